What follows belongs to an exercise in optimizing a design on an open flow for a short achievable clock period and few clock cycles; a production flow would make more cautious choices. The RTL was checked by simulation tests, not by an equivalence proof against the original design. Runs are listed by start time; runs that overlapped did not see each other's results, and the first one shown may already differ from the original design. The series may have gaps, and a smaller design here may also do less where the tests do not look. No activity file was given, so power comes from the tool's default toggle rates.

--- flow/run.sh ---
#!/bin/bash
# synth_recipe.tcl (not shown) runs the flow's synth.tcl, then flattens the netlist and writes it again
# the make line also repeats each setting of config.mk as NAME=value (left out here)
make -C /OpenROAD-flow-scripts/flow DESIGN_CONFIG=/design/flow/config.mk WORK_HOME=/design/flow/orfs CLKGATE_MAP_FILE= SYNTH_SCRIPT=/design/flow/synth_recipe.tcl finish
--- flow/config.mk ---
export PLATFORM = sky130hd
export DESIGN_NAME = arm_core
export DESIGN_NICKNAME = arm_core
export VERILOG_FILES = /design/flow/design.v
export SDC_FILE = /design/flow/constraint.sdc
export NUM_CORES = 4
export LEC_CHECK = 0
export CAP_MARGIN = 20
export CORE_MARGIN = 2
export CORE_UTILIZATION = 40
export SETUP_SLACK_MARGIN = 1.0
export SLEW_MARGIN = 20
--- flow/constraint.sdc ---
create_clock -name core_clock -period 22.0 [get_ports {clk}]
set_input_delay 4.4000 -clock core_clock [delete_from_list [all_inputs] [get_ports {clk}]]
set_output_delay 4.4000 -clock core_clock [all_outputs]
set_load 0.01 [all_outputs]
--- flow/design.v ---
module ALU (
    input[31:0] input1, input2,
    input carry_in,
    input[3:0] command,
    output reg[31:0] out,
    output reg carry_out, V,
	output N, Z
);
    always @ (input1, input2, carry_in, command) begin
        out = 32'b0;
        carry_out = 1'b0;
        case (command) 
            4'b0001: out = input2;
            4'b1001: out = ~input2;
            4'b0010: {carry_out, out} = input1 + input2;
            4'b0011: {carry_out, out} = input1 + input2 + carry_in;
            4'b0100: {carry_out, out} = input1 - input2;
            4'b0101: {carry_out, out} = input1 - input2 - 1 + carry_in;  
            4'b0110: out = input1 & input2;
            4'b0111: out = input1 | input2;
            4'b1000: out = input1 ^ input2;
            default: {carry_out, out} = 33'b0;
        endcase
    end
    assign N = out[31];
    assign Z = (out == 32'b0);
    always @(command, input1, input2, N) begin
        V = 1'b0;
        case (command)
            4'b0010: V = (input1[31] & input2[31] & (~N)) || ( (~input1[31]) & (~input2[31]) & N);
            4'b0011: V = (input1[31] & input2[31] & (~N)) || ( (~input1[31]) & (~input2[31]) & N);
            4'b0100: V = (input1[31] & (~input2[31]) & (~N)) || ( (~input1[31]) & input2[31] & N);
            4'b0101: V = (input1[31] & (~input2[31]) & (~N)) || ( (~input1[31]) & input2[31] & N);
            default: V = 1'b0;
        endcase
    end
endmodule
module ConditionCheck (
    input [3:0] cond,
    input [3:0] SR,    
    output reg condition_check_result
  );
  always @ (cond, SR)
  case (cond)
    4'b0000:
      condition_check_result = SR[2];
    4'b0001:
      condition_check_result = !SR[2];
    4'b0010:
      condition_check_result = SR[1];
    4'b0011:
      condition_check_result = !SR[1];
    4'b0100:
      condition_check_result = SR[3];
    4'b0101:
      condition_check_result = !SR[3];
    4'b0110:
      condition_check_result = SR[0];
    4'b0111:
      condition_check_result = !SR[0];
    4'b1000:
      condition_check_result = SR[1] && !SR[2];
    4'b1001:
      condition_check_result = !SR[1] || SR[2];
    4'b1010:
      condition_check_result = SR[3] == SR[0];
    4'b1011:
      condition_check_result = SR[3] != SR[0];
    4'b1100:
      condition_check_result = !SR[2] && (SR[3] == SR[0]);
    4'b1101:
      condition_check_result = SR[2] && (SR[3] != SR[0]);
    4'b1110:
      condition_check_result = 1'b1;
    4'b1111:
      condition_check_result = 1'b0;
  endcase
endmodule
module ControlUnit (
    input [3:0] opcode,
    input [1:0] mode,
    input S_IN,
    output reg [3:0] EXE_CMD,
    output reg writeBackEn, MEM_R_en, MEM_W_en, b, S
  );
  always @(mode, opcode, S_IN)
  begin
    {EXE_CMD, writeBackEn, MEM_R_en, MEM_W_en, b, S} = 9'b0;
    case(mode)
      2'b00:
      begin
        S = S_IN;
        case(opcode)
          4'b1101:
          begin
            EXE_CMD = 4'b0001;
            writeBackEn = 1'b1;
          end
          4'b1111:
          begin
            EXE_CMD = 4'b1001;
            writeBackEn = 1'b1;
          end
          4'b0100:
          begin
            EXE_CMD = 4'b0010;
            writeBackEn = 1'b1;
          end
          4'b0101:
          begin
            EXE_CMD = 4'b0011;
            writeBackEn = 1'b1;
          end
          4'b0010:
          begin
            EXE_CMD = 4'b0100;
            writeBackEn = 1'b1;
          end
          4'b0110:
          begin
            EXE_CMD = 4'b0101;
            writeBackEn = 1'b1;
          end
          4'b0000:
          begin
            EXE_CMD = 4'b0110;
            writeBackEn = 1'b1;
          end
          4'b1100:
          begin
            EXE_CMD = 4'b0111;
            writeBackEn = 1'b1;
          end
          4'b0001:
          begin
            EXE_CMD = 4'b1000;
            writeBackEn = 1'b1;
          end
          4'b1010:
          begin
            EXE_CMD = 4'b0100;
          end
          4'b1000:
          begin
            EXE_CMD = 4'b0110;
          end
          default:
            EXE_CMD = 4'b0000;
        endcase
      end
      2'b01:
      begin
        EXE_CMD = 4'b0010;
        MEM_R_en = S_IN;
        MEM_W_en = !S_IN;
        writeBackEn = S_IN;
      end
      2'b10:
      begin
        b = 1'b1;
      end
      default:;
    endcase
  end
endmodule
module EXE_Reg (
    input clk, rst, freeze, WB_en_in, MEM_R_en_in, MEM_W_en_in, 
    input[31:0] ALU_result_in, ST_val_in,
    input[3:0] Dest_in, 
    output reg WB_en, MEM_R_en, MEM_W_en,
    output reg[31:0] address, data, 
    output reg[3:0] Dest
);
    always @(posedge clk, posedge rst) begin
        if (rst) begin
            address <= 32'b0; 
            data <= 32'b0;
            Dest <= 4'b0;
            WB_en <= 1'b0; 
            MEM_R_en <= 1'b0; 
            MEM_W_en <= 1'b0;
        end else if (~freeze) begin
            address <= ALU_result_in; 
            data <= ST_val_in;
            Dest <= Dest_in;
            WB_en <= WB_en_in; 
            MEM_R_en <= MEM_R_en_in; 
            MEM_W_en <= MEM_W_en_in;            
        end
    end
endmodule
module EXE_Stage (
    input clk, rst,
    input[3:0] EXE_CMD,
    input MEM_R_en, MEM_W_en,
    input[31:0] PC_ID_Stage_Reg,
    input[31:0] Val_Rm_in, Val_Rn, ALU_res_f, WB_val_f,
    input imm,
    input[11:0] Shift_operand,
    input[23:0] Signed_imm_24,
    input[3:0] status_IN,
    input [1:0] sel_src1, sel_src2,
    output[31:0] address, Branch_Address, Val_Rm_out,
    output[3:0] status
  );
  wire [31:0] ALU_src_1, Val2_src;
  wire[31:0] Signed_imm_32 = { {6{Signed_imm_24[23]}}, Signed_imm_24, 2'b00};
  wire mem = MEM_R_en || MEM_W_en;
  wire[31:0] Val2;
  assign ALU_src_1 = (sel_src1 == 2'b00) ? Val_Rn :
         (sel_src1 == 2'b01) ? ALU_res_f:
         (sel_src1 == 2'b10) ? WB_val_f:
         Val_Rn;
  assign Val2_src = (sel_src2 == 2'b00) ? Val_Rm_in :
         (sel_src2 == 2'b01) ? ALU_res_f:
         (sel_src2 == 2'b10) ? WB_val_f:
         Val_Rm_in;
  assign Val_Rm_out = Val2_src;
  num2 num2_(
                     .Shift_operand(Shift_operand),
                     .RM_value(Val2_src),
                     .imm(imm),
                     .mem(mem),
                     .Val2(Val2)
                   );
  ALU alu(
        .input1(ALU_src_1),
        .input2(Val2),
        .carry_in(status_IN[1]),
        .command(EXE_CMD),
        .out(address),
        .carry_out(status[1]),
        .V(status[0]),
        .Z(status[2]),
        .N(status[3])
      );
  Adder adder(
          .a(PC_ID_Stage_Reg),
          .b(Signed_imm_32),
          .res(Branch_Address)
        );
endmodule
module Forwarding_unit (input forward_en,
                        input [3:0] src1, 
                        input [3:0] src2,
                        input [3:0] WB_dest, 
                        input [3:0] MEM_dest,
                        input WB_WB_en, 
                        input MEM_WB_en,
                        output reg [1:0] sel_src1, 
                        output reg [1:0] sel_src2
                        );
  always @(forward_en, src1, src2, MEM_WB_en, MEM_dest, WB_WB_en, WB_dest)
  begin
    sel_src1 = 2'b00;
    if (forward_en)
    begin
      if (MEM_WB_en && (src1 == MEM_dest))
      begin
        sel_src1 = 2'b01;
      end
      else if (WB_WB_en && (src1 == WB_dest))
      begin
        sel_src1 = 2'b10;
      end
      else
      begin
        sel_src1 = 2'b00;
      end
    end
  end
  always @(forward_en, src1, src2, MEM_WB_en, MEM_dest, WB_WB_en, WB_dest)
  begin
    sel_src2 = 2'b00;
    if (forward_en)
    begin
      if (MEM_WB_en && (src2 == MEM_dest))
      begin
        sel_src2 = 2'b01;
      end
      else if (WB_WB_en && (src2 == WB_dest))
      begin
        sel_src2 = 2'b10;
      end
      else
      begin
        sel_src2 = 2'b00;
      end
    end
  end
endmodule
module HazardDetector (input [3:0] src1,
                         input [3:0] src2,
                         input [3:0] Exe_Dest,
                         input Exe_WB_EN,
                         input [3:0] Mem_Dest,
                         input Mem_WB_EN,
                         input Two_src,
                         input use_src1,
                         input forward_mode,
                         input Exe_Mem_R_EN,
                         output hazard_Detected
                        );
  assign hazard_Detected = !forward_mode && ((Exe_WB_EN && (use_src1 && src1 == Exe_Dest)) ||
         (Exe_WB_EN && (Two_src  && src2 == Exe_Dest)) ||
         (Mem_WB_EN && (use_src1 && src1 == Mem_Dest)) ||
         (Mem_WB_EN && (Two_src  && src2 == Mem_Dest))) || Exe_Mem_R_EN && (src1 == Exe_Dest || src2 == Exe_Dest);
endmodule
module ID_Stage (
    input clk, rst,
    input hazard, WB_WB_EN,
    input [3:0] Dest_wb, SR,
    input [31:0] Ins, dest_wb,
    output writeBackEn, MEM_R_en, MEM_W_en, b, S, Two_src, imm, use_src1,
    output [3:0] EXE_CMD, Dest, src1, src2,
    output [11:0] Shift_operand,
    output [23:0] Signed_imm_24,
    output [31:0] Val_Rn, Val_Rm
  );
  wire stop, WB_EN_CU, MEM_R_EN_CU, MEM_W_EN_CU, B_CU, S_CU;
  wire [3:0] EXE_CMD_CU;
  wire [3:0] cond = Ins[31:28];
  wire [1:0] mode = Ins[27:26];
  wire I = Ins[25];
  wire [3:0] opcode = Ins[24:21];
  wire S_in = Ins[20];
  wire [3:0] Rn = Ins[19:16];
  wire [3:0] Rd = Ins[15:12];
  wire [3:0] Rm = MEM_W_EN_CU ? Rd : Ins[3:0];
  assign Shift_operand = Ins[11:0];
  assign Signed_imm_24 = Ins[23:0];
  ConditionCheck CC (
                   .cond(cond),
                   .SR(SR),
                   .condition_check_result(Is_Valid)
                 );
  Register_File RF (
                 .clk(clk),
                 .rst(rst),
                 .src_1(Rn),
                 .src_2(Rm),
                 .WB_WB_EN(WB_WB_EN),
                 .Dest_wb(Dest_wb),
                 .dest_wb(dest_wb),
                 .Val_Rn(Val_Rn),
                 .Val_Rm(Val_Rm)
               );
  ControlUnit CU (
                .opcode(opcode),
                .mode(mode),
                .S_IN(S_in),
                .EXE_CMD(EXE_CMD_CU),
                .writeBackEn(WB_EN_CU),
                .MEM_R_en(MEM_R_EN_CU),
                .MEM_W_en(MEM_W_EN_CU),
                .b(B_CU),
                .S(S_CU)
              );
  assign imm = I;
  assign Dest = Rd;
  assign stop = hazard || !Is_Valid;
  assign {EXE_CMD, writeBackEn, MEM_R_en, MEM_W_en, b, S} = stop ? 9'b0 : {EXE_CMD_CU, WB_EN_CU, MEM_R_EN_CU, MEM_W_EN_CU, B_CU, S_CU};
  assign Two_src = MEM_W_EN_CU || (!I && mode == 2'b00);
  assign use_src1 = opcode != 4'b1101 && opcode != 4'b1111 && mode != 2'b10;
  assign src1 = Rn;
  assign src2 = Rm;
endmodule
module ID_Stage_Reg (
    input clk, rst, freeze, flush,
    input WB_en_in, MEM_R_en_in, MEM_W_en_in, B_IN, S_IN, imm_IN,
    input [3:0] EXE_CMD_IN, Dest_in, Status_R_in,
    input [11:0] shift_operand_IN,
    input [23:0] signed_imm_24_IN,
    input [31:0] PC_IF_stage_Reg, Val_Rn_IN, Val_Rm_IN,
    input [3:0] src1_in, src2_in,
    output reg WB_en, MEM_R_en, MEM_W_EN, B, S, imm,
    output reg [3:0] EXE_CMD, Dest, Status_R_out,
    output reg [11:0] Shift_operand,
    output reg [23:0] Signed_imm_24,
    output reg [31:0] PC_out, Val_Rn, Val_Rm,
    output reg [3:0] src1_out, src2_out
  );
  always @(posedge clk, posedge rst)
  begin
    if (rst)
    begin
      PC_out <= 0;
      {WB_en, MEM_R_en, MEM_W_EN, B, S, EXE_CMD, Val_Rn, Val_Rm, imm, Shift_operand, Signed_imm_24, Dest, Status_R_out, src1_out, src2_out} <= 126'b0;
    end
    else if (freeze)
    begin
      PC_out <= PC_out;
      {WB_en, MEM_R_en, MEM_W_EN, B, S, EXE_CMD, Val_Rn, Val_Rm, imm, Shift_operand, Signed_imm_24, Dest, Status_R_out, src1_out, src1_out} <=
      {WB_en, MEM_R_en, MEM_W_EN, B, S, EXE_CMD, Val_Rn, Val_Rm, imm, Shift_operand, Signed_imm_24, Dest, Status_R_out, src1_out, src2_out};
    end
    else if (flush)
    begin
      PC_out <= 0;
      {WB_en, MEM_R_en, MEM_W_EN, B, S, EXE_CMD, Val_Rn, Val_Rm, imm, Shift_operand, Signed_imm_24, Dest, Status_R_out, src1_out, src2_out} <= 126'b0;
    end
    else
    begin
      PC_out <= PC_IF_stage_Reg;
      {WB_en, MEM_R_en, MEM_W_EN, B, S, EXE_CMD, Val_Rn, Val_Rm, imm, Shift_operand, Signed_imm_24, Dest, Status_R_out, src1_out, src2_out} <=
      {WB_en_in, MEM_R_en_in, MEM_W_en_in, B_IN, S_IN, EXE_CMD_IN, Val_Rn_IN, Val_Rm_IN, imm_IN, shift_operand_IN, signed_imm_24_IN, Dest_in, Status_R_in, src1_in, src2_in};
    end
  end
endmodule
module IF_Stage (
    input clk, rst, freeze, Branch_taken,
    input [31:0] Branch_Address,
    input  [31:0] Ins_in,
    output [31:0] PC_ID_Stage_Reg, Ins, PC_out
  );
  wire [31:0] PC_reg_in;
  reg  [31:0] PC_reg_out;
  Mux mux (
        PC_ID_Stage_Reg,
        Branch_Address,
        Branch_taken,
        PC_reg_in
      );
  Adder pcAdder (
          PC_reg_out,
          4,
          PC_ID_Stage_Reg
        );
  assign PC_out = PC_reg_out;
  assign Ins = Ins_in;
  always @(posedge clk, posedge rst)
  begin
    if (rst)
      PC_reg_out <= 0;
    else if (~freeze)
      PC_reg_out <= PC_reg_in;
  end
endmodule
module IF_stage_Reg (
    input clk, rst, freeze, flush,
    input [31:0] PC_IF_stage_Reg, Instruction_in,
    output reg [31:0] PC_out, Ins
  );
  always @(posedge clk, posedge rst)
  begin
    if (rst)
    begin
      PC_out <= 0;
      Ins <= 0;
    end
    else if (flush)
    begin
      PC_out <= 0;
      Ins <= 0;
    end
    else if (~freeze)
    begin
      PC_out <= PC_IF_stage_Reg;
      Ins <= Instruction_in;
    end
  end
endmodule
module MEM_Reg (
    input clk, rst, freeze, WB_en_in, MEM_R_en_in,
    input[31:0] ALU_result_in, Mem_read_value_in,
    input[3:0] Dest_in, 
    output reg WB_en, MEM_R_en, 
    output reg[31:0] address, MEM_result,
    output reg[3:0] Dest
);
    always @(posedge clk, posedge rst) begin
        if (rst) begin
            Dest <= 0;
            WB_en <= 0;
            MEM_R_en <= 0;
            address <= 0;
            MEM_result <= 0;
        end else if(~freeze) begin
            WB_en <= WB_en_in;
            MEM_R_en <= MEM_R_en_in;
            Dest <= Dest_in;
            address <= ALU_result_in;
            MEM_result <= Mem_read_value_in;
        end
    end
endmodule
module Mux (
    input [31:0] a, b,
    input sel,
    output [31:0] c
  );
  assign c = (sel ? b : a);
endmodule
module Adder (
    input  [31:0] a, b,
    output [31:0] res
  );
  assign res = a + b;
endmodule
module Register_File (
    input clk, rst,
    input [3:0] Dest_wb, src_1, src_2,
    input [31:0] dest_wb,
    input WB_WB_EN,
    output [31:0] Val_Rn, Val_Rm
  );
  reg [31:0] RegFile [0:14];
  integer i;
  assign Val_Rn = RegFile[src_1];
  assign Val_Rm = RegFile[src_2];
  always @(negedge clk, posedge rst)
  begin
    if (rst)
      for (i = 0; i < 15 ; i = i + 1 )
        RegFile[i] <= i;
    else if (WB_WB_EN)
      RegFile[Dest_wb] <= dest_wb;
  end
endmodule
module Status_Register (
    input clk, rst,
    input [3:0] status_in,
    input S,
    output reg [3:0] status_out
  );
  always @(negedge clk, posedge rst)
  begin
    if (rst)
      status_out <= 0;
    else if (S)
      status_out <= status_in;
  end
endmodule
module WB_Stage (
    input clk, rst, MEM_R_en,
    input[31:0] address, MEM_result,
    output[31:0] WB_value
);
    Mux mux(
        .a(address),
        .b(MEM_result),
        .sel(MEM_R_en),
        .c(WB_value)
    );
endmodule
module num2 (
    input[11:0] Shift_operand,
    input[31:0] RM_value,
    input imm, mem,
    output reg[31:0] Val2
);
    wire[7:0] immed_8 = Shift_operand[7:0];
    wire[3:0] rotate_imm = Shift_operand[11:8];
    wire[4:0] shift_imm = Shift_operand[11:7];
    wire[1:0] shift = Shift_operand[6:5];
    reg[63:0] temp_64;
    always @ (*) begin
        temp_64 = 64'b0;
        Val2 = 32'b0;
        if (mem)
            Val2 = { {20{Shift_operand[11]}}, Shift_operand };
        else if (imm) begin
            temp_64[39:32] = immed_8;
            temp_64 = temp_64 >> (2*rotate_imm);
            Val2 = temp_64[31:0] | temp_64[63:32];
        end else begin
            temp_64[63:32] = RM_value;
            if (shift == 2'b11) begin
                temp_64[63:32] = RM_value;
                temp_64 = temp_64 >> shift_imm;
                Val2 = temp_64[31:0] | temp_64[63:32];
            end else if (shift == 2'b01) 
                Val2 = RM_value >> shift_imm;
			else if (shift == 2'b10) 
                Val2 = RM_value >>> shift_imm;
            else 
                Val2 = RM_value << shift_imm; 
        end
    end
endmodule
module arm_core (
    input clk,
    input rst,
    output [31:0] imem_addr,
    input  [31:0] imem_data,
    output [31:0] dmem_addr,
    output [31:0] dmem_wdata,
    output        dmem_we,
    input  [31:0] dmem_rdata
  );
  wire branch_taken;
  wire [31:0] branchAddr, PC_IF, inst_IF;
  wire wb_en_ID, mem_r_en_ID, mem_w_en_ID, b_ID, s_ID, imm_ID, hazard;
  wire[3:0] exe_cmd_ID, dest_ID;
  wire[31:0] val_rn_ID, val_rm_ID, PC_ID, inst_ID;
  wire[11:0] shift_operand_ID;
  wire[23:0] signed_imm_24_ID;
  wire two_src, use_src1;
  wire wb_en_EXE, mem_r_en_EXE, mem_w_en_EXE, s_EXE, imm_EXE;
  wire[3:0] exe_cmd_EXE, dest_EXE, src1_ID, src2_ID, src1_EXE, src2_EXE;
  wire[31:0] val_rn_EXE, val_rm_EXE, PC_EXE, ALU_res_EXE, val_rm_EXE_out;
  wire[11:0] shift_operand_EXE;
  wire[23:0] signed_imm_24_EXE;
  wire wb_en_MEM, mem_r_en_MEM, mem_w_en_MEM;
  wire[31:0] ALU_res_MEM, val_rm_MEM, mem_out_MEM;
  wire[3:0] Dest_MEM;
  wire[31:0] WB_value;
  wire[3:0] WB_Dest;
  wire WB_EN_WB, MEM_R_EN_WB;
  wire[31:0] ALU_res_WB, mem_out_WB;
  wire[3:0] status_EXE_in, status_EXE_out, status_ID;
  wire [1:0] sel_src1, sel_src2;
  assign dmem_addr  = ALU_res_MEM;
  assign dmem_wdata = val_rm_MEM;
  assign dmem_we    = mem_w_en_MEM;
  assign mem_out_MEM = dmem_rdata;
  Status_Register status_register (
                   .clk(clk),
                   .rst(rst),
                   .status_in(status_EXE_out),
                   .S(s_EXE),
                   .status_out(status_ID)
                 );
  IF_Stage if_stage (
             .clk(clk),
             .rst(rst),
             .freeze(hazard),
             .Branch_taken(branch_taken),
             .Branch_Address(branchAddr),
             .Ins_in(imem_data),
             .PC_ID_Stage_Reg(PC_IF),
             .Ins(inst_IF),
             .PC_out(imem_addr)
           );
  IF_stage_Reg if_reg (
           .clk(clk),
           .rst(rst),
           .freeze(hazard),
           .flush(branch_taken),
           .PC_IF_stage_Reg(PC_IF),
           .Instruction_in(inst_IF),
           .PC_out(PC_ID),
           .Ins(inst_ID)
         );
  ID_Stage id_stage (
             .clk(clk),
             .rst(rst),
             .hazard(hazard),
             .WB_WB_EN(WB_EN_WB),
             .Dest_wb(WB_Dest),
             .dest_wb(WB_value),
             .SR(status_ID),
             .Ins(inst_ID),
             .writeBackEn(wb_en_ID),
             .MEM_R_en(mem_r_en_ID),
             .MEM_W_en(mem_w_en_ID),
             .b(b_ID),
             .S(s_ID),
             .Two_src(two_src),
             .use_src1(use_src1),
             .imm(imm_ID),
             .EXE_CMD(exe_cmd_ID),
             .Dest(dest_ID),
             .Shift_operand(shift_operand_ID),
             .Signed_imm_24(signed_imm_24_ID),
             .Val_Rn(val_rn_ID),
             .Val_Rm(val_rm_ID),
             .src1(src1_ID),
             .src2(src2_ID)
           );
  ID_Stage_Reg id_reg (
           .clk(clk),
           .rst(rst),
           .freeze(1'b0),
           .flush(branch_taken),
           .WB_en_in(wb_en_ID),
           .MEM_R_en_in(mem_r_en_ID),
           .MEM_W_en_in(mem_w_en_ID),
           .B_IN(b_ID),
           .S_IN(s_ID),
           .EXE_CMD_IN(exe_cmd_ID),
           .PC_IF_stage_Reg(PC_ID),
           .Val_Rn_IN(val_rn_ID),
           .Val_Rm_IN(val_rm_ID),
           .imm_IN(imm_ID),
           .shift_operand_IN(shift_operand_ID),
           .signed_imm_24_IN(signed_imm_24_ID),
           .Dest_in(dest_ID),
           .Status_R_in(status_ID),
           .src1_in(src1_ID),
           .src2_in(src2_ID),
           .WB_en(wb_en_EXE),
           .MEM_R_en(mem_r_en_EXE),
           .MEM_W_EN(mem_w_en_EXE),
           .B(branch_taken),
           .S(s_EXE),
           .EXE_CMD(exe_cmd_EXE),
           .PC_out(PC_EXE),
           .Val_Rn(val_rn_EXE),
           .Val_Rm(val_rm_EXE),
           .imm(imm_EXE),
           .Shift_operand(shift_operand_EXE),
           .Signed_imm_24(signed_imm_24_EXE),
           .Dest(dest_EXE),
           .Status_R_out(status_EXE_in),
           .src1_out(src1_EXE),
           .src2_out(src2_EXE)
         );
  EXE_Stage exe_stage(
              .clk(clk),
              .rst(rst),
              .EXE_CMD(exe_cmd_EXE),
              .MEM_R_en(mem_r_en_EXE),
              .MEM_W_en(mem_w_en_EXE),
              .PC_ID_Stage_Reg(PC_EXE),
              .Val_Rm_in(val_rm_EXE),
              .Val_Rn(val_rn_EXE),
              .ALU_res_f(ALU_res_MEM),
              .WB_val_f(WB_value),
              .imm(imm_EXE),
              .Shift_operand(shift_operand_EXE),
              .Signed_imm_24(signed_imm_24_EXE),
              .status_IN(status_EXE_in),
              .sel_src1(sel_src1),
              .sel_src2(sel_src2),
              .address(ALU_res_EXE),
              .Branch_Address(branchAddr),
              .Val_Rm_out(val_rm_EXE_out),
              .status(status_EXE_out)
            );
  EXE_Reg exe_reg(
            .clk(clk),
            .rst(rst),
            .freeze(1'b0),
            .WB_en_in(wb_en_EXE),
            .MEM_R_en_in(mem_r_en_EXE),
            .MEM_W_en_in(mem_w_en_EXE),
            .ALU_result_in(ALU_res_EXE),
            .ST_val_in(val_rm_EXE_out),
            .Dest_in(dest_EXE),
            .WB_en(wb_en_MEM),
            .MEM_W_en(mem_w_en_MEM),
            .MEM_R_en(mem_r_en_MEM),
            .address(ALU_res_MEM),
            .data(val_rm_MEM),
            .Dest(Dest_MEM)
          );
  MEM_Reg mem_reg(
            .clk(clk),
            .rst(rst),
            .freeze(1'b0),
            .WB_en_in(wb_en_MEM),
            .MEM_R_en_in(mem_r_en_MEM),
            .ALU_result_in(ALU_res_MEM),
            .Mem_read_value_in(mem_out_MEM),
            .Dest_in(Dest_MEM),
            .WB_en(WB_EN_WB),
            .MEM_R_en(MEM_R_EN_WB),
            .address(ALU_res_WB),
            .MEM_result(mem_out_WB),
            .Dest(WB_Dest)
          );
  WB_Stage wb_stage(
             .clk(clk),
             .rst(rst),
             .MEM_R_en(MEM_R_EN_WB),
             .address(ALU_res_WB),
             .MEM_result(mem_out_WB),
             .WB_value(WB_value)
           );
  HazardDetector hazard_unit(
                   .src1(src1_ID),
                   .src2(src2_ID),
                   .Exe_Dest(dest_EXE),
                   .Exe_WB_EN(wb_en_EXE),
                   .Mem_Dest(Dest_MEM),
                   .Mem_WB_EN(wb_en_MEM),
                   .Two_src(two_src),
                   .use_src1(use_src1),
                   .forward_mode(1'b1),
                   .Exe_Mem_R_EN(mem_r_en_EXE),
                   .hazard_Detected(hazard)
                 );
  Forwarding_unit FU (
                   .forward_en(1'b1),
                   .src1(src1_EXE),
                   .src2(src2_EXE),
                   .MEM_WB_en(wb_en_MEM),
                   .MEM_dest(Dest_MEM),
                   .WB_WB_en(WB_EN_WB),
                   .WB_dest(WB_Dest),
                   .sel_src1(sel_src1),
                   .sel_src2(sel_src2)
                 );
endmodule
==> metrics.md, run 1 <==
| Metric | Value |
|---|---|
| CP required | 11.66 ns |
| Clk latency of the worst-skew pair | 0.73 ns |
| Worst VDD drop | 74.9 µV |
| FF-to-FF path depth | 26 |
| Fin util | 46.1% |
| Power per cell area | 179 nW/µm² |
| HP Start | id_reg.WB_en$_DFF_PP0_ |
| GRT Util Overall | 36.2% |
| Worst-margin pin slew | 1.24 ns |
| Critical path origin | exe_reg.Dest[0]$_DFF_PP0_ |
| Worst min path class | reg2reg |
| Cell taking the most area after synthesis | dfrtn_1 |
| Initial antenna violation count | 11 |
| CORE AREA | 130000 µm² |
| Largest cells by area after synthesis | dfrtn_1 (22%), dfrtp_1 (18%), a21oi_1 (5.7%) |
| Clock skew | 0.0879 ns |
| Fin Setup TNS | 0 ns |
| Clock root cell | clkbuf_16 |
| DRT iter0 DRCs | 7183 |
| Post-DRT Antenna Nets | 0 |
| Critical Path End Type | flop |
| Kind of critical path | reg2reg |
| FF-to-FF setup slack | 1.23 ns |
| Die height | 366 µm |
| Max clock buf depth | 3 |
| Yosys top cell area share | 21.7% |
| R2r startpoint | exe_reg.Dest[0]$_DFF_PP0_ |
| Layout filler cell count | 12700 |
| TritonRoute pass-1 iters | 8 |
| Crit path max fanout | 23 |
| Port Buffer Count | 162 |
| Grt total ovfl | 0 |
| Final Hold Violating Endpoints | 0 |
| Max cap viols | 0 |
| Placed cell area | 56400 µm² |
| Final Hold Slack | 0.359 ns |
| Arr. time, crit path | 10.43 ns |
| CTS Buf Count | 94 |
| Final cell count without fillers | 7858 |
| Routability Congestion | 1.10 |
| DRC viols | 0 |
| Die width | 366 µm |
| Largest net degree at the start of global routing | 178 |
| RSZ-0062 raised after global routing | no |
| Worst Setup EP | status_register.status_out[2]$_DFFE_NP0P_ |
| Area grow syn2layout | 14.0% |
| Post-synth EDFFs | 0 |
| Synthesized cell area | 52500 µm² |
| CTS tree | done |
| Fin area | 59800 µm² |
| Worst rel slew slack | 17.2% |
| Detailed-route via count | 52600 |
| First-pass GRT wire length | 359 mm |
| Wirelength per Cell | 32.0 µm |
| Row count | 132 |
| Clock Sinks | 856 |
| HPWL after DPL | 167 mm |
| Clock-pin slew on the worst setup and hold paths | 0.06 ns |
| DR vias/cell | 6.69 |
| Setup-failing EPs final | 0 |
| Synth cell count leaders | nor2_1 (615), a21oi_1 (602), nand2_1 (582) |
| Die area | 134000 µm² |
| Cells after DPL | 7649 |
| Top FF cell, synth | dfrtn_1 |
| Fin. max-slew vios | 0 |
| Synth warn | 14 |
| Final wirelength | 251 mm |
| #FFs+latches synth | 856 |
| Cell variety after synth | 106 |
| Syn nets | 6256 |
| Async SR Flop Fraction | 100% |
| Static Leak | 24.9 nW |
| Num ports | 163 |
| Share of cells above drive strength 1 | 11.2% |
| Gate Count Post-Synth | 6051 |
| Crit path launch type | flop |
| Post-synthesis area per instance | 8.67 µm² |
| Outcome | finished clean |
| R2R Path End | status_register.status_out[2]$_DFFE_NP0P_ |
| Count leader, synth | nor2_1 |
| Vias in the first global route | 49800 |
| Final #Nets | 6238 |
| Post-synthesis sequential area ratio | 40.9% |
| H-tree depth | 3 |
| Initial Util | 40.4% |
-- cells in the final DEF (no fill, tap or decap), types with 19 or more instances in the layout --
cell type	Yosys	routed
or2_2	24	24
a31oi_1	36	36
o21ai_0	422	419
clkdlybuf4s50_1	0	162
and3_1	68	65
clkbuf_16	0	97
nand3_1	181	181
o22ai_1	76	75
mux2i_1	96	86
inv_1	137	160
nor2_4	0	30
nand4_1	103	103
o31a_1	22	22
nor2_1	615	581
xor2_1	66	66
nor2b_1	75	75
xnor2_1	113	113
clkinv_2	0	22
ha_1	136	135
dfstp_2	28	28
nor3_1	77	70
dfrtn_1	456	456
o211ai_1	31	31
a222oi_1	66	66
a22oi_1	362	362
a211oi_1	72	69
nand2b_1	33	32
mux4_2	33	33
and2_1	26	24
dfrtp_1	372	365
o221a_2	70	70
buf_4	2	202
a21o_1	35	35
nor4_1	35	30
or3_1	24	21
a221oi_1	41	41
a21oi_1	602	602
nand2_1	582	581
o311ai_0	41	36
clkbuf_8	0	19
-- flip-flops by register name, summed over array words and instances (netlist names), 4 cells and up --
name,cells
id_reg.Signed_imm_24,24
id_reg.PC_out,32
id_reg.src2_out,4
mem_reg.Dest,4
if_reg.Ins,32
mem_reg.MEM_result,32
id_stage.RF.RegFile,480
mem_reg.address,32
if_reg.PC_out,32
id_reg.EXE_CMD,4
exe_reg.data,32
status_register.status_out,4
exe_reg.Dest,4
id_reg.Val_Rm,32
if_stage.PC_reg_out,32
id_reg.Val_Rn,32
exe_reg.address,32
-- per-layer routing --
metal / track usage (%) / share of wire [%]
met5: 0 / 0.0080
met4: 25.0 / 8.3
met3: 8.70 / 11
met2: 54.0 / 43
met1: 46.4 / 38
-- area by class of cell --
cell class	count	area, µm²	share of cell area (%)
clock inverter	74	563	0.941
timing repair buffer	370	3260	5.45
inverter	150	576	0.962
tap	1742	2180	3.64
clock buffer	131	2750	4.59
multi-input combinational	4533	29000	48.5
sequential	856	21500	35.9
antenna	2	5.00	0.00837
-- critical path: stages (launching register included) --
cell and delay, ns:
dfrtp_1 0.41, xnor2_1 0.17, and3_1 0.29, and2_4 0.30
buf_4 0.25, o31a_1 0.38, inv_1 0.50, mux2i_1 0.32
a222oi_1 1.12, o221a_2 0.47, nand2_1 0.10, a311oi_1 0.63
o21a_1 0.41, ha_1 0.36, a21oi_1 0.46, nor4b_1 0.64
a21oi_1 0.31, a41o_1 0.31, a31oi_1 0.37, nor4b_1 0.45
nand2_1 0.12, xnor2_1 0.16, a21oi_1 0.19, o211ai_1 0.13
nor2_1 0.10, or4b_1 0.46, o41ai_2 0.31
-- through the flow --
| step | setup WS (ns) | total power [mW] |
|---|---|---|
| 5_1_grt | 1.00 | 11.2 |
| 4_1_cts | 1.16 | 10.5 |
| 3_5_place_dp | 1.16 | 8.77 |
| 3_3_place_gp | 0.525 | 8.75 |
| 6_report | 1.23 | 10.7 |
| 2_1_floorplan | -4.81 | 6.46 |
-- worst min-delay path by stage --
stage | endpoint | slack, ns | cells past startpoint
finish | exe_reg.WB_en$_DFF_PP0_ | 0.36 | 0
global route | exe_reg.WB_en$_DFF_PP0_ | 0.38 | 0
CTS | exe_reg.WB_en$_DFF_PP0_ | 0.37 | 0
detailed placement | exe_reg.WB_en$_DFF_PP0_ | 0.35 | 0
global placement | exe_reg.WB_en$_DFF_PP0_ | 0.36 | 0
floorplan | exe_reg.WB_en$_DFF_PP0_ | 0.33 | 0
-- cell families after synthesis --
family          Yosys count  share of synthesized area (%)
fa+ha+maj               139                           3.36
mux                     146                           3.61
compound gates         2142                           27.3
simple gates           1926                           17.0
xor+xnor                179                           2.99
buf+inv                 663                           4.86
flops                   856                           40.9
-- timing repair --
action / 4_1_cts / 5_1_grt
setup buffers: 0 / 1
gates resized for setup: 0 / 19
setup endpoints to repair: 0 / 3
hold buffers: 0 / 0
hold endpoints to repair: 0 / 0
-- report_power, final --
| group | internal, mW | switching (mW) | leakage (nW) |
|---|---|---|---|
| Combinational | 2.13 | 4.07 | 12.0 |
| Sequential | 2.21 | 0.632 | 11.1 |
| Clock | 0.936 | 0.725 | 1.74 |
Testbench counts, summed over its fixed seeds: cycles 62,451.
==> run 2: changes to the inputs <==
==> flow/design.v (replaced) <==
module arm_core (
    input clk,
    input rst,
    output [31:0] imem_addr,
    input  [31:0] imem_data,
    output [31:0] dmem_addr,
    output [31:0] dmem_wdata,
    output        dmem_we,
    input  [31:0] dmem_rdata
  );
  function cond_ok;
    input [3:0] c;
    input n, z, cy, v;
    case (c)
      4'b0000: cond_ok = z;
      4'b0001: cond_ok = !z;
      4'b0010: cond_ok = cy;
      4'b0011: cond_ok = !cy;
      4'b0100: cond_ok = n;
      4'b0101: cond_ok = !n;
      4'b0110: cond_ok = v;
      4'b0111: cond_ok = !v;
      4'b1000: cond_ok = cy && !z;
      4'b1001: cond_ok = !cy || z;
      4'b1010: cond_ok = n == v;
      4'b1011: cond_ok = n != v;
      4'b1100: cond_ok = !z && (n == v);
      4'b1101: cond_ok = z && (n != v);
      4'b1110: cond_ok = 1'b1;
      default: cond_ok = 1'b0;
    endcase
  endfunction
  reg [31:0] pc;
  reg        x_v;
  reg [31:0] x_ir;
  reg        x_pt;       
  reg [31:0] x_alt;      
  reg [31:0] R [0:14];
  reg        fN, fZ, fC, fV;
  reg        m_we, m_ld;
  reg [3:0]  m_rd;
  reg [31:0] m_addr, m_wdata;
  assign imem_addr  = pc;
  assign dmem_addr  = m_addr;
  assign dmem_wdata = m_wdata;
  assign dmem_we    = m_we;
  wire [3:0] xc   = x_ir[31:28];
  wire [1:0] xmd  = x_ir[27:26];
  wire       xI   = x_ir[25];
  wire [3:0] xop  = x_ir[24:21];
  wire       xS   = x_ir[20];
  wire [3:0] xrn  = x_ir[19:16];
  wire [3:0] xrd  = x_ir[15:12];
  wire [3:0] xrm  = x_ir[3:0];
  wire x_ok  = x_v && cond_ok(xc, fN, fZ, fC, fV);
  wire x_dp  = xmd == 2'b00;
  wire x_mem = xmd == 2'b01;
  wire x_br  = xmd == 2'b10;
  wire x_ld  = x_mem && xS;
  wire x_st  = x_mem && !xS;
  wire op_mov = xop == 4'b1101, op_mvn = xop == 4'b1111;
  wire op_add = xop == 4'b0100, op_adc = xop == 4'b0101;
  wire op_sub = xop == 4'b0010, op_sbc = xop == 4'b0110;
  wire op_and = xop == 4'b0000, op_orr = xop == 4'b1100, op_eor = xop == 4'b0001;
  wire op_cmp = xop == 4'b1010, op_tst = xop == 4'b1000;
  wire op_wr  = op_mov | op_mvn | op_add | op_adc | op_sub | op_sbc | op_and | op_orr | op_eor;
  wire use_rn = (x_dp && !op_mov && !op_mvn) || x_mem;
  wire use_rm = x_dp && !xI;
  wire stall = x_ok && m_ld &&
       ((use_rn && xrn == m_rd) || (use_rm && xrm == m_rd));
  wire x_go = x_ok && !stall;
  wire [31:0] rn_val = R[xrn];
  wire [31:0] rm_val = R[xrm];
  wire [31:0] rd_val = R[xrd];
  reg  [31:0] op2;
  wire [4:0]  sh_amt = x_ir[11:7];
  wire [63:0] ror_imm = {24'b0, x_ir[7:0], 24'b0, x_ir[7:0]} >> {x_ir[11:8], 1'b0};
  wire [63:0] ror_reg = {rm_val, rm_val} >> sh_amt;
  always @(*) begin
    if (xI)
      op2 = ror_imm[31:0];
    else case (x_ir[6:5])
      2'b00: op2 = rm_val << sh_amt;
      2'b11: op2 = ror_reg[31:0];
      default: op2 = rm_val >> sh_amt;
    endcase
  end
  wire        arith = op_add | op_adc | op_sub | op_sbc | op_cmp;
  wire        neg   = op_sub | op_sbc | op_cmp;
  wire        cin   = (op_adc | op_sbc) ? fC : (op_sub | op_cmp);
  wire [31:0] b2    = neg ? ~op2 : op2;
  wire [32:0] sum   = {1'b0, rn_val} + {1'b0, b2} + {32'b0, cin};
  reg  [31:0] res;
  always @(*) begin
    case (1'b1)
      op_mov: res = op2;
      op_mvn: res = ~op2;
      op_and | op_tst: res = rn_val & op2;
      op_orr: res = rn_val | op2;
      op_eor: res = rn_val ^ op2;
      arith:  res = sum[31:0];
      default: res = 32'b0;
    endcase
  end
  wire r_n = res[31];
  wire r_z = res == 32'b0;
  wire r_c = arith ? (sum[32] ^ neg) : 1'b0;
  wire r_v = arith ? ((rn_val[31] & b2[31] & ~r_n) | (~rn_val[31] & ~b2[31] & r_n)) : 1'b0;
  wire x_wr  = x_go && x_dp && op_wr;
  wire x_fl  = x_go && x_dp && xS;
  wire [31:0] ea = rn_val + {{20{x_ir[11]}}, x_ir[11:0]};
  wire [3:0]  fc    = imem_data[31:28];
  wire        f_br  = imem_data[27:26] == 2'b10;
  wire        x_sets_flags = x_ok && x_dp && xS;
  wire        f_now = cond_ok(fc, fN, fZ, fC, fV);
  wire        f_pred = f_br && (fc == 4'b1110 ||
                       (fc != 4'b1111 && (x_sets_flags ? imem_data[23] : f_now)));
  wire [31:0] pc4   = pc + 32'd4;
  wire [31:0] ftgt  = pc4 + {{6{imem_data[23]}}, imem_data[23:0], 2'b00};
  wire redirect = x_ok ? (x_br && !x_pt) : (x_v && x_br && x_pt);
  integer i;
  always @(posedge clk, posedge rst) begin
    if (rst) begin
      pc <= 32'b0;
      x_v <= 1'b0;
      x_ir <= 32'b0;
      x_pt <= 1'b0;
      x_alt <= 32'b0;
    end else if (redirect) begin
      pc <= x_alt;
      x_v <= 1'b0;
    end else if (!stall) begin
      pc <= f_pred ? ftgt : pc4;
      x_v <= 1'b1;
      x_ir <= imem_data;
      x_pt <= f_pred;
      x_alt <= f_pred ? pc4 : ftgt;
    end
  end
  always @(posedge clk, posedge rst) begin
    if (rst) begin
      fN <= 1'b0; fZ <= 1'b0; fC <= 1'b0; fV <= 1'b0;
    end else if (x_fl) begin
      fN <= r_n; fZ <= r_z; fC <= r_c; fV <= r_v;
    end
  end
  always @(posedge clk, posedge rst) begin
    if (rst) begin
      m_we <= 1'b0;
      m_ld <= 1'b0;
      m_rd <= 4'b0;
      m_addr <= 32'b0;
      m_wdata <= 32'b0;
    end else begin
      m_we <= x_go && x_st;
      m_ld <= x_go && x_ld;
      if (x_go && x_mem) begin
        m_rd <= xrd;
        m_addr <= ea;
        m_wdata <= (m_ld && m_rd == xrd) ? dmem_rdata : rd_val;
      end
    end
  end
  always @(posedge clk, posedge rst) begin
    if (rst) begin
      for (i = 0; i < 15; i = i + 1)
        R[i] <= i;
    end else begin
      for (i = 0; i < 15; i = i + 1)
        if (x_wr && xrd == i)
          R[i] <= res;
        else if (m_ld && m_rd == i)
          R[i] <= dmem_rdata;
    end
  end
endmodule
==> run 2 against run 1 <==
  * Core utilization fell by 1.0 points
  * Critical endpoint is now fZ$_DFFE_PP0P_
  * Via count rose by 11%
  * Critical path type unchanged
  * Synthesized cell count rose by 7.4%
==> metrics.md, run 2 <==
| Metric | Value |
|---|---|
| Outcome | finished clean |
| Reg with most FFs | R |
| Max clock buf depth | 3 |
| Worst min path class | reg2reg |
| Top FF cell, synth | dfrtp_1 |
| Post-synthesis area per instance | 8.27 µm² |
| Cell variety after synth | 100 |
| Clock skew | 0.0717 ns |
| Row count | 134 |
| HPWL after DPL | 213 mm |
| Synth cell count leaders | nand2_1 (745), dfrtp_1 (624), o21ai_0 (546) |
| Final Hold Violating Endpoints | 0 |
| Max FFs per register | 480 |
| Wirelength per Cell | 37.5 µm |
| Kind of critical path | reg2reg |
| Area grow syn2layout | 11.7% |
| Die width | 371 µm |
| Largest net degree at the start of global routing | 163 |
| First-pass GRT wire length | 427 mm |
| CORE AREA | 133000 µm² |
| Slowest stage delay, CP | 1.03 ns |
| Hold_buf cts | 0 |
| Critical path origin | x_ir[1]$_DFFE_PP0P_ |
| Grt total ovfl | 0 |
| Crit path max fanout | 57 |
| Final wirelength | 307 mm |
| Post-DRT Antenna Nets | 0 |
| Post-synth EDFFs | 0 |
| Kind of cell adding the most delay to the critical path | compound AO/OA/AOI/OAI gates |
| H-tree depth | 3 |
| #FFs+latches synth | 652 |
| CTS Buf Count | 79 |
| Initial antenna violation count | 20 |
| Share of cells above drive strength 1 | 13.2% |
| Worst-margin pin slew | 1.27 ns |
| Setup-failing EPs final | 0 |
| Synth warn | 2 |
| Clock root cell | clkbuf_16 |
| Critical path's slowest cell | a311oi_1 |
| Die height | 371 µm |
| Async SR Flop Fraction | 100% |
| Clk latency of the worst-skew pair | 0.75 ns |
| Fin crit period | 11.58 ns |
| Initial Util | 40.3% |
| Clock-pin slew on the worst setup and hold paths | 0.07 ns |
| Setup Buffers After CTS | 0 |
| Largest cells by area after synthesis | dfrtp_1 (29%), mux2i_1 (6.5%), mux2_2 (6.3%) |
| Clock Sinks | 652 |
| Final #Nets | 6580 |
| Post-synthesis sequential area ratio | 30.4% |
| TritonRoute pass-1 iters | 12 |
| HP Start | m_addr[20]$_DFFE_PP0P_ |
| CP required | 22.67 ns |
| Resized cells post-CTS | 0 |
| DRC viols | 0 |
| F_max | 0.0863 GHz |
| Cell taking the most area after synthesis | dfrtp_1 |
| R2r startpoint | x_ir[1]$_DFFE_PP0P_ |
| Worst rel slew slack | 15.1% |
| Max cap viols | 0 |
| Arr. time, crit path | 12.25 ns |
| Synthesized cell area | 53800 µm² |
| Count leader, synth | nand2_1 |
| CTS tree | done |
| DR vias/cell | 7.15 |
| Final Cycle Share | 52.6% |
| Num ports | 163 |
| Detailed-route via count | 58600 |
| Routability Congestion | 1.12 |
| Gate Count Post-Synth | 6500 |
| Yosys top cell area share | 29.0% |
| RSZ-0062 raised after global routing | no |
| Worst Path Buf+Inv | 2 |
| Crit path launch type | flop |
| Commonest non-fill, non-tap cell in the layout | nand2_1 |
| GRT Util Overall | 43.5% |
| Fin Setup TNS | 0 ns |
| Die area | 137000 µm² |
| Fin util | 45.0% |
| Vias in the first global route | 54600 |
| Commonest non-fill, non-tap cells in the layout | nand2_1 (729), dfrtp_1 (615), o21ai_0 (546) |
| Critical Path End Type | flop |
| Fin. max-slew vios | 0 |
| Syn nets | 6727 |
| DRT iter0 DRCs | 10600 |
| Port Buffer Count | 162 |
run 2: cell count changes in the layout (fill, tap and decap cells not counted), moves of 40 or more:
cell / before / now
o221a_2: 70 / 5
a21oi_1: 602 / 510
inv_1: 160 / 102
dfrtn_1: 456 / 0
nand3b_1: 8 / 50
o21ai_0: 419 / 546
nand2_1: 581 / 729
and3_1: 65 / 25
mux2i_1: 86 / 350
nor2_1: 581 / 511
mux2_2: 17 / 299
a22o_1: 14 / 68
dfrtp_1: 365 / 615
run 2: stage by stage:
stage	cells	hold WS (ns)	area, µm²	setup slack [ns]
floorplan	6500	0.440	53800	8.71
global placement	8037	0.452	57200	11.22
detailed placement	8037	0.465	57200	10.97
CTS	8182	0.478	60000	10.94
global route	8186	0.500	60100	10.03
finish	8192	0.472	60100	10.42
run 2: final timing paths:
path,end,slack [ns],cells after the start
worst max-delay path,fZ$_DFFE_PP0P_,10.42,29
worst min-delay path,m_addr[20]$_DFFE_PP0P_,0.47,2
worst max register to register,fZ$_DFFE_PP0P_,10.42,29
worst min register to register,m_addr[20]$_DFFE_PP0P_,0.47,2
max in group asynchronous,m_wdata[12]$_DFFE_PP0P_,13.90,7
min in group asynchronous,R[8][10]$_DFFE_PP0P_,4.11,2
run 2: area by class of cell:
class	count	area (µm²)
tap	1768	2210
antenna	7	17.5
inverter	110	417
timing repair buffer	366	3220
clock buffer	112	2270
fill	13200	73400
multi-input combinational	5144	35100
clock inverter	33	520
sequential	652	16400
run 2: logic make-up (layout without fill, tap and decap cells):
kind of cell               Yosys count  after routing  synth area share (%)
DFF                                652            652                  30.4
adders and majority gates          161            161                  3.80
buffers and inverters              704            621                  5.24
xor gates and xnor gates           168            168                  2.74
AOI/OAI and AO/OA                 2218           2218                  27.4
muxes                              687            687                  14.3
other                                0              7                     0
and+or+nand+nor                   1910           1910                  16.1
run 2: worst min-delay path: stages (launching register included):
cell and delay (ns):
dfrtp_1 0.34, nand2_1 0.05, nand2_1 0.05
run 2: per-layer routing:
metal,vias up,share of wire (%),track usage [%]
li1,24000,-,-
met1,28400,38,55.3
met2,4801,40,60.5
met3,1353,14,17.5
met4,20,8.1,27.8
met5,-,0.077,0.455
Testbench counts for the RTL of run 2, summed over its fixed seeds: cycles 52,046.
Power of run 2 is not shown: default switching activity piles up to over one toggle a cycle in this logic, so the estimate is an artifact.
==> run 3: changes to the inputs <==
==> flow/design.v (replaced) <==
module arm_alu (
    input  [31:0] opn, opm,
    input  [4:0]  rot,
    input  [31:0] msk, imm,
    input         mov, mvn, and_, orr, eor, arith, neg, cfl, cone, fc,
    output [31:0] res,
    output        r_n, r_z, r_c, r_v
  );
  wire [63:0] rotw = {opm, opm} >> rot;
  wire [31:0] op2  = (rotw[31:0] & msk) | imm;
  wire        cin = cfl ? fc : cone;
  wire [31:0] b2  = neg ? ~op2 : op2;
  wire [33:0] s34 = {opn, 1'b1} + {b2, cin};
  wire [32:0] sum = s34[33:1];
  wire [31:0] lres = ({32{mov}} & op2) | ({32{mvn}} & ~op2) |
                     ({32{and_}} & (opn & op2)) | ({32{orr}} & (opn | op2)) |
                     ({32{eor}} & (opn ^ op2));
  assign res = arith ? sum[31:0] : lres;
  wire [31:0] hx = opn ^ b2;
  wire [31:0] hg = opn & b2;
  wire        zsum = (hx[0] == cin) && (hx[31:1] == (hx[30:0] | hg[30:0]));
  assign r_n = res[31];
  assign r_z = arith ? zsum : (lres == 32'b0);
  assign r_c = arith & (sum[32] ^ neg);
  assign r_v = arith & ((opn[31] & b2[31] & ~r_n) | (~opn[31] & ~b2[31] & r_n));
endmodule
module arm_ftgt (
    input  [31:0] pc,
    input  [20:0] hi_p1, hi_m1,
    input  [9:0]  off,       
    output [31:0] tgt
  );
  wire [10:0] lo_s = {1'b0, pc[10:2], 1'b1} + {1'b0, off[8:0], 1'b1};
  wire [20:0] hi   = off[9] ? (lo_s[10] ? pc[31:11] : hi_m1) :
                              (lo_s[10] ? hi_p1 : pc[31:11]);
  assign tgt = {hi, lo_s[9:1], 2'b00};
endmodule
module arm_rfread (
    input  [479:0] r,
    input  [3:0]   sel,
    output reg [31:0] q
  );
  integer i;
  always @(*) begin
    q = 32'b0;
    for (i = 0; i < 15; i = i + 1)
      q = q | ({32{sel == i}} & r[32*i +: 32]);
  end
endmodule
module arm_core (
    input clk,
    input rst,
    output [31:0] imem_addr,
    input  [31:0] imem_data,
    output [31:0] dmem_addr,
    output [31:0] dmem_wdata,
    output        dmem_we,
    input  [31:0] dmem_rdata
  );
  function cond_ok;
    input [3:0] c;
    input n, z, cy, v;
    case (c)
      4'b0000: cond_ok = z;
      4'b0001: cond_ok = !z;
      4'b0010: cond_ok = cy;
      4'b0011: cond_ok = !cy;
      4'b0100: cond_ok = n;
      4'b0101: cond_ok = !n;
      4'b0110: cond_ok = v;
      4'b0111: cond_ok = !v;
      4'b1000: cond_ok = cy && !z;
      4'b1001: cond_ok = !cy || z;
      4'b1010: cond_ok = n == v;
      4'b1011: cond_ok = n != v;
      4'b1100: cond_ok = !z && (n == v);
      4'b1101: cond_ok = z && (n != v);
      4'b1110: cond_ok = 1'b1;
      default: cond_ok = 1'b0;
    endcase
  endfunction
  reg [31:0] pc;
  reg        x_v;
  reg [31:0] x_ir;
  reg        x_pt;       
  reg [31:0] x_pc4;      
  reg [29:0] x_key;      
  reg        x_fb_v, x_fb_pt;
  reg [3:0]  x_fb_c;
  reg [31:0] x_fb_alt;
  reg        p_v, p_pt;
  reg [3:0]  p_c;
  reg [31:0] p_alt;
  localparam BW = 3;      
  localparam BN = 1 << BW;
  reg        bt_v   [0:BN-1];
  reg [29-BW:0] bt_tag [0:BN-1];
  reg [29:0] bt_tgt [0:BN-1];
  reg [3:0]  bt_c   [0:BN-1];
  reg        bt_bwd [0:BN-1];
  reg [14:0] x_rd_oh;
  reg [31:0] x_opn, x_opm, x_opd;   
  reg [4:0]  x_rot;          
  reg [31:0] x_msk, x_imm;   
  reg        x_dp, x_mem, x_br, x_ld, x_st, x_wrop, x_S, x_use_rn, x_use_rm;
  reg        x_mov, x_mvn, x_and, x_orr, x_eor, x_arith, x_neg, x_cfl, x_cone;
  reg [31:0] R [0:14];
  reg [14:0] r_set;
  reg        fN, fZ, fC, fV;
  reg        m_we, m_ld;
  reg [3:0]  m_rd;
  reg [14:0] m_rd_oh;
  reg [31:0] m_addr, m_wdata;
  assign imem_addr  = pc;
  assign dmem_addr  = m_addr;
  assign dmem_wdata = m_wdata;
  assign dmem_we    = m_we;
  integer i;
  wire [3:0] xrn = x_ir[19:16];
  wire [3:0] xrd = x_ir[15:12];
  wire [3:0] xrm = x_ir[3:0];
  wire x_fbok = !x_fb_v || (cond_ok(x_fb_c, fN, fZ, fC, fV) == x_fb_pt);
  wire x_cnd  = cond_ok(x_ir[31:28], fN, fZ, fC, fV);
  wire x_ok   = x_v && x_fbok && x_cnd;
  wire fb_bad = x_v && !x_fbok;
  wire stall = x_ok && m_ld &&
       ((x_use_rn && xrn == m_rd) || (x_use_rm && xrm == m_rd));
  wire x_go = x_ok && !stall;
  wire [31:0] rn_val = x_opn;
  wire [31:0] rm_val = x_opm;
  wire [31:0] res;
  wire        r_n, r_z, r_c, r_v;
  arm_alu alu (
    .opn(rn_val), .opm(rm_val), .rot(x_rot), .msk(x_msk), .imm(x_imm),
    .mov(x_mov), .mvn(x_mvn), .and_(x_and), .orr(x_orr), .eor(x_eor),
    .arith(x_arith), .neg(x_neg), .cfl(x_cfl), .cone(x_cone), .fc(fC),
    .res(res), .r_n(r_n), .r_z(r_z), .r_c(r_c), .r_v(r_v)
  );
  wire x_wr = x_go && x_wrop;
  wire x_fl = x_go && x_S;
  wire [31:0] ea = rn_val + {{20{x_ir[11]}}, x_ir[11:0]};
  wire [31:0] d     = imem_data;
  wire        f_dp  = d[27:26] == 2'b00;
  wire        f_mem = d[27:26] == 2'b01;
  wire [3:0]  fc    = d[31:28];
  wire        f_br  = d[27:26] == 2'b10;
  wire        x_sets_flags = x_ok && x_S;
  wire        f_now = cond_ok(fc, fN, fZ, fC, fV);
  wire        f_pred = f_br && f_short && (fc == 4'b1110 ||
                       (fc != 4'b1111 && (x_sets_flags ? d[23] : f_now)));
  wire [31:0] pc4   = pc + 32'd4;
  wire        f_short = d[23:9] == 15'h0000 || d[23:9] == 15'h7fff;
  wire [20:0] hi_p1   = pc[31:11] + 21'd1;
  wire [20:0] hi_m1   = pc[31:11] - 21'd1;
  wire [31:0] ftgt;
  arm_ftgt ftg (.pc(pc), .hi_p1(hi_p1), .hi_m1(hi_m1), .off({d[23], d[8:0]}), .tgt(ftgt));
  wire [29:0] x_tgt   = x_pc4[31:2] + {{6{x_ir[23]}}, x_ir[23:0]};
  wire br_bad   = x_v && x_fbok && x_br && (x_cnd != x_pt);
  wire redirect = fb_bad || br_bad;
  wire [31:0] redirect_pc = fb_bad ? x_fb_alt : x_pt ? x_pc4 : {x_tgt, 2'b00};
  wire [BW-1:0] bi   = pc[BW+1:2];
  wire        bhit   = bt_v[bi] && bt_tag[bi] == pc[31:BW+2];
  wire [3:0]  bc     = bt_c[bi];
  wire        f_fold = bhit && !f_br;
  wire        f_sets = f_dp && d[20];
  wire        b_now  = cond_ok(bc, fN, fZ, fC, fV);
  wire        b_pred = bc == 4'b1110 ||
                       (bc != 4'b1111 && ((x_sets_flags || f_sets) ? bt_bwd[bi] : b_now));
  wire [31:0] btgt   = {bt_tgt[bi], 2'b00};
  wire [31:0] pc8    = pc + 32'd8;
  wire [31:0] f_next = f_pred ? ftgt : f_fold ? (b_pred ? btgt : pc8) : pc4;
  wire [3:0] f_rn = d[19:16];
  wire [3:0] f_rm = d[3:0];
  wire [3:0] f_rd = d[15:12];
  wire [479:0] rpk;
  genvar gi;
  generate
    for (gi = 0; gi < 15; gi = gi + 1) begin : pk
      assign rpk[32*gi +: 32] = r_set[gi] ? R[gi] : gi;
    end
  endgenerate
  wire [31:0] f_rdn, f_rdm;
  arm_rfread rdn (.r(rpk), .sel(f_rn), .q(f_rdn));
  arm_rfread rdm (.r(rpk), .sel(f_rm), .q(f_rdm));
  wire [31:0] f_rdd;
  arm_rfread rdd (.r(rpk), .sel(f_rd), .q(f_rdd));
  wire [31:0] f_opn = (x_wr && xrd == f_rn) ? res :
                      (m_ld && m_rd == f_rn) ? dmem_rdata : f_rdn;
  wire [31:0] f_opm = (x_wr && xrd == f_rm) ? res :
                      (m_ld && m_rd == f_rm) ? dmem_rdata : f_rdm;
  wire [31:0] f_opd = (x_wr && xrd == f_rd) ? res :
                      (m_ld && m_rd == f_rd) ? dmem_rdata : f_rdd;
  wire [4:0]  f_amt = d[11:7];
  wire [63:0] f_immw = {24'b0, d[7:0], 24'b0, d[7:0]} >> {d[11:8], 1'b0};
  wire [4:0]  f_rot = d[25] ? 5'd0 : (d[6:5] == 2'b00) ? 5'd0 - f_amt : f_amt;
  wire [31:0] f_msk = d[25] ? 32'b0 :
                      (d[6:5] == 2'b00) ? 32'hffffffff << f_amt :
                      (d[6:5] == 2'b11) ? 32'hffffffff : 32'hffffffff >> f_amt;
  wire [31:0] f_imm = d[25] ? f_immw[31:0] : 32'b0;
  wire [3:0] fop   = d[24:21];
  wire f_mov = fop == 4'b1101, f_mvn = fop == 4'b1111;
  wire f_add = fop == 4'b0100, f_adc = fop == 4'b0101;
  wire f_sub = fop == 4'b0010, f_sbc = fop == 4'b0110;
  wire f_and = fop == 4'b0000, f_orr = fop == 4'b1100, f_eor = fop == 4'b0001;
  wire f_cmp = fop == 4'b1010, f_tst = fop == 4'b1000;
  always @(posedge clk, posedge rst) begin
    if (rst) begin
      pc <= 32'b0;
      x_v <= 1'b0;
      p_v <= 1'b0;
    end else if (redirect) begin
      pc <= redirect_pc;
      x_v <= 1'b0;
      p_v <= 1'b0;
    end else if (!stall) begin
      pc <= f_next;
      x_v <= 1'b1;
      p_v <= f_fold;
    end
  end
  always @(posedge clk) begin
    if (!redirect && !stall) begin
      x_ir <= d;
      x_pt <= f_pred;
      x_pc4 <= pc4;
      x_key <= pc[31:2] - 30'd1;
      x_fb_v <= p_v;
      x_fb_c <= p_c;
      x_fb_pt <= p_pt;
      x_fb_alt <= p_alt;
      p_c <= bc;
      p_pt <= b_pred;
      p_alt <= b_pred ? pc8 : btgt;
      for (i = 0; i < 15; i = i + 1)
        x_rd_oh[i] <= d[15:12] == i;
      x_opn <= f_opn;
      x_opm <= f_opm;
      x_opd <= f_opd;
      x_rot <= f_rot;
      x_msk <= f_msk;
      x_imm <= f_imm;
      x_dp <= f_dp;
      x_mem <= f_mem;
      x_br <= f_br;
      x_ld <= f_mem && d[20];
      x_st <= f_mem && !d[20];
      x_wrop <= f_dp && (f_mov | f_mvn | f_add | f_adc | f_sub | f_sbc | f_and | f_orr | f_eor);
      x_S <= f_dp && d[20];
      x_use_rn <= (f_dp && !f_mov && !f_mvn) || f_mem;
      x_use_rm <= f_dp && !d[25];
      x_mov <= f_mov;
      x_mvn <= f_mvn;
      x_and <= f_and | f_tst;
      x_orr <= f_orr;
      x_eor <= f_eor;
      x_arith <= f_add | f_adc | f_sub | f_sbc | f_cmp;
      x_neg <= f_sub | f_sbc | f_cmp;
      x_cfl <= f_adc | f_sbc;
      x_cone <= f_sub | f_cmp;
    end else if (!redirect) begin
      if (m_ld && m_rd == xrn) x_opn <= dmem_rdata;
      if (m_ld && m_rd == xrm) x_opm <= dmem_rdata;
      if (m_ld && m_rd == xrd) x_opd <= dmem_rdata;
    end
  end
  always @(posedge clk, posedge rst) begin
    if (rst) begin
      for (i = 0; i < BN; i = i + 1)
        bt_v[i] <= 1'b0;
    end else if (x_v && x_br) begin
      bt_v[x_key[BW-1:0]] <= 1'b1;
    end
  end
  always @(posedge clk) begin
    if (x_v && x_br) begin
      bt_tag[x_key[BW-1:0]] <= x_key[29:BW];
      bt_tgt[x_key[BW-1:0]] <= x_tgt;
      bt_c[x_key[BW-1:0]] <= x_ir[31:28];
      bt_bwd[x_key[BW-1:0]] <= x_ir[23];
    end
  end
  always @(posedge clk, posedge rst) begin
    if (rst) begin
      fN <= 1'b0; fZ <= 1'b0; fC <= 1'b0; fV <= 1'b0;
    end else if (x_fl) begin
      fN <= r_n; fZ <= r_z; fC <= r_c; fV <= r_v;
    end
  end
  always @(posedge clk, posedge rst) begin
    if (rst) begin
      m_we <= 1'b0;
      m_ld <= 1'b0;
    end else begin
      m_we <= x_go && x_st;
      m_ld <= x_go && x_ld;
    end
  end
  always @(posedge clk) begin
    if (x_go && x_mem) begin
      m_rd <= xrd;
      m_rd_oh <= x_rd_oh;
      m_addr <= ea;
      m_wdata <= (m_ld && m_rd == xrd) ? dmem_rdata : x_opd;
    end
  end
  wire [14:0] r_wx = {15{x_wr}} & x_rd_oh;
  wire [14:0] r_wm = {15{m_ld}} & m_rd_oh;
  always @(posedge clk, posedge rst) begin
    if (rst)
      r_set <= 15'b0;
    else
      r_set <= r_set | r_wx | r_wm;
  end
  always @(posedge clk) begin
    for (i = 0; i < 15; i = i + 1)
      if (r_wx[i])
        R[i] <= res;
      else if (r_wm[i])
        R[i] <= dmem_rdata;
  end
endmodule
==> flow/flow/run.sh (new file) <==
#!/bin/bash
set -euo pipefail
MARGIN=${MARGIN:-17}
bash standard.sh SETUP_SLACK_MARGIN=$MARGIN TNS_END_PERCENT=0 finish > flow_make.log 2>&1
==> flow/standard.sh (new file) <==
#!/bin/bash
# synth_recipe.tcl (not shown) runs the flow's synth.tcl, then flattens the netlist and writes it again
# the make line also repeats each setting of config.mk as NAME=value (left out here)
make -C /OpenROAD-flow-scripts/flow DESIGN_CONFIG=/design/flow/config.mk WORK_HOME=/design/flow/orfs CLKGATE_MAP_FILE= SYNTH_SCRIPT=/design/flow/synth_recipe.tcl "${@:-finish}"
--- a/flow/config.mk
+++ b/flow/config.mk
@@ -7,6 +7,5 @@
 export LEC_CHECK = 0
-export CAP_MARGIN = 20
+export CAP_MARGIN = 30
 export CORE_MARGIN = 2
 export CORE_UTILIZATION = 40
-export SETUP_SLACK_MARGIN = 1.0
-export SLEW_MARGIN = 20
+export SLEW_MARGIN = 30
removed: flow/run.sh
==> run 3 against run 2 <==
  * Worst setup slack improved by 4.9 ns
  * Still clean on timing, DRC and antenna
  * First-iteration DRC count increased by 23%
  * Via count rose by 28%
  * Highest routed layer unchanged
  * Sequential cell count rose by 832
  * Worst hold slack worse by 0.063 ns
  * Critical path depth fell by 17
  * Fmax increased by 73%
  * Non-clock buffer count is 214 higher
==> metrics.md, run 3 <==
| Metric | Value |
|---|---|
| Synth cell count leaders | edfxtp_1 (1421), nand2_1 (1196), o21ai_0 (633) |
| Gate Count Post-Synth | 7962 |
| Post-synthesis sequential area ratio | 52.0% |
| H-tree depth | 4 |
| Initial antenna violation count | 44 |
| Crit path max fanout | 10 |
| Post-synthesis area per instance | 10.7 µm² |
| Worst rel slew slack | 26.3% |
| Die area | 216000 µm² |
| Grt total ovfl | 0 |
| Area fraction in compound gates after synthesis | 15.1% |
| Kind of critical path | in2reg |
| Fraction of synthesized area in multiplexers | 9.02% |
| CP required | 22.62 ns |
| Port Buffer Count | 162 |
| Crit path launch type | primary input |
| Clock skew | 0.0771 ns |
| Final Cycle Share | 30.4% |
| Final Hold Violating Endpoints | 0 |
| RSZ-0062 raised after global routing | yes |
| Clock root cell | clkbuf_16 |
| Clk latency of the worst-skew pair | 0.89 ns |
| TritonRoute pass-1 iters | 12 |
| Final wirelength | 416 mm |
| Fin Setup TNS | 0 ns |
| Fin. max-slew vios | 0 |
| Cell variety after synth | 103 |
| F_max | 0.150 GHz |
| Cell taking the most area after synthesis | edfxtp_1 |
| Syn nets | 8267 |
| Final Hold Slack | 0.408 ns |
| Post-DRT Antenna Nets | 0 |
| Crit-path cells | buf_2 > buf_12 > clkinvlp_4 > nor2_2 > nand3_1 > buf_6 > bufbuf_16 > o22ai_1 > nor2_1 > nand3_1 > nor3_1 > a221oi_1 |
| Worst-margin pin slew | 1.10 ns |
| Clock-pin slew on the worst setup and hold paths | 0.07 ns |
| Count leader, synth | edfxtp_1 |
| Final #Nets | 8369 |
| Reg with most FFs | R |
| Max cap viols | 0 |
| Outcome | finished clean |
| Detailed-route via count | 75000 |
| Arr. time, crit path | 7.30 ns |
| GRT Util Overall | 37.3% |
| Top FF cell, synth | edfxtp_1 |
| Die width | 465 µm |
| CTS Buf Count | 163 |
| Synth Area in XOR/XNOR | 3.35% |
| First-pass GRT wire length | 566 mm |
| DRC viols | 0 |
| Largest cells by area after synthesis | edfxtp_1 (50%), nand2_1 (5.3%), mux4_2 (4.8%) |
| Critical Path End Type | flop |
| Row count | 169 |
| Slowest stage delay, CP | 0.42 ns |
| Post-synth EDFFs | 1421 |
| CTS tree | done |
| Hold_buf cts | 0 |
| Commonest non-fill, non-tap cell in the layout | edfxtp_1 |
| Layout filler cell count | 19300 |
| Area grow syn2layout | 16.9% |
| Largest net degree at the start of global routing | 99 |
| Synthesized cell area | 85100 µm² |
| FF-to-FF setup slack | 15.61 ns |
| Die height | 465 µm |
| DRT iter0 DRCs | 13000 |
| Post-Synth Adder-Cell Area | 3.57% |
| Fin crit period | 6.68 ns |
| #FFs+latches synth | 1484 |
| Critical path's slowest cell | a221oi_1 |
| Worst min path class | reg2reg |
| DR vias/cell | 6.80 |
| Initial Util | 40.2% |
| Routability Congestion | 1.02 |
| Setup-failing EPs final | 0 |
| Share of cells above drive strength 1 | 15.7% |
| Num ports | 163 |
| HPWL after DPL | 253 mm |
| Commonest non-fill, non-tap cells in the layout | edfxtp_1 (1421), nand2_1 (1152), o21ai_0 (611) |
| Wirelength per Cell | 37.7 µm |
| Synth warn | 4 |
| Yosys top cell area share | 50.2% |
| Clock Sinks | 1484 |
| Vias in the first global route | 69800 |
| Max FFs per register | 480 |
| Synth Area in Simple Gates | 13.1% |
| Most frequent CP cell | nand3_1 |
| CORE AREA | 212000 µm² |
| Max clock buf depth | 3 |
| Largest family of logic cells by synthesized area | compound AO/OA/AOI/OAI gates |
| Async SR Flop Fraction | 4.25% |
-- run 3: changes by cell type in the layout (fill, tap and decap cells not counted), moves of 147 or more --
cell / delta
a22oi_1: -299
dfrtp_1: -574
edfxtp_1: +1421
mux4_2: +147
mux2_2: -198
a21oi_1: -248
nand2_1: +423
o22ai_1: +461
-- run 3: final timing paths --
check,startpoint,end,depth (start not counted)
min,p_alt[7]$_DFFE_PP_,x_fb_alt[7]$_DFFE_PP_,0
min in group asynchronous,rst,r_set[11]$_DFF_PP0_,2
max reg2reg,x_rot[1]$_SDFFCE_PP0P_,x_opn[11]$_DFFE_PP_,20
max,imem_data[0],x_opm[10]$_DFFE_PP_,12
min reg2reg,p_alt[7]$_DFFE_PP_,x_fb_alt[7]$_DFFE_PP_,0
max in group asynchronous,rst,r_set[1]$_DFF_PP0_,4
-- run 3: cell type report --
type	count	area [µm²]	area share [%]
Antenna cell	12	30.0	0.0302
Clock buffer	203	4290	4.31
Clock inverter	95	1280	1.28
Inverter	197	801	0.805
Multi-Input combinational cell	5638	39000	39.2
Sequential cell	1484	44300	44.5
Tap cell	2821	3530	3.55
Timing Repair Buffer	580	6240	6.28
-- run 3: routing by layer --
layer  global-route usage (%)  wire length (µm)
met1                     48.0            154000
met2                     54.8            176000
met3                     11.7             53400
met4                     22.7             33000
met5                        0               218
-- run 3: kinds of logic after synthesis --
| kind of cell | count (synthesis) |
|---|---|
| buffers and inverters | 841 |
| AO/OA/AOI/OAI | 2083 |
| AND/OR/NAND/NOR | 2470 |
| multiplexers | 519 |
| adder cells (fa/ha/maj) | 240 |
| XOR/XNOR | 325 |
| flip-flops | 1484 |
-- run 3: critical path, delay by kind of cell --
family / cells / cell delay (ns)
buffers and inverters: 5 / 1.18
and+or+nand+nor: 5 / 1.06
AOI/OAI and AO/OA: 2 / 0.59
-- run 3: per-stage QoR --
step	instance area, µm²	setup slack (ns)	std cells	util (%)
4_1_cts	98500	15.48	11000	46.5
3_5_place_dp	90200	12.83	10600	42.6
2_1_floorplan	85100	14.86	7962	-
3_3_place_gp	90100	12.84	10600	42.6
5_1_grt	99400	15.41	11000	47.0
6_report	99500	15.32	11000	47.0
-- run 3: what timing repair did --
action,CTS,global route
pin swaps,43,42
resized for setup,372,103
endpoints found under the hold margin,0,0
cloned,19,3
endpoints found under the setup margin,1267,1290
setup buffers,87,46
Testbench counts for the RTL of run 3, summed over its fixed seeds: cycles 48,930.
Power of run 3 is not shown: the default activity estimate is doubtful for this run.
==> run 4: changes to the inputs <==
--- a/flow/design.v
+++ b/flow/design.v
@@ -2,3 +2,4 @@
     input  [31:0] opn, opm,
-    input  [4:0]  rot,
+    input  [3:0]  rlo,
+    input  [7:0]  rhi,
     input  [31:0] msk, imm,
@@ -8,4 +9,17 @@
   );
-  wire [63:0] rotw = {opm, opm} >> rot;
-  wire [31:0] op2  = (rotw[31:0] & msk) | imm;
+  reg [31:0] r1, r2;
+  integer j, k;
+  always @(*) begin
+    for (j = 0; j < 32; j = j + 1) begin
+      r1[j] = 1'b0;
+      for (k = 0; k < 4; k = k + 1)
+        r1[j] = r1[j] | (rlo[k] & opm[(j + k) % 32]);
+    end
+    for (j = 0; j < 32; j = j + 1) begin
+      r2[j] = 1'b0;
+      for (k = 0; k < 8; k = k + 1)
+        r2[j] = r2[j] | (rhi[k] & r1[(j + 4 * k) % 32]);
+    end
+  end
+  wire [31:0] op2  = (r2 & msk) | imm;
   wire        cin = cfl ? fc : cone;
@@ -102,3 +116,4 @@
   reg [31:0] x_opn, x_opm, x_opd;   
-  reg [4:0]  x_rot;          
+  reg [3:0]  x_rlo;          
+  reg [7:0]  x_rhi;          
   reg [31:0] x_msk, x_imm;   
@@ -108,2 +123,4 @@
   reg [14:0] r_set;
+  reg [14:0] wb_w;
+  reg [31:0] wb_res;
   reg        fN, fZ, fC, fV;
@@ -133,3 +150,3 @@
   arm_alu alu (
-    .opn(rn_val), .opm(rm_val), .rot(x_rot), .msk(x_msk), .imm(x_imm),
+    .opn(rn_val), .opm(rm_val), .rlo(x_rlo), .rhi(x_rhi), .msk(x_msk), .imm(x_imm),
     .mov(x_mov), .mvn(x_mvn), .and_(x_and), .orr(x_orr), .eor(x_eor),
@@ -178,3 +195,3 @@
     for (gi = 0; gi < 15; gi = gi + 1) begin : pk
-      assign rpk[32*gi +: 32] = r_set[gi] ? R[gi] : gi;
+      assign rpk[32*gi +: 32] = wb_w[gi] ? wb_res : r_set[gi] ? R[gi] : gi;
     end
@@ -238,3 +255,6 @@
       x_opd <= f_opd;
-      x_rot <= f_rot;
+      for (i = 0; i < 4; i = i + 1)
+        x_rlo[i] <= f_rot[1:0] == i;
+      for (i = 0; i < 8; i = i + 1)
+        x_rhi[i] <= f_rot[4:2] == i;
       x_msk <= f_msk;
@@ -305,14 +325,18 @@
   end
-  wire [14:0] r_wx = {15{x_wr}} & x_rd_oh;
+  wire [14:0] r_wx = wb_w;
   wire [14:0] r_wm = {15{m_ld}} & m_rd_oh;
   always @(posedge clk, posedge rst) begin
-    if (rst)
+    if (rst) begin
       r_set <= 15'b0;
-    else
+      wb_w <= 15'b0;
+    end else begin
       r_set <= r_set | r_wx | r_wm;
+      wb_w <= {15{x_wr}} & x_rd_oh;
+    end
   end
   always @(posedge clk) begin
+    wb_res <= res;
     for (i = 0; i < 15; i = i + 1)
       if (r_wx[i])
-        R[i] <= res;
+        R[i] <= wb_res;
       else if (r_wm[i])
==> run 4 against run 3 <==
  * Via count grew 4.1%
  * Core utilization grew 0.19 points
  * Highest routed layer unchanged
  * Critical path depth is the same
  * Largest cell class unchanged
  * Synthesized cell count shrank 3.1%
==> metrics.md, run 4 <==
| Metric | Value |
|---|---|
| Outcome | finished clean |
| Worst Path Buf+Inv | 5 |
| Cell taking the most area after synthesis | edfxtp_1 |
| Largest cells by area after synthesis | edfxtp_1 (48%), mux2_2 (6.8%), a22oi_1 (4.8%) |
| Fin crit period | 6.54 ns |
| DRC viols | 0 |
| Post-synth EDFFs | 1428 |
| Max clock buf depth | 3 |
| R2R Path End | x_opm[25]$_DFFE_PP_ |
| Die height | 476 µm |
| Kind of cell adding the most delay to the critical path | buffers and inverters |
| Clock-pin slew on the worst setup and hold paths | 0.06 ns |
| Final wirelength | 455 mm |
| Count leader, synth | edfxtp_1 |
| CTS tree | done |
| Synth warn | 5 |
| Setup-failing EPs final | 0 |
| Top FF cell, synth | edfxtp_1 |
| Reg with most FFs | R |
| Fin area | 105000 µm² |
| Worst-margin pin slew | 1.14 ns |
| CTS Buf Count | 174 |
| Vias in the first global route | 72000 |
| Slowest stage delay, CP | 0.60 ns |
| Max FFs per register | 480 |
| Detailed-route via count | 78100 |
| FF-to-FF path depth | 20 |
| FF-to-FF setup slack | 15.76 ns |
| HPWL after DPL | 275 mm |
| RSZ-0062 raised after global routing | yes |
| Final #Nets | 8120 |
| Post-synthesis area per instance | 11.5 µm² |
| Initial antenna violation count | 71 |
| Crit path launch type | primary input |
| Yosys top cell area share | 48.2% |
| First-pass GRT wire length | 613 mm |
| Final Cycle Share | 29.7% |
| Grt total ovfl | 0 |
| TritonRoute pass-1 iters | 12 |
| Post-DRT Antenna Nets | 0 |
| Gate Count Post-Synth | 7717 |
| Arr. time, crit path | 7.13 ns |
| Kind of critical path | in2reg |
| Synthesized cell area | 89000 µm² |
| Worst rel slew slack | 23.8% |
| Clock root cell | clkbuf_16 |
| Num ports | 163 |
| H-tree depth | 4 |
| Fin. max-slew vios | 0 |
| GRT Util Overall | 39.1% |
| Clock Sinks | 1538 |
| Die area | 226000 µm² |
| Placed cell area | 94600 µm² |
| Largest net degree at the start of global routing | 182 |
| Crit path max fanout | 11 |
| Share of cells above drive strength 1 | 22.1% |
| Row count | 173 |
| Critical path origin | imem_data[3] |
| Initial Util | 40.1% |
| Worst min path class | reg2reg |
| Fin Setup TNS | 0 ns |
| Commonest non-fill, non-tap cells in the layout | edfxtp_1 (1428), a22oi_1 (563), mux2_2 (540) |
| Area grow syn2layout | 17.5% |
| Fin util | 47.2% |
| Die width | 476 µm |
| Critical Path End Type | flop |
| Syn nets | 8022 |
| Stages on worst setup path | 12 |
| Cells after DPL | 10400 |
| Port Buffer Count | 162 |
| Critical path's slowest cell | a211oi_1 |
| Clock skew | 0.0763 ns |
| Wirelength per Cell | 41.4 µm |
| Routability Congestion | 1.01 |
| Most frequent CP cell | buf_12 |
| CORE AREA | 222000 µm² |
| Final cell count without fillers | 11000 |
| Async SR Flop Fraction | 5.07% |
| Crit-path cells | buf_4 > buf_12 > inv_2 > nor2_1 > nand3_1 > buf_12 > bufbuf_16 > o22ai_1 > a211oi_1 > nand4_1 > mux2i_1 > a21oi_1 |
| Max cap viols | 0 |
| DRT iter0 DRCs | 14000 |
| Cell variety after synth | 105 |
| CP required | 22.59 ns |
| Clk latency of the worst-skew pair | 0.90 ns |
| F_max | 0.153 GHz |
| Final Hold Violating Endpoints | 0 |
| R2r startpoint | x_opm[3]$_DFFE_PP_ |
| Worst Setup EP | x_opm[31]$_DFFE_PP_ |
| Synth cell count leaders | edfxtp_1 (1428), a22oi_1 (563), mux2_2 (540) |
| DR vias/cell | 7.11 |
| Commonest non-fill, non-tap cell in the layout | edfxtp_1 |
| Post-synthesis sequential area ratio | 51.1% |
| #FFs+latches synth | 1538 |
## run 4: cell count changes after synthesis, sizes merged, moves of 62 or more
cell   before  now
nand2    1196  451
a22oi      43  563
o21ai     715  246
mux2      123  543
o22ai     540  366
a22o        7  159
nand3     223  135
mux4      183  121
## run 4: logic make-up after synthesis
kind of cell	synth area share, %
muxes	11.8
DFF	51.1
adders and majority gates	3.40
and+or+nand+nor	8.43
xor gates and xnor gates	3.08
buffers and inverters	4.12
AOI/OAI and AO/OA	18.1
## run 4: per-stage QoR
stage	setup slack (ns)	hold WS, ns
after floorplan	15.32	0.400
after global placement	13.20	0.401
after detailed placement	13.22	0.405
after CTS	15.80	0.417
after global routing	15.57	0.425
final	15.46	0.419
## run 4: worst reg2reg max path, delay by kind of cell, from the launching register on
kind                       cells  cell delay, ns
AOI/OAI and AO/OA             13            3.55
buffers and inverters          1            0.06
xor gates and xnor gates       1            0.22
muxes                          1            0.49
DFF                            1            0.58
adders and majority gates      1            0.36
and+or+nand+nor                3            0.70
## run 4: metal layers
metal,part of all wire (%),up-vias,wire [µm],global-route usage [%]
met2,41,6565,188000,55.2
li1,-,30500,-,-
met5,0.083,-,376,0.682
met4,7.5,40,34200,23.8
met1,38,39200,172000,50.6
met3,13,1859,60700,14.7
## run 4: area by class of cell
cell class                      instances  area, µm²
Clock buffer                          225       4740
Inverter                              231        988
Antenna cell                           48        120
Fill cell                           20000     117000
Sequential cell                      1538      45600
Multi-Input combinational cell       5245      41200
Tap cell                             2975       3720
Timing Repair Buffer                  625       6870
Clock inverter                        102       1370
## run 4: worst min path at each step
stage,from,end,slack (ns),cells past startpoint
floorplan,p_alt[0]$_SDFFCE_PN0P_,x_fb_alt[0]$_DFFE_PP_,0.40,0
finish,p_alt[20]$_DFFE_PP_,x_fb_alt[20]$_DFFE_PP_,0.42,0
CTS,p_alt[31]$_DFFE_PP_,x_fb_alt[31]$_DFFE_PP_,0.42,0
global route,p_alt[0]$_SDFFCE_PN0P_,x_fb_alt[0]$_DFFE_PP_,0.42,0
global placement,p_alt[23]$_DFFE_PP_,x_fb_alt[23]$_DFFE_PP_,0.40,0
detailed placement,p_alt[13]$_DFFE_PP_,x_fb_alt[13]$_DFFE_PP_,0.40,0
## run 4: what timing repair did
action / CTS / global route
endpoints found under the setup margin: 845 / 779
setup buffers: 123 / 11
hold buffers: 0 / 0
gates resized for setup: 516 / 30
pin swaps: 49 / 18
gates cloned: 31 / 0
Testbench counts for the RTL of run 4, summed over its fixed seeds: cycles 48,930.
Power of run 4 is not shown: the default activity estimate is doubtful for this run.
==> run 5: changes to the inputs <==
--- a/flow/design.v
+++ b/flow/design.v
@@ -116,2 +116,4 @@
   reg [31:0] x_opn, x_opm, x_opd;   
+  reg [2:0]  x_sx, x_sm;
+  reg [31:0] ld_res;
   reg [3:0]  x_rlo;          
@@ -145,4 +147,5 @@
   wire x_go = x_ok && !stall;
-  wire [31:0] rn_val = x_opn;
-  wire [31:0] rm_val = x_opm;
+  wire [31:0] rn_val = x_sx[0] ? wb_res : x_sm[0] ? ld_res : x_opn;
+  wire [31:0] rm_val = x_sx[1] ? wb_res : x_sm[1] ? ld_res : x_opm;
+  wire [31:0] rd_val = x_sx[2] ? wb_res : x_sm[2] ? ld_res : x_opd;
   wire [31:0] res;
@@ -203,8 +206,2 @@
   arm_rfread rdd (.r(rpk), .sel(f_rd), .q(f_rdd));
-  wire [31:0] f_opn = (x_wr && xrd == f_rn) ? res :
-                      (m_ld && m_rd == f_rn) ? dmem_rdata : f_rdn;
-  wire [31:0] f_opm = (x_wr && xrd == f_rm) ? res :
-                      (m_ld && m_rd == f_rm) ? dmem_rdata : f_rdm;
-  wire [31:0] f_opd = (x_wr && xrd == f_rd) ? res :
-                      (m_ld && m_rd == f_rd) ? dmem_rdata : f_rdd;
   wire [4:0]  f_amt = d[11:7];
@@ -252,5 +249,7 @@
         x_rd_oh[i] <= d[15:12] == i;
-      x_opn <= f_opn;
-      x_opm <= f_opm;
-      x_opd <= f_opd;
+      x_opn <= f_rdn;
+      x_opm <= f_rdm;
+      x_opd <= f_rdd;
+      x_sx <= {x_wr && xrd == f_rd, x_wr && xrd == f_rm, x_wr && xrd == f_rn};
+      x_sm <= {m_ld && m_rd == f_rd, m_ld && m_rd == f_rm, m_ld && m_rd == f_rn};
       for (i = 0; i < 4; i = i + 1)
@@ -280,5 +279,7 @@
     end else if (!redirect) begin
-      if (m_ld && m_rd == xrn) x_opn <= dmem_rdata;
-      if (m_ld && m_rd == xrm) x_opm <= dmem_rdata;
-      if (m_ld && m_rd == xrd) x_opd <= dmem_rdata;
+      x_opn <= (m_ld && m_rd == xrn) ? dmem_rdata : rn_val;
+      x_opm <= (m_ld && m_rd == xrm) ? dmem_rdata : rm_val;
+      x_opd <= (m_ld && m_rd == xrd) ? dmem_rdata : rd_val;
+      x_sx <= 3'b0;
+      x_sm <= 3'b0;
     end
@@ -322,3 +323,3 @@
       m_addr <= ea;
-      m_wdata <= (m_ld && m_rd == xrd) ? dmem_rdata : x_opd;
+      m_wdata <= (m_ld && m_rd == xrd) ? dmem_rdata : rd_val;
     end
@@ -338,2 +339,3 @@
     wb_res <= res;
+    ld_res <= dmem_rdata;
     for (i = 0; i < 15; i = i + 1)
==> run 5 against run 4 <==
  * Still clean on timing, DRC and antenna
  * Worst hold slack worse by 0.011 ns
  * Worst setup slack improved by 0.019 ns
  * Core utilization decreased by 0.78 points
  * Via count rose by 2.7%
  * Routed wire length down 5.4%
  * Synthesized cell count rose by 4.1%
  * Sequential share of layout area grew 0.41 points
  * First-iteration DRC count rose by 6.1%
  * Final area up 0.84%
  * Critical endpoint is now x_opn[5]$_DFFE_PP_
  * Highest routed layer unchanged
==> metrics.md, run 5 <==
| Metric | Value |
|---|---|
| Outcome | finished clean |
| Final wirelength | 431 mm |
| Worst-margin pin slew | 1.16 ns |
| R2r startpoint | x_sm[1]$_SDFFCE_PN0P_ |
| CP required | 22.68 ns |
| HPWL after DPL | 250 mm |
| HP Start | p_alt[30]$_DFFE_PP_ |
| Hold_buf cts | 0 |
| Vias in the first global route | 75100 |
| Syn nets | 8337 |
| Grt total ovfl | 0 |
| Worst min path class | reg2reg |
| CORE AREA | 227000 µm² |
| DRT iter0 DRCs | 14900 |
| Num ports | 163 |
| Clk latency of the worst-skew pair | 0.92 ns |
| Crit path launch type | primary input |
| CTS tree | done |
| Worst hold path depth | 0 |
| Arr. time, crit path | 7.20 ns |
| Async SR Flop Fraction | 4.95% |
| Synthesized cell area | 91300 µm² |
| Gate Count Post-Synth | 8032 |
| Max cap viols | 0 |
| Post-synthesis sequential area ratio | 50.7% |
| Post-synthesis area per instance | 11.4 µm² |
| F_max | 0.153 GHz |
| Detailed-route via count | 80200 |
| Largest net degree at the start of global routing | 164 |
| Clock Sinks | 1576 |
| Clock skew | 0.100 ns |
| Final Hold Violating Endpoints | 0 |
| Critical path origin | imem_data[19] |
| Routability Congestion | 1.01 |
| FF-to-FF setup slack | 15.75 ns |
| Share of cells above drive strength 1 | 19.9% |
| Fin Setup TNS | 0 ns |
| DRC viols | 0 |
| Post-synth EDFFs | 1434 |
| DR vias/cell | 7.13 |
| CTS Buf Count | 180 |
| Crit path max fanout | 16 |
| Layout filler cell count | 20500 |
| Max clock buf depth | 3 |
| Die height | 482 µm |
| Synth cell count leaders | edfxtp_1 (1434), o22ai_1 (657), a22oi_1 (611) |
| RSZ-0062 raised after global routing | yes |
| Largest cells by area after synthesis | edfxtp_1 (47%), mux2_2 (6.6%), a22oi_1 (5.0%) |
| Clock-pin slew on the worst setup and hold paths | 0.07 ns |
| Initial Util | 40.2% |
| Clock root cell | clkbuf_16 |
| Fin. max-slew vios | 0 |
| Port Buffer Count | 162 |
| Final Cycle Share | 29.7% |
| Die width | 482 µm |
| Worst Hold End | x_fb_alt[30]$_DFFE_PP_ |
| Wirelength per Cell | 38.3 µm |
| #FFs+latches synth | 1576 |
| GRT Util Overall | 36.0% |
| Die area | 232000 µm² |
| Count leader, synth | edfxtp_1 |
| Kind of critical path | in2reg |
| Setup-failing EPs final | 0 |
| TritonRoute pass-1 iters | 14 |
| Fin crit period | 6.53 ns |
| Synth warn | 5 |
| First-pass GRT wire length | 593 mm |
| Initial antenna violation count | 36 |
| Max FFs per register | 480 |
| Top FF cell, synth | edfxtp_1 |
| Reg with most FFs | R |
| Worst rel slew slack | 22.5% |
| Final #Nets | 8359 |
| Commonest non-fill, non-tap cell in the layout | edfxtp_1 |
| R2R Path End | fC$_DFFE_PP0P_ |
| Critical Path End Type | flop |
| Cell variety after synth | 104 |
| Yosys top cell area share | 47.1% |
| H-tree depth | 4 |
| Cell taking the most area after synthesis | edfxtp_1 |
| Area grow syn2layout | 15.4% |
| Commonest non-fill, non-tap cells in the layout | edfxtp_1 (1434), o22ai_1 (657), a22oi_1 (611) |
| FF-to-FF path depth | 22 |
| Post-DRT Antenna Nets | 0 |
| Row count | 175 |
-- run 5: cell types whose count changed after synthesis, sizes merged, moves of 70 or more --
cell and delta:
mux2i +77, nand2 -129, nor4 +113, xor2 -70, o211ai +71, a31oi +90, o22ai +291, a22o -135
xnor2 +77
-- run 5: metal layers --
layer	vias to the layer above	share of wire [%]	GRT usage, %
met2	6941	41	51.8
met1	39300	36	45.1
met3	2128	14	13.3
met4	19	8.6	23.5
met5	-	0.12	1.82
li1	31800	-	-
-- run 5: cell families after synthesis --
family          count (synthesis)  synth area share, %
compound gates               2438                 18.0
simple gates                 1579                 8.61
flops                        1576                 50.7
buf+inv                       993                 4.31
mux                           886                 12.0
xor+xnor                      320                 3.08
fa+ha+maj                     240                 3.33
-- run 5: repair_timing --
| item | 4_1_cts | 5_1_grt |
|---|---|---|
| setup endpoints to repair | 752 | 976 |
| pin swaps | 67 | 16 |
| gates cloned | 20 | 0 |
| setup buffers | 158 | 5 |
| gates resized for setup | 491 | 9 |
-- run 5: layout make-up --
type	count	area, µm²	area share (%)
timing repair buffer	608	5970	5.66
inverter	217	831	0.788
clock inverter	86	1170	1.11
sequential	1576	46400	44.0
clock buffer	248	4920	4.67
tap	3009	3760	3.57
multi-input combinational	5471	42300	40.1
antenna	31	77.6	0.0736
-- run 5: worst max-delay path by stage --
stage	endpoint	slack (ns)	cells past startpoint
4_1_cts	pc[25]$_DFFE_PP0P_	15.86	14
3_5_place_dp	pc[27]$_DFFE_PP0P_	12.66	12
5_1_grt	pc[25]$_DFFE_PP0P_	15.59	14
3_3_place_gp	pc[27]$_DFFE_PP0P_	12.77	12
6_report	x_opn[5]$_DFFE_PP_	15.47	6
2_1_floorplan	bt_v[0]$_DFFE_PP0P_	14.78	2
-- run 5: worst max-delay path, stage by stage --
cell,delay [ns]
buf_4,0.33
nor2b_2,0.95
nand3_4,0.76
o22ai_1,0.43
nor4_1,0.09
a31oi_1,0.20
-- run 5: metrics by stage --
stage          area (µm²)  hold slack (ns)  util (%)  instances  setup slack, ns
6_report           105000            0.408      46.4      11200            15.47
5_1_grt            105000            0.424      46.4      11200            15.59
4_1_cts            105000            0.411      46.2      11200            15.86
3_5_place_dp        96300            0.405      42.4      10700            12.66
3_3_place_gp        96100            0.401      42.3      10700            12.77
2_1_floorplan       91300            0.400         -       8032            14.78
Testbench counts for the RTL of run 5, summed over its fixed seeds: cycles 48,930.
Power of run 5 is not shown: the default activity estimate is doubtful for this run.
==> run 6: changes to the inputs <==
--- a/flow/design.v
+++ b/flow/design.v
@@ -107,3 +107,3 @@
   reg [31:0] p_alt;
-  localparam BW = 3;      
+  localparam BW = 4;      
   localparam BN = 1 << BW;
==> run 6 against run 5 <==
  * Routed wire length grew 18%
  * Critical endpoint is now pc[8]$_DFFE_PP0P_
  * Clock skew shrank 0.0055 ns
  * Die area grew 21%
  * Via count grew 12%
  * Still clean
  * Final cell count grew 14%
  * Global-route usage shrank 0.69 points
  * Worst setup slack lost 0.0063 ns
==> metrics.md, run 6 <==
| Metric | Value |
|---|---|
| First-pass GRT wire length | 694 mm |
| Area grow syn2layout | 15.1% |
| Met2 routed WL | 221 mm |
| Vias in the first global route | 85100 |
| Crit-path cells | buf_12 > nand4_1 > nor4_2 > o21ai_2 > nand3b_1 > a31o_2 > and3_4 > inv_12 > a31oi_4 > buf_12 > nand2_8 > nor2_1 > a311o_1 |
| Max cap viols | 0 |
| Hold_buf cts | 0 |
| HPWL after DPL | 300 mm |
| Kind of critical path | in2reg |
| Crit path launch type | primary input |
| Placed cell area | 117000 µm² |
| Metal-1 WL | 184 mm |
| Initial antenna violation count | 49 |
| Syn nets | 9174 |
| Commonest non-fill, non-tap cells in the layout | edfxtp_1 (1914), o22ai_1 (656), a22oi_1 (624) |
| Port Buffer Count | 162 |
| Post-synthesis sequential area ratio | 55.2% |
| Row count | 192 |
| Post-DRT Antenna Nets | 0 |
| CTS tree | done |
| Synth cell count leaders | edfxtp_1 (1914), o22ai_1 (656), a22oi_1 (625) |
| Yosys top cell area share | 52.1% |
| Post-synthesis area per instance | 12.4 µm² |
| WL met3 | 57.6 mm |
| Fin Setup TNS | 0 ns |
| DRT iter0 DRCs | 14100 |
| Multi-input gate area | 46500 µm² |
| Synthesized cell area | 110000 µm² |
| Worst min path class | reg2reg |
| Routability Congestion | 0.986 |
| Clock skew | 0.0950 ns |
| Critical path's slowest cell | nand4_1 |
| Initial Util | 40.3% |
| Worst-margin pin slew | 1.16 ns |
| DRC viols | 0 |
| Setup-failing EPs final | 0 |
| Final #Nets | 9228 |
| Worst Path Buf+Inv | 3 |
| Die height | 529 µm |
| Grt total ovfl | 0 |
| Final Cycle Share | 29.7% |
| Fin area | 127000 µm² |
| Clock root cell | clkbuf_16 |
| Largest cells by area after synthesis | edfxtp_1 (52%), mux2_2 (5.7%), mux4_2 (5.1%) |
| F_max | 0.153 GHz |
| Gate Count Post-Synth | 8874 |
| Final wirelength | 508 mm |
| Layout filler cell count | 24500 |
| Clk latency of the worst-skew pair | 0.96 ns |
| TritonRoute pass-1 iters | 12 |
| GRT Util Overall | 35.3% |
| Final Hold Slack | 0.413 ns |
| Die width | 529 µm |
| Crit path max fanout | 14 |
| Cell taking the most area after synthesis | edfxtp_1 |
| Kind of cell adding the most delay to the critical path | simple AND/OR/NAND/NOR gates |
| Num ports | 163 |
| H-tree depth | 4 |
| DR vias/cell | 6.99 |
| Share of cells above drive strength 1 | 21.3% |
| Die area | 280000 µm² |
| Most frequent CP cell | buf_12 |
| Sequential cell area | 61000 µm² |
| Commonest non-fill, non-tap cell in the layout | edfxtp_1 |
| CTS Buf Count | 232 |
| Largest net degree at the start of global routing | 150 |
| Top FF cell, synth | edfxtp_1 |
| Cell variety after synth | 98 |
| FF-to-FF setup slack | 15.63 ns |
| Fin. max-slew vios | 0 |
| Max clock buf depth | 4 |
| Outcome | finished clean |
| Clock Sinks | 2064 |
| DR top layer | met5 |
| Detailed-route via count | 89800 |
| CP required | 22.83 ns |
| CORE AREA | 274000 µm² |
| Wirelength per Cell | 39.5 µm |
| Worst rel slew slack | 21.6% |
| Synth warn | 5 |
| Post-synth EDFFs | 1914 |
| Async SR Flop Fraction | 4.17% |
| #FFs+latches synth | 2064 |
| Fin crit period | 6.53 ns |
| Final Hold Violating Endpoints | 0 |
| Critical Path End Type | flop |
| Count leader, synth | edfxtp_1 |
| Arr. time, crit path | 7.37 ns |
| RSZ-0062 raised after global routing | yes |
| Slowest stage delay, CP | 0.66 ns |
| Clock-pin slew on the worst setup and hold paths | 0.06 ns |
run 6: changes by cell type after synthesis, moves of 21 or more:
cell,delta
edfxtp_1,+480
mux4_2,+141
nor2_1,+61
o21ai_0,+56
mux2i_1,-54
nor4_1,-33
inv_1,+23
mux2_2,+23
nand2_1,+23
xnor2_1,-22
a21oi_1,+21
run 6: path summary, 6_finish.rpt:
check,start,cells after the start,endpoint
setup / recovery,imem_data[15],13,pc[8]$_DFFE_PP0P_
hold / removal,x_rd_oh[4]$_DFFE_PP_,0,m_rd_oh[4]$_DFFE_PP_
setup reg to reg,x_sm[1]$_SDFFCE_PN0P_,20,fN$_DFFE_PP0P_
hold reg to reg,x_rd_oh[4]$_DFFE_PP_,0,m_rd_oh[4]$_DFFE_PP_
min in group asynchronous,rst,2,wb_w[8]$_DFF_PP0_
max in group asynchronous,rst,3,fZ$_DFFE_PP0P_
run 6: area by class of cell:
cell class                 instances  area share (%)
clock buffer                     307            5.01
antenna                           37          0.0729
tap                             3686            3.63
sequential                      2064            48.0
timing repair inverter             2          0.0158
clock inverter                   130            1.02
timing repair buffer             632            4.91
inverter                         236           0.725
multi-input combinational       5760            36.6
run 6: per-layer routing:
| metal | track usage, % | vias to the layer above |
|---|---|---|
| met5 | 0.139 | - |
| met1 | 44.0 | 45100 |
| met4 | 25.7 | 16 |
| met2 | 52.9 | 7154 |
| li1 | - | 35500 |
| met3 | 9.46 | 2106 |
run 6: timing repair:
| item | in CTS | in global routing |
|---|---|---|
| setup buffers | 105 | 13 |
| pin swaps | 44 | 10 |
| setup endpoints to repair | 1061 | 1171 |
| endpoints found under the hold margin | 0 | 0 |
| cloned | 19 | 0 |
| gates resized for setup | 371 | 28 |
run 6: through the flow:
| step | std cells | setup WS, ns | utilization [%] |
|---|---|---|---|
| final | 12900 | 15.47 | 46.4 |
| after global routing | 12800 | 15.47 | 46.3 |
| after CTS | 12800 | 15.72 | 46.2 |
| after detailed placement | 12200 | 12.40 | 42.5 |
| after global placement | 12200 | 12.51 | 42.5 |
| after floorplan | 8874 | 15.34 | - |
run 6: cell families (layout without fill, tap and decap cells):
logic type	Yosys count	after routing	share of synthesized area, %
AOI/OAI and AO/OA	2575	2578	15.8
xor gates and xnor gates	310	310	2.47
adders and majority gates	234	234	2.69
buffers and inverters	1056	1307	3.93
DFF	2064	2064	55.2
muxes	1001	1001	12.7
other	0	37	0
and+or+nand+nor	1634	1637	7.21
run 6: worst reg2reg max path: stages, from the launching register on:
cell and delay (ns):
edfxtp_1 0.39, buf_8 0.31, mux2_2 0.56, o211ai_1 0.20, nand4_1 0.51, a22oi_1 0.40
nand4_1 0.13, a21oi_1 0.44, xnor2_1 0.16, ha_1 0.45, nand4_1 0.23, a2111oi_1 0.49
a22oi_1 0.16, buf_4 0.19, nor3_1 0.32, o31ai_2 0.16, o21a_1 0.26, a21oi_1 0.20
xnor2_1 0.22, a21oi_1 0.15, mux2_2 0.30
Testbench counts for the RTL of run 6, summed over its fixed seeds: cycles 48,483.
Power of run 6 is not shown: the default activity estimate is doubtful for this run.

re-timing with driven ports:
Ports are ideal in the flow. The routed layouts listed here were re-timed in OpenROAD. Step 1: set_driving_cell puts a clkbuf_16 on clk and a buf_2 on each other input, an assumption about the parent block. Step 2 adds t to the input delays and takes it off the output delays; t is the mean of the earliest and latest rising clock arrival at the registers after step 1. Input paths then give back, and output paths get back, about the clock's delay inside the block. a / b / c = no drivers / after step 1 / after step 2; a / b = the first two.
| run | t (ns) | setup slack, ns | worst hold slack (ns) | worst register clock-pin slew, ns |
|---|---|---|---|---|
| run 2 | 0.804 | 10.418 / 10.418 / 10.418 | 0.472 / 0.472 / 0.472 | 0.08 / 0.08 |
| run 3 | 0.949 | 15.320 / 15.321 / 14.372 | 0.408 / 0.408 / 0.408 | 0.07 / 0.07 |
| run 4 | 0.964 | 15.455 / 15.531 / 14.568 | 0.419 / 0.419 / 0.419 | 0.07 / 0.07 |
| run 5 | 0.952 | 15.474 / 15.517 / 14.565 | 0.408 / 0.408 / 0.408 | 0.07 / 0.07 |
| run 6 | 1.014 | 15.468 / 15.504 / 14.489 | 0.413 / 0.413 / 0.413 | 0.07 / 0.07 |
After both steps setup and hold are still met in every run listed. The setup slack of run 6, which loses most, moves by +0.036 ns with the drivers and by -0.979 ns with both steps.
